This design comes from an exercise in tuning for small area on the open sky130 flow, not from production work.
At most, simulation tests tie the RTL to the original design; equivalence was not proved.
The runs stand in the order in which they began. Some may have run side by side, so a run need not build on the results above it, and the first need not be the original design.
Some runs may be left out. An edit can pass the tests and still lose a function that they never use.
The RTL of run 1 was laid out without a check of its function.
Power and IR drop assume default switching activity.

[design/flow/run.sh]
#!/bin/bash
# synth_recipe.tcl (not shown) runs the flow's synth.tcl, then flattens the netlist and writes it again
# the make line also repeats each setting of config.mk as NAME=value (left out here)
make -C /OpenROAD-flow-scripts/flow DESIGN_CONFIG=/design/flow/config.mk WORK_HOME=/design/flow/orfs CLKGATE_MAP_FILE= SYNTH_SCRIPT=/design/flow/synth_recipe.tcl finish
[design/flow/config.mk]
export PLATFORM = sky130hd
export DESIGN_NAME = project
export DESIGN_NICKNAME = project
export VERILOG_FILES = /design/flow/design.v
export SDC_FILE = /design/flow/constraint.sdc
export NUM_CORES = 4
export LEC_CHECK = 0
export CAP_MARGIN = 20
export CORE_MARGIN = 2
export CORE_UTILIZATION = 40
export SLEW_MARGIN = 20
[design/flow/constraint.sdc]
create_clock -name core_clock -period 20.0 [get_ports {clk}]
set_input_delay 4.0000 -clock core_clock [delete_from_list [all_inputs] [get_ports {clk}]]
set_output_delay 4.0000 -clock core_clock [all_outputs]
set_load 0.01 [all_outputs]
[design/flow/design.v]
  module project(input clk, left, right, start, rst, output reg [7:0] ROW, COL,
	output reg [7:0] seg7_3, seg7_2, seg7_1, output reg [4:0] state, next_state);
	reg [1:0] matrix[7:0][7:0]; 
	reg [9:0] score;
	reg [3:0] BCD_1;
	reg [3:0] BCD_2;
	reg [3:0] BCD_3;
	reg [9:0] temp;
	reg [2:0] player_X;  
	reg [2:0] player_Y;
	reg player_clk;
	reg [3:0] jump_count;
	reg jump;
	reg [7:0] player_clk_count;
	reg move_finish;
	reg [2:0] rand_num_3; 
	reg [4:0] rand_num_5;
	reg end_game;
	reg [7:0] ROW_REG;
	reg [2:0] generate_fg;  
	reg [4:0] disappear_probility; 
	reg [2:0] display_count;
	reg display;
	reg [7:0] display_clk;
	reg shift_clk;
	reg [10:0] shift_clk_count;
	reg [1:0] shift_flag[7:0];
	parameter S_IDLE = 0, S_INITIAL_GAME = 1, 
	S_GENERATE = 2, S_MOVE = 3, S_MOVE_2 = 4,
	S_NEW_STAIR = 5, S_RST = 6;
	parameter BLANK = 8'b00000000, ZERO = 8'b11000000, ONE = 8'b11111001, TWO = 8'b10100100, THREE = 8'b10110000,
	FOUR = 8'b10011001, FIVE = 8'b10010010, SIX = 8'b10000010, SEVEN = 8'b11111000, EIGHT = 8'b10000000,
	NINE = 8'b10010000;
	parameter PLAYER_MOVE_STOP = 150;
	parameter SHIFT_TIME_SPACE = 1000;
	integer i, j, k, x;
	wire [1:0] above_cell = (player_Y == 3'd7) ? 2'b00 : matrix[player_X][player_Y + 3'd1];
	wire [1:0] below_cell = (player_Y == 3'd0) ? 2'b00 : matrix[player_X][player_Y - 3'd1];
	always@(posedge clk) begin
		case(state)
		S_RST: begin
			disappear_probility <= 31;
		end
		default: begin
			if(score < 10) begin
				disappear_probility <= 31;
			end
			else if(score == 10) begin
				disappear_probility <= 28;
			end
			else if(score == 20) begin
				disappear_probility <= 25;
			end
			else if(score == 30) begin
				disappear_probility <= 20;
			end
			else if(score == 40) begin
				disappear_probility <= 15;
			end
			else if(score == 50) begin
				disappear_probility <= 13;
			end
			else if(score > 60)begin
				disappear_probility <= 10;
			end
		end
		endcase
	end
	always@(posedge clk) begin  
		case(state) 
			S_RST: begin
				player_clk <= 0;
				player_clk_count <= 0;
				shift_clk <= 0;
				shift_clk_count <= 0;
			end
			S_MOVE: begin
				if(player_clk_count < PLAYER_MOVE_STOP) begin
					player_clk_count <= player_clk_count + 1;
					player_clk <= 0;
				end
				else begin
					player_clk <= 1;
					player_clk_count <= 0;
				end
				if(shift_clk_count < SHIFT_TIME_SPACE)begin
					shift_clk_count <= shift_clk_count + 1;
					shift_clk <= 0;
				end
				else begin
					shift_clk <= 1;
					shift_clk_count <= 0;
				end
			end
		endcase
		if(rst) begin
			display <= 0;
			display_clk <= 0;
		end
		else if(display_clk > 150) begin
			display <= ~display;
			display_clk <= 0;
		end
		else begin
			display_clk <= display_clk + 1;
		end
	end
	always@(posedge clk) begin  
		if(rst) begin
			state <= S_RST;
		end
		else begin
			state <= next_state;
		end
	end
	always@(*) begin
		next_state = state;
		case(state)
			S_RST: begin
				next_state = S_IDLE;
			end
			S_IDLE: begin
				if(start == 1) begin
					next_state = S_INITIAL_GAME;
				end
				else begin
					next_state = S_IDLE;
				end
			end
			S_INITIAL_GAME: begin  
				next_state = S_MOVE;
			end
			S_GENERATE: begin 
				if(generate_fg != 0) begin
					next_state = S_GENERATE;
				end
				else begin
					next_state = S_MOVE;
				end
			end
			S_MOVE: begin
				next_state = S_MOVE_2;
			end
			S_MOVE_2: begin  
				if(end_game == 1) begin
					next_state = S_RST;
				end
				else if(move_finish == 1) begin
					next_state = S_NEW_STAIR;
				end
				else begin
					next_state = S_MOVE;
				end
			end
			S_NEW_STAIR: begin	  
				next_state = S_GENERATE;
			end
		endcase
	end
	always@(posedge clk) begin
		case(state)
		S_RST:begin
			end_game <= 0;
		end
		default: begin
				if(player_Y == 0) begin
					end_game <= 1;
				end
			end
		endcase
	end
	always@(posedge clk) begin  
		case(state)
			S_RST: begin
				generate_fg <= 0;
			end
			S_NEW_STAIR:begin
				if(above_cell == 2) begin 
					generate_fg <= 4;
				end
				else if(above_cell == 1) begin
					generate_fg <= 3;
				end
			end
			S_GENERATE:
				if(generate_fg > 0) begin
					generate_fg <= generate_fg - 1;
				end
		endcase
	end
	always @(posedge clk) begin
    case(state)
		S_RST: begin
			move_finish <= 0;
			jump <= 1;
			jump_count <= 0;
			player_X <= 2;
			player_Y <= 2;
		end
        S_MOVE: begin
			if(player_clk == 1) begin
				if (jump_count < 2) begin
					jump_count <= jump_count + 1;
					jump <= 1;
				end
				else begin
					jump <= 0;
				end
				if (right == 1) begin
					if (player_X > 0) begin
						player_X <= player_X - 1;  
					end
					else begin
						player_X <= player_X; 
					end
				end
				else if (left == 1) begin
					if (player_X < 7) begin
						player_X <= player_X + 1;  
					end
					else begin
						player_X <= player_X;
					end
				end
				if (jump == 0) begin
					if (below_cell == 0) begin
						player_Y <= player_Y - 1;  
					end
					else begin
						player_Y <= player_Y;  
						jump <= 1;  
						jump_count <= 0;
						if(player_Y == 4) begin
							move_finish <= 1;
							player_Y <= player_Y - 2;
						end
					end
				end
				else if (jump == 1) begin
					player_Y <= player_Y + 1;  
				end
			end
        end
		S_GENERATE:begin
			move_finish <= 0;
		end
    endcase
	end
	always@(negedge clk) begin  
		if(rst) begin
			score <= 0;
		end
		case(state)
			S_RST: begin
				for (i = 0; i < 8; i = i + 1) begin
					for (j = 0; j < 8; j = j + 1) begin
						matrix[i][j] <= 2'b00; 
					end
					shift_flag[i] <= 2'b00;
				end
			end
			S_INITIAL_GAME: begin  
				score <= 0;
				matrix[3][1] <= 2'b01;
				matrix[2][1] <= 2'b01;
				matrix[1][1] <= 2'b01;
				matrix[7][3] <= 2'b01;
				matrix[6][3] <= 2'b01;
				matrix[5][3] <= 2'b01;
				matrix[4][5] <= 2'b01;
				matrix[3][5] <= 2'b01;
				matrix[2][5] <= 2'b01;
				matrix[5][7] <= 2'b01;
				matrix[6][7] <= 2'b01;
				matrix[7][7] <= 2'b01;
				shift_flag[3] <= 2'b01;
			end
			S_GENERATE: begin
				if(generate_fg == 4) begin  
					for(i = 0; i < 8; i = i + 1) begin
						matrix[i][3] <= 2'b00;
					end
					shift_flag[3] <= 0;
				end
				else if((generate_fg == 3) || (generate_fg == 2)) begin  
					for (i = 0; i < 8; i = i + 1) begin
						matrix[i][0] <= matrix[i][1];  
						matrix[i][1] <= matrix[i][2];  
						matrix[i][2] <= matrix[i][3];  
						matrix[i][3] <= matrix[i][4];  
						matrix[i][4] <= matrix[i][5];  
						matrix[i][5] <= matrix[i][6];  
						matrix[i][6] <= matrix[i][7];  
						matrix[i][7] <= 2'b00;
					end
				end
				else if(generate_fg == 1) begin
					score <= score + 1;
					case(rand_num_3)  
						0:begin
							if(rand_num_5 <= disappear_probility) begin
								matrix[2][7] <= 1;
								matrix[1][7] <= 1;
								matrix[0][7] <= 1;
								shift_flag[7] <= 2'b00;
								shift_flag[6] <= 2'b00;
								shift_flag[5] <= shift_flag[7];
								shift_flag[4] <= shift_flag[6];
								shift_flag[3] <= shift_flag[5];
								shift_flag[2] <= shift_flag[4];
								shift_flag[1] <= shift_flag[3];
								shift_flag[0] <= shift_flag[2];
							end
							else begin
								matrix[2][7] <= 2;
								matrix[1][7] <= 2;
								matrix[0][7] <= 2;
								shift_flag[7] <= 2'b00;
								shift_flag[6] <= 2'b00;
								shift_flag[5] <= shift_flag[7];
								shift_flag[4] <= shift_flag[6];
								shift_flag[3] <= shift_flag[5];
								shift_flag[2] <= shift_flag[4];
								shift_flag[1] <= shift_flag[3];
								shift_flag[0] <= shift_flag[2];
							end
						end
						1:begin
							if(rand_num_5 <= disappear_probility) begin
								matrix[3][7] <= 1;
								matrix[2][7] <= 1;
								matrix[1][7] <= 1;
								shift_flag[7] <= 2'b00;
								shift_flag[6] <= 2'b00;
								shift_flag[5] <= shift_flag[7];
								shift_flag[4] <= shift_flag[6];
								shift_flag[3] <= shift_flag[5];
								shift_flag[2] <= shift_flag[4];
								shift_flag[1] <= shift_flag[3];
								shift_flag[0] <= shift_flag[2];
							end
							else begin
								matrix[3][7] <= 2;
								matrix[2][7] <= 2;
								matrix[1][7] <= 2;
								shift_flag[7] <= 2'b00;
								shift_flag[6] <= 2'b00;
								shift_flag[5] <= shift_flag[7];
								shift_flag[4] <= shift_flag[6];
								shift_flag[3] <= shift_flag[5];
								shift_flag[2] <= shift_flag[4];
								shift_flag[1] <= shift_flag[3];
								shift_flag[0] <= shift_flag[2];
							end
						end
						2:begin
							if(rand_num_5 <= disappear_probility) begin
								matrix[4][7] <= 1;
								matrix[3][7] <= 1;
								matrix[2][7] <= 1;
								shift_flag[7] <= 2'b00;
								shift_flag[6] <= 2'b00;
								shift_flag[5] <= shift_flag[7];
								shift_flag[4] <= shift_flag[6];
								shift_flag[3] <= shift_flag[5];
								shift_flag[2] <= shift_flag[4];
								shift_flag[1] <= shift_flag[3];
								shift_flag[0] <= shift_flag[2];
							end
							else begin
								matrix[4][7] <= 2;
								matrix[3][7] <= 2;
								matrix[2][7] <= 2;
								shift_flag[7] <= 2'b00;
								shift_flag[6] <= 2'b00;
								shift_flag[5] <= shift_flag[7];
								shift_flag[4] <= shift_flag[6];
								shift_flag[3] <= shift_flag[5];
								shift_flag[2] <= shift_flag[4];
								shift_flag[1] <= shift_flag[3];
								shift_flag[0] <= shift_flag[2];
							end
						end
						3:begin
							if(rand_num_5 <= disappear_probility) begin
								matrix[5][7] <= 1;
								matrix[4][7] <= 1;
								matrix[3][7] <= 1;
								shift_flag[7] <= 2'b00;
								shift_flag[6] <= 2'b00;
								shift_flag[5] <= shift_flag[7];
								shift_flag[4] <= shift_flag[6];
								shift_flag[3] <= shift_flag[5];
								shift_flag[2] <= shift_flag[4];
								shift_flag[1] <= shift_flag[3];
								shift_flag[0] <= shift_flag[2];
							end
							else begin
								matrix[5][7] <= 2;
								matrix[4][7] <= 2;
								matrix[3][7] <= 2;
								shift_flag[7] <= 2'b00;
								shift_flag[6] <= 2'b00;
								shift_flag[5] <= shift_flag[7];
								shift_flag[4] <= shift_flag[6];
								shift_flag[3] <= shift_flag[5];
								shift_flag[2] <= shift_flag[4];
								shift_flag[1] <= shift_flag[3];
								shift_flag[0] <= shift_flag[2];
							end
						end
						4:begin
							if(rand_num_5 <= disappear_probility) begin
								matrix[6][7] <= 1;
								matrix[5][7] <= 1;
								matrix[4][7] <= 1;
								shift_flag[7] <= 2'b00;
								shift_flag[6] <= 2'b00;
								shift_flag[5] <= shift_flag[7];
								shift_flag[4] <= shift_flag[6];
								shift_flag[3] <= shift_flag[5];
								shift_flag[2] <= shift_flag[4];
								shift_flag[1] <= shift_flag[3];
								shift_flag[0] <= shift_flag[2];
							end
							else begin
								matrix[6][7] <= 2;
								matrix[5][7] <= 2;
								matrix[4][7] <= 2;
								shift_flag[7] <= 2'b00;
								shift_flag[6] <= 2'b00;
								shift_flag[5] <= shift_flag[7];
								shift_flag[4] <= shift_flag[6];
								shift_flag[3] <= shift_flag[5];
								shift_flag[2] <= shift_flag[4];
								shift_flag[1] <= shift_flag[3];
								shift_flag[0] <= shift_flag[2];
							end
						end
						5:begin
							if(rand_num_5 <= disappear_probility) begin
								matrix[5][7] <= 1;
								matrix[6][7] <= 1;
								matrix[7][7] <= 1;
								shift_flag[7] <= 2'b00;
								shift_flag[6] <= 2'b00;
								shift_flag[5] <= shift_flag[7];
								shift_flag[4] <= shift_flag[6];
								shift_flag[3] <= shift_flag[5];
								shift_flag[2] <= shift_flag[4];
								shift_flag[1] <= shift_flag[3];
								shift_flag[0] <= shift_flag[2];
							end
							else begin
								matrix[5][7] <= 2;
								matrix[6][7] <= 2;
								matrix[7][7] <= 2;
								shift_flag[7] <= 2'b00;
								shift_flag[6] <= 2'b00;
								shift_flag[5] <= shift_flag[7];
								shift_flag[4] <= shift_flag[6];
								shift_flag[3] <= shift_flag[5];
								shift_flag[2] <= shift_flag[4];
								shift_flag[1] <= shift_flag[3];
								shift_flag[0] <= shift_flag[2];
							end
						end
						6:begin
							if(rand_num_5 <= disappear_probility) begin
								matrix[2][7] <= 1;
								matrix[1][7] <= 1;
								matrix[0][7] <= 1;
								shift_flag[7] <= 2'b01;
								shift_flag[6] <= 2'b00;
								shift_flag[5] <= shift_flag[7];
								shift_flag[4] <= shift_flag[6];
								shift_flag[3] <= shift_flag[5];
								shift_flag[2] <= shift_flag[4];
								shift_flag[1] <= shift_flag[3];
								shift_flag[0] <= shift_flag[2];
							end
							else begin
								matrix[3][7] <= 2;
								matrix[2][7] <= 2;
								matrix[1][7] <= 2;
								shift_flag[7] <= 2'b01;
								shift_flag[6] <= 2'b00;
								shift_flag[5] <= shift_flag[7];
								shift_flag[4] <= shift_flag[6];
								shift_flag[3] <= shift_flag[5];
								shift_flag[2] <= shift_flag[4];
								shift_flag[1] <= shift_flag[3];
								shift_flag[0] <= shift_flag[2];
							end
						end
						7:begin
							if(rand_num_5 <= disappear_probility) begin
								matrix[4][7] <= 1;
								matrix[3][7] <= 1;
								matrix[2][7] <= 1;
								shift_flag[7] <= 2'b10;
								shift_flag[6] <= 2'b00;
								shift_flag[5] <= shift_flag[7];
								shift_flag[4] <= shift_flag[6];
								shift_flag[3] <= shift_flag[5];
								shift_flag[2] <= shift_flag[4];
								shift_flag[1] <= shift_flag[3];
								shift_flag[0] <= shift_flag[2];
							end
							else begin
								matrix[5][7] <= 2;
								matrix[4][7] <= 2;
								matrix[3][7] <= 2;
								shift_flag[7] <= 2'b10;
								shift_flag[6] <= 2'b00;
								shift_flag[5] <= shift_flag[7];
								shift_flag[4] <= shift_flag[6];
								shift_flag[3] <= shift_flag[5];
								shift_flag[2] <= shift_flag[4];
								shift_flag[1] <= shift_flag[3];
								shift_flag[0] <= shift_flag[2];
							end
						end
					endcase
				end
			end
			S_MOVE: begin
				if(shift_clk == 1) begin
					for(x = 0; x < 8; x = x + 1) begin
						if(shift_flag[x] == 1 && matrix[7][x] == 0) begin
							matrix[7][x] <= matrix[6][x];
							matrix[6][x] <= matrix[5][x];
							matrix[5][x] <= matrix[4][x];
							matrix[4][x] <= matrix[3][x];
							matrix[3][x] <= matrix[2][x];
							matrix[2][x] <= matrix[1][x];
							matrix[1][x] <= matrix[0][x];
							matrix[0][x] <= 0;
						end
						else if(shift_flag[x] == 2 && matrix[0][x] == 0) begin
							matrix[0][x] <= matrix[1][x];
							matrix[1][x] <= matrix[2][x];
							matrix[2][x] <= matrix[3][x];
							matrix[3][x] <= matrix[4][x];
							matrix[4][x] <= matrix[5][x];
							matrix[5][x] <= matrix[6][x];
							matrix[6][x] <= matrix[7][x];
							matrix[7][x] <= 0;
						end
						else if(shift_flag[x] == 1 && matrix[7][x] != 0) begin
							shift_flag[x] <= 2;
							matrix[0][x] <= matrix[1][x];
							matrix[1][x] <= matrix[2][x];
							matrix[2][x] <= matrix[3][x];
							matrix[3][x] <= matrix[4][x];
							matrix[4][x] <= matrix[5][x];
							matrix[5][x] <= matrix[6][x];
							matrix[6][x] <= matrix[7][x];
							matrix[7][x] <= 0;
						end
						else if(shift_flag[x] == 2 && matrix[0][x] != 0) begin
							shift_flag[x] <= 1;
							matrix[7][x] <= matrix[6][x];
							matrix[6][x] <= matrix[5][x];
							matrix[5][x] <= matrix[4][x];
							matrix[4][x] <= matrix[3][x];
							matrix[3][x] <= matrix[2][x];
							matrix[2][x] <= matrix[1][x];
							matrix[1][x] <= matrix[0][x];
							matrix[0][x] <= 0;
						end
					end
				end
			end
		endcase
	end
	reg [3:0] bcd_3_c, bcd_2_c, bcd_1_c;
	always@(posedge clk) begin
		temp = score;
		bcd_3_c = 0;
		bcd_2_c = 0;
		bcd_1_c = 0;
		for(k = 0; k < 9; k = k + 1)
		begin
			{bcd_3_c, bcd_2_c, bcd_1_c, temp} = {bcd_3_c, bcd_2_c, bcd_1_c, temp} * 2;
			if(bcd_2_c >= 5)
			begin
				bcd_2_c = bcd_2_c + 3;
			end
			if(bcd_1_c >= 5)
			begin
				bcd_1_c = bcd_1_c + 3;
			end
		end
		{bcd_3_c, bcd_2_c, bcd_1_c} = {bcd_3_c, bcd_2_c, bcd_1_c} * 2 + temp[9];
		BCD_3 <= bcd_3_c;
		BCD_2 <= bcd_2_c;
		BCD_1 <= bcd_1_c;
	end
	always@(posedge clk) begin
		case(BCD_3)
			0: seg7_3 <= ZERO;
			1: seg7_3 <= ONE;
			2: seg7_3 <= TWO;
			3: seg7_3 <= THREE;
			4: seg7_3 <= FOUR;
			5: seg7_3 <= FIVE;
			6: seg7_3 <= SIX;
			7: seg7_3 <= SEVEN;
			8: seg7_3 <= EIGHT;
			9: seg7_3 <= NINE;
			default: seg7_3 <= BLANK;
		endcase
	end
	always@(posedge clk) begin
		case(BCD_2)
			0: seg7_2 <= ZERO;
			1: seg7_2 <= ONE;
			2: seg7_2 <= TWO;
			3: seg7_2 <= THREE;
			4: seg7_2 <= FOUR;
			5: seg7_2 <= FIVE;
			6: seg7_2 <= SIX;
			7: seg7_2 <= SEVEN;
			8: seg7_2 <= EIGHT;
			9: seg7_2 <= NINE;
			default: seg7_2 <= BLANK;
		endcase
	end
	always@(posedge clk) begin
		case(BCD_1)
			0: seg7_1 <= ZERO;
			1: seg7_1 <= ONE;
			2: seg7_1 <= TWO;
			3: seg7_1 <= THREE;
			4: seg7_1 <= FOUR;
			5: seg7_1 <= FIVE;
			6: seg7_1 <= SIX;
			7: seg7_1 <= SEVEN;
			8: seg7_1 <= EIGHT;
			9: seg7_1 <= NINE;
			default: seg7_1 <= BLANK;
		endcase
	end
	always@(posedge clk) begin  
		if(rst) begin
			display_count = 0;
		end
		case(state)
			S_IDLE, S_RST:begin
				ROW <= 0;
				COL <= (COL << 1);
			end
			default: begin
				case(display_count)
					0:begin
						ROW_REG = 0;
						for(i = 0; i < 8; i = i + 1) begin
							if(matrix[i][0] == 1 || (player_X == i && player_Y == 0)) begin
								ROW_REG = (ROW_REG << 1) + 1;
							end
							else if(matrix[i][0] == 2 || (player_X == i && player_Y == 0)) begin
								ROW_REG = (ROW_REG << 1) + display;
							end
							else begin
								ROW_REG = (ROW_REG << 1);
							end
						end
						ROW <= ROW_REG;
						display_count = display_count + 1;
						COL <= 8'b10000000;
					end
					1:begin
						ROW_REG = 0;
						for(i = 0; i < 8; i = i + 1) begin
							if(matrix[i][1] == 1|| (player_X == i && player_Y == 1)) begin
								ROW_REG = (ROW_REG << 1) + 1;
							end
							else if(matrix[i][1] == 2 || (player_X == i && player_Y == 1)) begin
								ROW_REG = (ROW_REG << 1) + display;
							end
							else begin
								ROW_REG = (ROW_REG << 1);
							end
						end
						ROW <= ROW_REG;
						display_count = display_count + 1;
						COL <= 8'b01000000;
					end
					2:begin
						ROW_REG = 0;
						for(i = 0; i < 8; i = i + 1) begin
							if(matrix[i][2] == 1 || (player_X == i && player_Y == 2)) begin
								ROW_REG = (ROW_REG << 1) + 1;
							end
							else if(matrix[i][2] == 2 || (player_X == i && player_Y == 2)) begin
								ROW_REG = (ROW_REG << 1) + display;
							end
							else begin
								ROW_REG = (ROW_REG << 1);
							end
						end
						ROW <= ROW_REG;
						display_count = display_count + 1;
						COL <= 8'b00100000;
					end
					3:begin
						ROW_REG = 0;
						for(i = 0; i < 8; i = i + 1) begin
							if(matrix[i][3] == 1 || (player_X == i && player_Y == 3)) begin
								ROW_REG = (ROW_REG << 1) + 1;
							end
							else if(matrix[i][3] == 2 || (player_X == i && player_Y == 3)) begin
								ROW_REG = (ROW_REG << 1) + display;
							end
							else begin
								ROW_REG = (ROW_REG << 1);
							end
						end
						ROW <= ROW_REG;
						display_count = display_count + 1;
						COL <= 8'b00010000;
					end
					4:begin
						ROW_REG = 0;
						for(i = 0; i < 8; i = i + 1) begin
							if(matrix[i][4] == 1 || (player_X == i && player_Y == 4)) begin
								ROW_REG = (ROW_REG << 1) + 1;
							end
							else if(matrix[i][4] == 2 || (player_X == i && player_Y == 4)) begin
								ROW_REG = (ROW_REG << 1) + display;
							end
							else begin
								ROW_REG = (ROW_REG << 1);
							end
						end
						ROW <= ROW_REG;
						display_count = display_count + 1;
						COL <= 8'b00001000;
					end
					5:begin
						ROW_REG = 0;
						for(i = 0; i < 8; i = i + 1) begin
							if(matrix[i][5] == 1 || (player_X == i && player_Y == 5)) begin
								ROW_REG = (ROW_REG << 1) + 1;
							end
							else if(matrix[i][5] == 2 || (player_X == i && player_Y == 5)) begin
								ROW_REG = (ROW_REG << 1) + display;
							end
							else begin
								ROW_REG = (ROW_REG << 1);
							end
						end
						ROW <= ROW_REG;
						display_count = display_count + 1;
						COL <= 8'b00000100;
					end
					6:begin
						ROW_REG = 0;
						for(i = 0; i < 8; i = i + 1) begin
							if(matrix[i][6] == 1 || (player_X == i && player_Y == 6)) begin
								ROW_REG = (ROW_REG << 1) + 1;
							end
							else if(matrix[i][6] == 2 || (player_X == i && player_Y == 6)) begin
								ROW_REG = (ROW_REG << 1) + display;
							end
							else begin
								ROW_REG = (ROW_REG << 1);
							end
						end
						ROW <= ROW_REG;
						display_count = display_count + 1;
						COL <= 8'b00000010;
					end
					7:begin
						ROW_REG = 0;
						for(i = 0; i < 8; i = i + 1) begin
							if(matrix[i][7] == 1 || (player_X == i && player_Y == 7)) begin
								ROW_REG = (ROW_REG << 1) + 1;
							end
							else if(matrix[i][7] == 2 || (player_X == i && player_Y == 7)) begin
								ROW_REG = (ROW_REG << 1) + display;
							end
							else begin
								ROW_REG = (ROW_REG << 1);
							end
						end
						ROW <= ROW_REG;
						COL <= 8'b00000001;
						display_count = 0;
					end
					default: begin
						display_count = 0;
					end
				endcase
			end
		endcase
	end
	always@(posedge clk) begin
		case(state) 
			S_RST: begin
				rand_num_5 <= 1;
				rand_num_3 <= 1;
			end
			default: begin
				if(rand_num_5 == 31) begin
					rand_num_5 <= 0;
				end
				else begin
					rand_num_5 <= rand_num_5 + 1;
				end
				if(rand_num_3 == 7) begin
					rand_num_3 <= 0;
				end
				else begin
					rand_num_3 <= rand_num_3 + 1;
				end
			end
		endcase
	end
endmodule 
==> results.json, run 1 <==
{
  "status": "finished clean",
  "leakage_uw": 0.00926,
  "cts_buffer_depth": 3,
  "root_buffer": "clkbuf_16",
  "critPathMaxFanout": 9,
  "layout-drive-gt1-share_pct": 6.70,
  "holdPathEnd": "COL[4]$_DFF_P_",
  "start_kind": "register",
  "r2r-end": "BCD_2[3]$_DFF_P_",
  "ff2ff_path_depth": 36,
  "syn2layout_area_growth_pct": 14.1,
  "cp_top_family": "compound AO/OA/AOI/OAI gates",
  "drc": 0,
  "rsz0062_at_grt": "no",
  "clock_insertion_delay_worst_skew_ns": 0.62,
  "synth.avg_cell_area_um2": 8.53,
  "async_flop_share_pct": 0,
  "skew_ns": 0.0669,
  "p_int_uw": 2110,
  "layout.nets": 2590,
  "antenna_found_initial": 5,
  "min_path_cells": 2,
  "whs_ns": 0.449,
  "critPathCaptureType": "register",
  "cts_resized": 0,
  "critPathRequiredTime_ns": 20.46,
  "p_seq_share_pct": 35.9,
  "first_pass_iters": 8,
  "finalSetupViolCount": 0,
  "swShare_pct": 52.0,
  "grt_pass1_wl_um": 126000,
  "grt_max_degree": 84,
  "worst_slew_pin_slew_ns": 1.10,
  "arrival_ns": 18.19,
  "worst_path_largest_cell_delay_ns": 0.55,
  "p_switching_uw": 2290,
  "post_cts_buffers": 0,
  "pwr-share-comb_pct": 45.8,
  "p_per_area_mw_per_mm2": 191,
  "dieArea_mm2": 0.0524,
  "htree_levels": 2,
  "grt_usage_pct": 31.6,
  "io_buffers": 54,
  "io_pins": 55,
  "synth_seq_area_share_pct": 35.9,
  "n_fill_cell": 5024,
  "grt_pass1_vias": 19600,
  "std_cell_rows": 82,
  "dp_hpwl_um": 58600,
  "ant_nets": 0,
  "hold_path.class": "register to register",
  "numCtsBuffers": 34,
  "slew_viol_final": 0,
  "path_clk_slew_ns": 0.06,
  "rrSetupSlack_ns": 2.26,
  "initial_utilization_pct": 40.4,
  "worst-setup-path-type": "register to register",
  "relSlewSlack_pct": 26.8,
  "ys_warn_count": 3,
  "die_w_um": 229,
  "pwr-share-clk_pct": 18.3,
  "syn_inst": 2373,
  "critPathBufInv": 8,
  "cts_tree": "yes",
  "cp_common_cell": "ha_1",
  "worstReg2RegStart": "score[7]$_DFF_N_",
  "totalWireLength_um": 85000,
  "vias": 20400,
  "grt-ovfl-total": 0,
  "initialDrtViolationCount": 2748,
  "synth_area_mm2": 0.0202,
  "ys_ff_latch": 273,
  "drv_cap": 0,
  "irDropWorstVdd_uv": 90.6,
  "slowest_stage": "o21ai_0",
  "final_cell_mix": "270 x nand2_1, 254 x inv_1, 248 x o21ai_0, 180 x edfxtp_1, 166 x nor2_1",
  "final_cell_count_no_fill": 3183,
  "tns_ns": 0,
  "dp_cells": 2966,
  "wl_per_cell_um": 26.7,
  "place_congestion": 1.06,
  "hold_buffers": 0,
  "ys.flop_type": "edfxtp_1",
  "yosys.cell_types.count": 106,
  "cts.sinks": 273,
  "routed_via_density": 6.40,
  "final_common_cell": "nand2_1",
  "min-delay-start": "COL[3]$_DFF_P_",
  "die_y_um": 229,
  "synth_edf_count": 180,
  "coreArea_mm2": 0.0501,
  "finalHoldViolations": 0
}
cells by family (layout without fill, tap and decap cells):
group                    after synthesis  count (layout)  share of synthesized area [%]
AO/OA/AOI/OAI                        744             744                           24.6
XOR/XNOR                              50              50                           2.31
adder cells (fa/ha/maj)              104             104                           6.45
buffers and inverters                277             412                           5.33
flip-flops                           273             273                           35.9
multiplexers                         146             146                           7.31
other                                  1               4                         0.0185
AND/OR/NAND/NOR                      778             778                           18.1
state kept, by name, indices dropped and copies added (netlist names), 10 cells and up:
signal / count
score: 10
shift_clk_count: 11
shift_flag: 16
matrix: 128
metrics by stage:
| step | cell area, µm² | power [µW] | utilization (%) | setup WS (ns) |
|---|---|---|---|---|
| after floorplan | 20200 | 2570 | - | 3.73 |
| after global placement | 21300 | 3520 | 42.6 | 2.97 |
| after detailed placement | 21300 | 3530 | 42.6 | 2.52 |
| after CTS | 23100 | 4310 | 46.1 | 2.49 |
| after global routing | 23100 | 4580 | 46.1 | 1.61 |
| final | 23100 | 4410 | 46.1 | 2.26 |
Yosys cell counts, types with 38 or more instances:
| library cell | instances | area, µm² |
|---|---|---|
| inv_1 | 98 | 368 |
| edfxtp_1 | 180 | 5410 |
| nor2_1 | 168 | 631 |
| nor3_1 | 48 | 240 |
| a21oi_1 | 138 | 691 |
| nand3_1 | 100 | 500 |
| mux2i_1 | 137 | 1370 |
| clkbuf_1 | 134 | 503 |
| nand2_1 | 270 | 1010 |
| o21ai_0 | 249 | 1250 |
| a22oi_1 | 38 | 285 |
| ha_1 | 101 | 1260 |
| dfxtp_1 | 93 | 1860 |
| a31oi_1 | 41 | 257 |
metal layers:
metal  vias to the layer above  track usage [%]  part of all wire (%)
li1                       9025                -                     -
met1                      9833             41.0                    40
met2                      1223             48.4                    44
met3                       279             7.55                    10
met4                         4             17.8                   5.9
met5                         -                0                 0.027
worst min-delay path: stages (launching register included):
cell,delay (ns)
dfxtp_1,0.31
nand2_1,0.05
nand2_1,0.04
power groups by stage:
| stage | Combinational (µW) | Sequential [µW] | Clock, µW |
|---|---|---|---|
| after floorplan | 1350 | 1180 | 46.0 |
| after global placement | 1940 | 1530 | 46.0 |
| after detailed placement | 1950 | 1540 | 46.0 |
| after CTS | 1960 | 1530 | 815 |
| after global routing | 2160 | 1560 | 859 |
| final | 2020 | 1580 | 805 |
worst max-delay path by stage:
stage	end	startpoint	slack, ns	cells past startpoint
2_1_floorplan	BCD_2[3]$_DFF_P_	score[7]$_DFF_N_	3.73	39
3_3_place_gp	BCD_2[3]$_DFF_P_	score[7]$_DFF_N_	2.97	36
3_5_place_dp	BCD_2[3]$_DFF_P_	score[7]$_DFF_N_	2.52	36
4_1_cts	BCD_2[3]$_DFF_P_	score[7]$_DFF_N_	2.49	36
5_1_grt	BCD_2[3]$_DFF_P_	score[7]$_DFF_N_	1.61	36
6_report	BCD_2[3]$_DFF_P_	score[7]$_DFF_N_	2.26	36
area by class of cell:
class                           instances  area [µm²]  share of cell area (%)
Inverter                              104         393                    1.70
Tap cell                              672         841                    3.64
Clock buffer                           35         876                    3.79
Multi-Input combinational cell       1823       12000                    51.8
Sequential cell                       273        7270                    31.5
Timing Repair Buffer                   93         833                    3.61
Antenna cell                            3        7.51                  0.0325
Clock inverter                        180         911                    3.94
==> run 2: changes to the inputs <==
==> design/flow/design.v (replaced) <==
module project(input clk, left, right, start, rst, output reg [7:0] ROW, output [7:0] COL,
	output [7:0] seg7_3, seg7_2, seg7_1, output [4:0] state, output [4:0] next_state);
	localparam S_IDLE = 3'd0, S_INITIAL_GAME = 3'd1, S_GENERATE = 3'd2, S_MOVE = 3'd3,
		S_MOVE_2 = 3'd4, S_NEW_STAIR = 3'd5, S_RST = 3'd6;
	reg [2:0] st;
	reg [2:0] ns;
	assign state = {2'b00, st};
	assign next_state = {2'b00, ns};
	wire st_rst  = (st == S_RST);
	wire st_idle = (st == S_IDLE);
	wire st_init = (st == S_INITIAL_GAME);
	wire st_gen  = (st == S_GENERATE);
	wire st_move = (st == S_MOVE);
	wire st_new  = (st == S_NEW_STAIR);
	reg [2:0] fg;
	wire fg_act = fg[1] | fg[0];
	wire fg4 = ~fg[1] & fg[0];
	wire fg3 = ~fg[2] & fg[1];
	wire fg2 = fg[2] & fg[0];
	wire fg1 = fg[1] & ~fg[0];
	wire fgZ = fg[2] & ~fg[1];
	reg end_game, move_finish;
	always @(*) begin
		ns = st;
		case (st)
			S_RST: ns = S_IDLE;
			S_IDLE: ns = start ? S_INITIAL_GAME : S_IDLE;
			S_INITIAL_GAME: ns = S_MOVE;
			S_GENERATE: ns = fg_act ? S_GENERATE : S_MOVE;
			S_MOVE: ns = S_MOVE_2;
			S_MOVE_2: ns = end_game ? S_RST : (move_finish ? S_NEW_STAIR : S_MOVE);
			S_NEW_STAIR: ns = S_GENERATE;
			default: ns = st;
		endcase
	end
	always @(posedge clk)
		st <= rst ? S_RST : ns;
	reg [7:0] pc;
	wire pclk = pc[7] & pc[4] & pc[2] & pc[1] & pc[0];
	always @(posedge clk)
		if (st_rst) pc <= 8'd0;
		else if (st_move) pc <= pclk ? 8'd1 : pc + 8'd1;
	reg [9:0] sc;
	wire sclk = sc[9] & sc[8] & sc[7] & sc[6] & sc[5] & sc[3] & sc[0];
	always @(posedge clk)
		if (st_rst) sc <= 10'd0;
		else if (st_move) sc <= sclk ? 10'd1 : sc + 10'd1;
	reg [7:0] dclk;
	reg disp;
	wire dwrap = dclk[7] & dclk[4] & dclk[2] & dclk[1] & dclk[0];
	always @(posedge clk)
		if (rst) begin
			dclk <= 8'd0;
			disp <= 1'b0;
		end else if (dwrap) begin
			dclk <= 8'd0;
			disp <= ~disp;
		end else
			dclk <= dclk + 8'd1;
	reg [4:0] rnd;
	always @(posedge clk)
		if (st_rst) rnd <= 5'd1;
		else rnd <= rnd + 5'd1;
	reg [3:0] sc_h, sc_t, sc_u;
	reg clr_p;
	always @(posedge clk)
		clr_p <= rst | st_init;
	wire s_wrap = sc_h[3] & sc_h[1] & sc_t[1] & ~sc_t[2] & ~sc_t[0] & sc_u[1] & sc_u[0] & ~sc_u[2];
	always @(posedge clk)
		if (fgZ) begin
			if (s_wrap) begin
				sc_h <= 4'd0; sc_t <= 4'd0; sc_u <= 4'd0;
			end else if (sc_u[3] & sc_u[0]) begin
				sc_u <= 4'd0;
				if (sc_t[3] & sc_t[0]) begin
					sc_t <= 4'd0;
					sc_h <= sc_h + 4'd1;
				end else
					sc_t <= sc_t + 4'd1;
			end else
				sc_u <= sc_u + 4'd1;
		end else if (clr_p) begin
			sc_h <= 4'd0; sc_t <= 4'd0; sc_u <= 4'd0;
		end
	function [7:0] seg;
		input [3:0] d;
		case (d)
			4'd0: seg = 8'b11000000;
			4'd1: seg = 8'b11111001;
			4'd2: seg = 8'b10100100;
			4'd3: seg = 8'b10110000;
			4'd4: seg = 8'b10011001;
			4'd5: seg = 8'b10010010;
			4'd6: seg = 8'b10000010;
			4'd7: seg = 8'b11111000;
			4'd8: seg = 8'b10000000;
			4'd9: seg = 8'b10010000;
			default: seg = 8'b00000000;
		endcase
	endfunction
	assign seg7_3 = seg(sc_h);
	assign seg7_2 = seg(sc_t);
	assign seg7_1 = seg(sc_u);
	reg [4:0] limit;
	always @(*) begin
		if (sc_h != 4'd0) limit = 5'd10;
		else case (sc_t)
			4'd0: limit = 5'd31;
			4'd1: limit = 5'd28;
			4'd2: limit = 5'd25;
			4'd3: limit = 5'd20;
			4'd4: limit = 5'd15;
			4'd5: limit = 5'd13;
			4'd6: limit = (sc_u == 4'd0) ? 5'd13 : 5'd10;
			default: limit = 5'd10;
		endcase
	end
	wire solid_new = (rnd <= limit);
	reg [2:0] pos0, pos1, pos2, pos3;
	reg typ0, typ1, typ2, typ3;
	reg [1:0] dir0, dir1, dir2, dir3;
	reg [2:0] npos0, npos1, npos2, npos3;
	reg ntyp0, ntyp1, ntyp2, ntyp3;
	reg [1:0] ndir0, ndir1, ndir2, ndir3;
	task automatic slide;
		input [2:0] p;
		input [1:0] d;
		output [2:0] np;
		output [1:0] nd;
		begin
			np = p;
			nd = d;
			if (d == 2'd1) begin
				if (p == 3'd5) begin np = 3'd4; nd = 2'd2; end
				else np = p + 3'd1;
			end else if (d == 2'd2) begin
				if (p == 3'd0) begin np = 3'd1; nd = 2'd1; end
				else np = p - 3'd1;
			end
		end
	endtask
	always @(*) begin
		npos0 = pos0; npos1 = pos1; npos2 = pos2; npos3 = pos3;
		ntyp0 = typ0; ntyp1 = typ1; ntyp2 = typ2; ntyp3 = typ3;
		ndir0 = dir0; ndir1 = dir1; ndir2 = dir2; ndir3 = dir3;
		if (st_init) begin
			npos0 = 3'd1; ntyp0 = 1'b0; ndir0 = 2'd0;
			npos1 = 3'd5; ntyp1 = 1'b0; ndir1 = 2'd1;
			npos2 = 3'd2; ntyp2 = 1'b0; ndir2 = 2'd0;
			npos3 = 3'd5; ntyp3 = 1'b0; ndir3 = 2'd0;
		end else if (st_gen) begin
			if (fg4) begin
				ndir1 = 2'd3;
			end else if (fg2) begin
				npos0 = pos1; ntyp0 = typ1; ndir0 = dir1;
				npos1 = pos2; ntyp1 = typ2; ndir1 = dir2;
				npos2 = pos3; ntyp2 = typ3; ndir2 = dir3;
				ndir3 = 2'd3;
			end else if (fg1) begin
				ntyp3 = ~solid_new;
				case (rnd[2:0])
					3'd6: begin npos3 = solid_new ? 3'd0 : 3'd1; ndir3 = 2'd1; end
					3'd7: begin npos3 = solid_new ? 3'd2 : 3'd3; ndir3 = 2'd2; end
					default: begin npos3 = rnd[2:0]; ndir3 = 2'd0; end
				endcase
			end
		end else if (st_move & sclk) begin
			slide(pos0, dir0, npos0, ndir0);
			slide(pos1, dir1, npos1, ndir1);
			slide(pos2, dir2, npos2, ndir2);
			slide(pos3, dir3, npos3, ndir3);
		end
	end
	always @(posedge clk) begin
		pos0 <= npos0; pos1 <= npos1; pos2 <= npos2; pos3 <= npos3;
		typ0 <= ntyp0; typ1 <= ntyp1; typ2 <= ntyp2; typ3 <= ntyp3;
		dir0 <= ndir0; dir1 <= ndir1; dir2 <= ndir2; dir3 <= ndir3;
	end
	function covers;
		input [2:0] p;
		input [2:0] x;
		reg [3:0] d;
		begin
			d = {1'b0, x} - {1'b0, p};
			covers = (d[3:2] == 2'b00) & (d[1:0] != 2'b11);
		end
	endfunction
	reg [2:0] px, py;
	reg [1:0] jp;  
	reg [2:0] bpos;
	reg bvalid;
	always @(*) begin
		case (py[2:1])
			2'd1: begin bpos = npos0; bvalid = (ndir0 != 2'd3); end
			2'd2: begin bpos = npos1; bvalid = 1'b1; end
			2'd3: begin bpos = npos2; bvalid = 1'b1; end
			default: begin bpos = npos0; bvalid = 1'b0; end
		endcase
	end
	wire below = ~py[0] & bvalid & covers(bpos, px);
	wire above = covers(pos1, px);
	always @(posedge clk) begin
		if (st_rst) begin
			move_finish <= 1'b0;
			jp <= 2'd0;
			px <= 3'd2;
			py <= 3'd2;
		end else if (st_move) begin
			if (pclk) begin
				if (right) begin
					if (px != 3'd0) px <= px - 3'd1;
				end else if (left) begin
					if (px != 3'd7) px <= px + 3'd1;
				end
				if (jp != 2'd3) begin
					jp <= jp + 2'd1;
					py <= py + 3'd1;
				end else if (!below) begin
					py <= py - 3'd1;
				end else begin
					jp <= 2'd0;
					if (py == 3'd4) begin
						move_finish <= 1'b1;
						py <= 3'd2;
					end
				end
			end
		end else if (st_gen)
			move_finish <= 1'b0;
	end
	always @(posedge clk)
		if (st_rst) end_game <= 1'b0;
		else if (py == 3'd0) end_game <= 1'b1;
	always @(posedge clk)
		if (st_rst) fg <= 3'b000;
		else if (st_new) fg <= above ? (typ1 ? 3'b001 : 3'b011) : 3'b000;
		else if (st_gen & (fg_act | fg[2])) fg <= {fg[1], fg[0], ~fg[2]};
	reg [2:0] dc;
	reg colv;
	reg [2:0] coli;
	wire [2:0] r = rst ? 3'd0 : dc;
	wire show = ~(st_idle | st_rst);
	wire half = st_gen & fg3;
	reg [2:0] spos;
	reg styp;
	reg [1:0] sdir;
	always @(*)
		case (r[2:1])
			2'd0: begin spos = npos0; styp = ntyp0; sdir = ndir0; end
			2'd1: begin spos = npos1; styp = ntyp1; sdir = ndir1; end
			2'd2: begin spos = npos2; styp = ntyp2; sdir = ndir2; end
			default: begin spos = npos3; styp = ntyp3; sdir = ndir3; end
		endcase
	wire has = (r[0] ^ half) & (sdir != 2'd3);
	wire lit = ~styp | disp;
	reg [7:0] rowv;
	integer i;
	always @(*)
		for (i = 0; i < 8; i = i + 1)
			rowv[7 - i] = (has & lit & covers(spos, i)) | (px == i && py == r);
	always @(posedge clk) begin
		if (show) begin
			ROW <= rowv;
			dc <= r + 3'd1;
			coli <= r;
			colv <= 1'b1;
		end else begin
			ROW <= 8'd0;
			dc <= r;
			coli <= coli - 3'd1;
			colv <= colv & (coli != 3'd0);
		end
	end
	assign COL = colv ? (8'h80 >> coli) : 8'h00;
endmodule
==> run 2 against run 1 <==
Against the previous run: clock power is 58% lower; first-iteration DRC count is 81% lower; synthesized cell count is 61% lower; area after synthesis is 60% lower; register-to-register slack better by 13 ns; worst setup slack better by 8.3 ns; worst hold slack worse by 0.0091 ns; die area is 59% lower; via count is 67% lower; total power is 71% lower; critical path type is now input pin to output pin.
==> results.json, run 2 <==
{
  "grt_pass1_wl_um": 32900,
  "ant_nets": 0,
  "synth_xor_area_share_pct": 3.46,
  "status": "finished clean",
  "ys_warn_count": 1,
  "coreArea_mm2": 0.0200,
  "ys_top_cells_by_area": "dfxtp_1 28%, ha_1 11%, edfxtp_1 4.4%, nand2_1 3.9%, nor2_1 3.9%",
  "final_cell_mix": "112 x dfxtp_1, 84 x nor2_1, 84 x nand2_1, 73 x ha_1, 63 x inv_1",
  "io_pins": 55,
  "std_cell_rows": 52,
  "largest_reg_flops": 10,
  "cts_buffer_depth": 2,
  "synth_area_mm2": 0.00810,
  "finalSetupViolCount": 0,
  "synth-simple-area-share_pct": 23.9,
  "initialDrtViolationCount": 518,
  "layout.nets": 1037,
  "start_kind": "input pin",
  "critPathRequiredTime_ns": 16.00,
  "synthMuxAreaShare_pct": 2.41,
  "synth_top_family_by_area": "simple AND/OR/NAND/NOR gates",
  "cp_cell_sequence": "clkdlybuf4s50_1, nor2_1, o22ai_1, nor2_1, a31oi_1, clkdlybuf4s50_1",
  "ys.flop_type": "dfxtp_1",
  "synth-compound-area-share_pct": 19.5,
  "hold_buffers": 0,
  "min_period_ns": 9.48,
  "drv_cap": 0,
  "worst-setup-path-type": "input pin to output pin",
  "ys_ff_latch": 124,
  "synth_seq_area_share_pct": 32.1,
  "slew_viol_final": 0,
  "totalWireLength_um": 19800,
  "layout-drive-gt1-share_pct": 8.56,
  "drc": 0,
  "hold_path.class": "register to register",
  "antenna_found_initial": 0,
  "p_per_area_mw_per_mm2": 136,
  "synthAdderAreaFrac_pct": 11.8,
  "register_area_mm2": 0.00260,
  "tns_ns": 0,
  "worstSetupStartpoint": "start",
  "irDropWorstVdd_uv": 75.8,
  "synth.avg_cell_area_um2": 8.65,
  "place_congestion": 0.864,
  "wl_per_cell_um": 16.0,
  "synth_edf_count": 12,
  "dp_hpwl_um": 14600,
  "grt_pass1_vias": 6442,
  "finalHoldViolations": 0,
  "regMostFlops": "sc",
  "dieArea_mm2": 0.0214,
  "grt_max_degree": 22,
  "grt_usage_pct": 19.0,
  "yosysMostFrequentCell": "dfxtp_1",
  "cts.sinks": 124,
  "synthTopCellsByCount": "112 x dfxtp_1, 84 x nand2_1, 84 x nor2_1, 73 x ha_1, 63 x inv_1",
  "first_pass_iters": 5,
  "yosys.area.top_type_share_pct": 27.7,
  "routed_via_density": 5.46,
  "yosysTopAreaCell": "dfxtp_1",
  "min-delay-start": "rnd[0]$_SDFF_PP1_",
  "root_buffer": "clkbuf_16",
  "die_y_um": 146,
  "n_fill_cell": 2036,
  "numCtsBuffers": 17,
  "syn_inst": 937,
  "async_flop_share_pct": 0,
  "worst_path_largest_cell_delay_ns": 0.57,
  "initial_utilization_pct": 40.4,
  "slowest_stage": "clkdlybuf4s50_1",
  "arrival_ns": 5.48,
  "worst_slew_pin_slew_ns": 0.798,
  "rsz0062_at_grt": "no",
  "final_common_cell": "dfxtp_1",
  "clock_insertion_delay_worst_skew_ns": 0.43,
  "period_share_pct": 47.4,
  "die_w_um": 146,
  "placed_area_mm2": 0.00865,
  "syn2layout_area_growth_pct": 14.7,
  "multi_input_area_mm2": 0.00496,
  "grt-ovfl-total": 0,
  "yosys.cell_types.count": 106,
  "relSlewSlack_pct": 46.7,
  "worstReg2RegStart": "st[1]$_SDFF_PP1_",
  "path_clk_slew_ns": 0.06,
  "skew_ns": 0.0103,
  "num_antenna_cells": 0,
  "htree_levels": 4,
  "cts_resized": 0,
  "vias": 6768,
  "io_buffers": 50,
  "critPathCaptureType": "output pin",
  "fmax_mhz": 105,
  "design_area_mm2": 0.00930,
  "post_cts_buffers": 0,
  "critPathMaxFanout": 2,
  "cts_tree": "yes",
  "leakage_uw": 0.00381
}
==> run 2: worst max-delay path: cells and delay by family <==
kind                   cells  cell delay [ns]
buffers and inverters      2             1.02
AO/OA/AOI/OAI              2             0.37
AND/OR/NAND/NOR            2             0.10
==> run 2: final cells by class <==
cell class | count | share of cell area [%]
inverter | 65 | 2.62
multi-input combinational | 698 | 53.3
sequential | 124 | 28.0
tap | 270 | 3.63
clock buffer | 21 | 5.30
timing repair buffer | 51 | 5.46
clock inverter | 11 | 1.66
==> run 2: stage by stage <==
step	hold slack, ns	instances	total power (µW)	setup WS (ns)	utilization (%)
after floorplan	0.400	940	772	11.54	-
after global placement	0.432	1208	927	10.55	43.2
after detailed placement	0.429	1208	930	10.54	43.2
after CTS	0.443	1240	1270	10.52	46.4
after global routing	0.465	1240	1360	10.39	46.4
final	0.440	1240	1270	10.52	46.4
==> run 2: logic make-up (layout without fill, tap and decap cells) <==
group,after synthesis,count (layout)
compound gates,213,213
xor+xnor,32,32
fa+ha+maj,75,75
buf+inv,118,148
flops,124,124
mux,18,18
other cells,1,4
simple gates,356,356
==> run 2: per-layer routing <==
layer | up-vias | wire [µm] | global-route usage (%)
met5 | - | 0 | 0
met4 | 0 | 357 | 6.17
met3 | 34 | 887 | 3.97
met2 | 156 | 9030 | 29.8
met1 | 3191 | 9540 | 26.2
li1 | 3387 | - | -
==> run 2: path summary, 6_finish.rpt <==
path                              to  slack, ns  cells past startpoint
setup / recovery       next_state[0]      10.52                      6
hold / removal     rnd[0]$_SDFF_PP1_       0.44                      1
setup reg to reg  py[1]$_SDFFE_PP1P_      15.27                     14
hold reg to reg    rnd[0]$_SDFF_PP1_       0.44                      1
==> run 2: power by group <==
group / total [µW] / internal, µW / switching [µW]
clock network: 336 / 215 / 120
registers: 410 / 318 / 92.3
logic: 521 / 231 / 291
total: 1270 / 764 / 503
==> run 3: changes to the inputs <==
--- a/design/flow/design.v
+++ b/design/flow/design.v
@@ -7,4 +7,40 @@
 	assign state = {2'b00, st};
 	assign next_state = {2'b00, ns};
+	function [9:0] inc;
+		input [9:0] a;
+		integer k;
+		reg c;
+		begin
+			c = 1'b1;
+			for (k = 0; k < 10; k = k + 1) begin
+				inc[k] = a[k] ^ c;
+				c = c & a[k];
+			end
+		end
+	endfunction
+	function [9:0] dec;
+		input [9:0] a;
+		integer k;
+		reg b;
+		begin
+			b = 1'b1;
+			for (k = 0; k < 10; k = k + 1) begin
+				dec[k] = a[k] ^ b;
+				b = b & ~a[k];
+			end
+		end
+	endfunction
+	function le;
+		input [4:0] a;
+		input [4:0] b;
+		integer k;
+		reg res;
+		begin
+			res = 1'b1;
+			for (k = 0; k < 5; k = k + 1)
+				res = (~a[k] & b[k]) | (~(a[k] ^ b[k]) & res);
+			le = res;
+		end
+	endfunction
 	wire st_rst  = (st == S_RST);
 	wire st_idle = (st == S_IDLE);
@@ -40,10 +76,10 @@
 	always @(posedge clk)
 		if (st_rst) pc <= 8'd0;
-		else if (st_move) pc <= pclk ? 8'd1 : pc + 8'd1;
+		else if (st_move) pc <= pclk ? 8'd1 : inc({2'b0, pc});
 	reg [9:0] sc;
 	wire sclk = sc[9] & sc[8] & sc[7] & sc[6] & sc[5] & sc[3] & sc[0];
 	always @(posedge clk)
 		if (st_rst) sc <= 10'd0;
-		else if (st_move) sc <= sclk ? 10'd1 : sc + 10'd1;
+		else if (st_move) sc <= sclk ? 10'd1 : inc(sc);
 	reg [7:0] dclk;
 	reg disp;
@@ -57,9 +93,9 @@
 			disp <= ~disp;
 		end else
-			dclk <= dclk + 8'd1;
+			dclk <= inc({2'b0, dclk});
 	reg [4:0] rnd;
 	always @(posedge clk)
 		if (st_rst) rnd <= 5'd1;
-		else rnd <= rnd + 5'd1;
+		else rnd <= inc({5'b0, rnd});
 	reg [3:0] sc_h, sc_t, sc_u;
 	reg clr_p;
@@ -75,46 +111,40 @@
 				if (sc_t[3] & sc_t[0]) begin
 					sc_t <= 4'd0;
-					sc_h <= sc_h + 4'd1;
+					sc_h <= inc({6'b0, sc_h});
 				end else
-					sc_t <= sc_t + 4'd1;
+					sc_t <= inc({6'b0, sc_t});
 			end else
-				sc_u <= sc_u + 4'd1;
+				sc_u <= inc({6'b0, sc_u});
 		end else if (clr_p) begin
 			sc_h <= 4'd0; sc_t <= 4'd0; sc_u <= 4'd0;
 		end
-	function [7:0] seg;
+	function [6:0] seg;
 		input [3:0] d;
-		case (d)
-			4'd0: seg = 8'b11000000;
-			4'd1: seg = 8'b11111001;
-			4'd2: seg = 8'b10100100;
-			4'd3: seg = 8'b10110000;
-			4'd4: seg = 8'b10011001;
-			4'd5: seg = 8'b10010010;
-			4'd6: seg = 8'b10000010;
-			4'd7: seg = 8'b11111000;
-			4'd8: seg = 8'b10000000;
-			4'd9: seg = 8'b10010000;
-			default: seg = 8'b00000000;
-		endcase
-	endfunction
-	assign seg7_3 = seg(sc_h);
-	assign seg7_2 = seg(sc_t);
-	assign seg7_1 = seg(sc_u);
-	reg [4:0] limit;
+		reg a;
+		begin
+			a = ~d[3] & ~d[1] & (d[2] ^ d[0]);
+			seg[6] = (~d[3] & ~d[2] & ~d[1]) | (d[2] & d[1] & d[0]);
+			seg[5] = ~d[3] & ((~d[2] & (d[1] | d[0])) | (d[1] & d[0]));
+			seg[4] = d[0] | (d[2] & ~d[1]);
+			seg[3] = a | (d[2] & d[1] & d[0]);
+			seg[2] = ~d[3] & ~d[2] & d[1] & ~d[0];
+			seg[1] = d[2] & (d[1] ^ d[0]);
+			seg[0] = a;
+		end
+	endfunction
+	assign seg7_3 = {~(sc_h[3] & sc_h[1]), seg(sc_h)};
+	assign seg7_2 = {1'b1, seg(sc_t)};
+	assign seg7_1 = {1'b1, seg(sc_u)};
+	reg solid_new;
 	always @(*) begin
-		if (sc_h != 4'd0) limit = 5'd10;
-		else case (sc_t)
-			4'd0: limit = 5'd31;
-			4'd1: limit = 5'd28;
-			4'd2: limit = 5'd25;
-			4'd3: limit = 5'd20;
-			4'd4: limit = 5'd15;
-			4'd5: limit = 5'd13;
-			4'd6: limit = (sc_u == 4'd0) ? 5'd13 : 5'd10;
-			default: limit = 5'd10;
-		endcase
-	end
-	wire solid_new = (rnd <= limit);
+		if (sc_h != 4'd0) solid_new = le(rnd, 5'd10);
+		else if (sc_t == 4'd0) solid_new = 1'b1;
+		else if (sc_t == 4'd1) solid_new = le(rnd, 5'd28);
+		else if (sc_t == 4'd2) solid_new = le(rnd, 5'd25);
+		else if (sc_t == 4'd3) solid_new = le(rnd, 5'd20);
+		else if (sc_t == 4'd4) solid_new = le(rnd, 5'd15);
+		else if (sc_t == 4'd5 || (sc_t == 4'd6 && sc_u == 4'd0)) solid_new = le(rnd, 5'd13);
+		else solid_new = le(rnd, 5'd10);
+	end
 	reg [2:0] pos0, pos1, pos2, pos3;
 	reg typ0, typ1, typ2, typ3;
@@ -133,8 +163,8 @@
 			if (d == 2'd1) begin
 				if (p == 3'd5) begin np = 3'd4; nd = 2'd2; end
-				else np = p + 3'd1;
+				else np = inc({7'b0, p});
 			end else if (d == 2'd2) begin
 				if (p == 3'd0) begin np = 3'd1; nd = 2'd1; end
-				else np = p - 3'd1;
+				else np = dec({7'b0, p});
 			end
 		end
@@ -186,4 +216,18 @@
 		end
 	endfunction
+	function span;
+		input [2:0] p;
+		input [2:0] x;
+		case (x)
+			3'd0: span = ~p[2] & ~p[1] & ~p[0];
+			3'd1: span = ~p[2] & ~p[1];
+			3'd2: span = ~p[2] & ~(p[1] & p[0]);
+			3'd3: span = ~p[2] & (p[1] | p[0]);
+			3'd4: span = (~p[2] & p[1]) | (p[2] & ~p[1] & ~p[0]);
+			3'd5: span = (~p[2] & p[1] & p[0]) | (p[2] & ~p[1]);
+			3'd6: span = p[2];
+			default: span = p[2] & p[0];
+		endcase
+	endfunction
 	reg [2:0] px, py;
 	reg [1:0] jp;  
@@ -209,13 +253,13 @@
 			if (pclk) begin
 				if (right) begin
-					if (px != 3'd0) px <= px - 3'd1;
+					if (px != 3'd0) px <= dec({7'b0, px});
 				end else if (left) begin
-					if (px != 3'd7) px <= px + 3'd1;
+					if (px != 3'd7) px <= inc({7'b0, px});
 				end
 				if (jp != 2'd3) begin
-					jp <= jp + 2'd1;
-					py <= py + 3'd1;
+					jp <= inc({8'b0, jp});
+					py <= inc({7'b0, py});
 				end else if (!below) begin
-					py <= py - 3'd1;
+					py <= dec({7'b0, py});
 				end else begin
 					jp <= 2'd0;
@@ -258,9 +302,9 @@
 	always @(*)
 		for (i = 0; i < 8; i = i + 1)
-			rowv[7 - i] = (has & lit & covers(spos, i)) | (px == i && py == r);
+			rowv[7 - i] = (has & lit & span(spos, i)) | (px == i && py == r);
 	always @(posedge clk) begin
 		if (show) begin
 			ROW <= rowv;
-			dc <= r + 3'd1;
+			dc <= inc({7'b0, r});
 			coli <= r;
 			colv <= 1'b1;
@@ -268,8 +312,13 @@
 			ROW <= 8'd0;
 			dc <= r;
-			coli <= coli - 3'd1;
+			coli <= dec({7'b0, coli});
 			colv <= colv & (coli != 3'd0);
 		end
 	end
-	assign COL = colv ? (8'h80 >> coli) : 8'h00;
+	genvar gi;
+	generate
+		for (gi = 0; gi < 8; gi = gi + 1) begin : g_col
+			assign COL[7 - gi] = colv & (coli == gi);
+		end
+	endgenerate
 endmodule
--- a/design/flow/config.mk
+++ b/design/flow/config.mk
@@ -6,4 +6,5 @@
 export NUM_CORES = 4
 export LEC_CHECK = 0
+export ABC_AREA = 1
 export CAP_MARGIN = 20
 export CORE_MARGIN = 2
==> run 3 against run 2 <==
Against the previous run: largest power group unchanged; fmax rose by 3.4%; still clean on timing, DRC and antenna; combinational power is 9.0% lower; flip-flop and latch count decreased by 24; worst setup slack better by 0.31 ns; critical path type unchanged.
==> results.json, run 3 <==
{
  "min_period_ns": 9.18,
  "cp_common_cell": "clkdlybuf4s50_1",
  "final_cell_mix": "190 x nand2_1, 139 x inv_1, 94 x nor2_1, 88 x dfxtp_1, 67 x o21ai_0",
  "dp_hpwl_um": 11800,
  "die_y_um": 133,
  "numCtsBuffers": 9,
  "dieArea_mm2": 0.0177,
  "grt-ovfl-total": 0,
  "layout-drive-gt1-share_pct": 6.96,
  "cts_resized": 0,
  "initialDrtViolationCount": 377,
  "cp_top_family": "buffers and inverters",
  "first_pass_iters": 5,
  "io_buffers": 48,
  "grt_pass1_wl_um": 26200,
  "leakage_uw": 0.00353,
  "ys.flop_type": "dfxtp_1",
  "final_common_cell": "nand2_1",
  "cts.sinks": 100,
  "placed_area_mm2": 0.00730,
  "critPathBufInv": 2,
  "htree_levels": 3,
  "io_pins": 55,
  "drv_cap": 0,
  "synthTopCellsByCount": "190 x nand2_1, 139 x inv_1, 94 x nor2_1, 88 x dfxtp_1, 67 x o21ai_0",
  "final_cell_count_no_fill": 1212,
  "antenna_found_initial": 0,
  "regMostFlops": "sc",
  "arrival_ns": 5.18,
  "critPathMaxFanout": 2,
  "worst_slack_ns": 10.83,
  "slowest_stage": "clkdlybuf4s50_1",
  "dp_cells": 1196,
  "ys_top_cells_by_area": "dfxtp_1 26%, nand2_1 11%, ha_1 10%, inv_1 7.8%, edfxtp_1 5.4%",
  "worst_path_largest_cell_delay_ns": 0.57,
  "coreArea_mm2": 0.0165,
  "design_area_mm2": 0.00760,
  "die_w_um": 133,
  "totalWireLength_um": 15600,
  "syn2layout_area_growth_pct": 13.9,
  "status": "finished clean",
  "slew_viol_final": 0,
  "layout.nets": 1049,
  "wl_per_cell_um": 12.9,
  "vias": 6016,
  "root_buffer": "clkbuf_16",
  "grt_max_degree": 26,
  "period_share_pct": 45.9,
  "largest_reg_flops": 10,
  "finalHoldViolations": 0,
  "clock_insertion_delay_worst_skew_ns": 0.36,
  "initial_utilization_pct": 40.5,
  "hold_buffers": 0,
  "ys_ff_latch": 100,
  "synth_edf_count": 12,
  "yosys.cell_types.count": 58,
  "yosysMostFrequentCell": "nand2_1",
  "async_flop_share_pct": 0,
  "cts_buffer_depth": 2,
  "cp_cell_sequence": "clkdlybuf4s50_1, nand2_1, o211ai_1, clkdlybuf4s50_1",
  "routed_via_density": 4.96,
  "syn_inst": 949,
  "num_antenna_cells": 0,
  "worst_slew_pin_slew_ns": 1.06,
  "drc": 0,
  "worst-setup-path-type": "input pin to output pin",
  "post_cts_buffers": 0,
  "yosysTopAreaCell": "dfxtp_1",
  "synth_area_mm2": 0.00667,
  "critPathRequiredTime_ns": 16.00,
  "irDropWorstVdd_uv": 81.6,
  "grt_usage_pct": 17.9,
  "tns_ns": 0,
  "hold_path.class": "register to register",
  "finalSetupViolCount": 0,
  "yosys.area.top_type_share_pct": 26.4,
  "synth_seq_area_share_pct": 31.8,
  "rsz0062_at_grt": "no",
  "p_per_area_mw_per_mm2": 128,
  "skew_ns": 0.0113,
  "path_clk_slew_ns": 0.07,
  "critPathCaptureType": "output pin",
  "fmax_mhz": 109,
  "grt_pass1_vias": 5354,
  "start_kind": "input pin",
  "ant_nets": 0,
  "std_cell_rows": 47,
  "finalPower_uw": 973,
  "place_congestion": 0.844,
  "post-place-ws_ns": 10.83,
  "relSlewSlack_pct": 28.9,
  "cts_tree": "yes",
  "ys_warn_count": 1,
  "synth.avg_cell_area_um2": 7.03
}
-- run 3: cell count changes in the layout (fill, tap and decap cells not counted), sizes merged, moves of 23 or more --
cell and delta:
dfxtp -24, o21ai +40, nand3 +33, nand2 +115, inv +85, nand2b -23
-- run 3: kinds of logic (layout without fill, tap and decap cells) --
| group | Yosys count | after routing | synth area share (%) |
|---|---|---|---|
| simple gates | 411 | 411 | 28.2 |
| compound gates | 186 | 186 | 16.2 |
| buf+inv | 178 | 217 | 10.8 |
| flops | 100 | 100 | 31.8 |
| fa+ha+maj | 57 | 57 | 10.9 |
| xor+xnor | 15 | 15 | 1.97 |
| other cells | 2 | 6 | 0.113 |
-- run 3: routing by layer --
layer	vias up	track usage, %	wire, µm
met5	-	0	0
met2	100	27.5	6730
met4	0	6.44	229
met1	2732	26.0	8050
li1	3174	-	-
met3	10	2.17	585
-- run 3: final timing paths --
check | from | endpoint | slack (ns) | cells after the start
max | start | next_state[0] | 10.83 | 4
min | dclk[0]$_SDFF_PP0_ | dclk[0]$_SDFF_PP0_ | 0.45 | 1
max reg2reg | st[1]$_SDFF_PP1_ | py[2]$_SDFFE_PP0P_ | 15.92 | 20
min reg2reg | dclk[0]$_SDFF_PP0_ | dclk[0]$_SDFF_PP0_ | 0.45 | 1
-- run 3: layout make-up --
type | count | area (µm²)
Timing Repair Buffer | 49 | 488
Sequential cell | 100 | 2120
Clock buffer | 10 | 250
Clock inverter | 6 | 43.8
Tap cell | 220 | 275
Fill cell | 1743 | 8870
Multi-Input combinational cell | 675 | 3840
Inverter | 152 | 581
-- run 3: stage by stage --
step	hold WS (ns)	utilization [%]
floorplan	0.396	-
global placement	0.421	44.4
detailed placement	0.426	44.4
CTS	0.455	46.1
global route	0.463	46.1
finish	0.451	46.1
-- run 3: where the power goes --
group | internal, µW | switching [µW]
Clock | 92.7 | 83.2
Combinational | 182 | 292
Sequential | 260 | 63.1
==> run 4: changes to the inputs <==
--- a/design/flow/config.mk
+++ b/design/flow/config.mk
@@ -10,3 +10,6 @@
 export CORE_MARGIN = 2
 export CORE_UTILIZATION = 40
+export CTS_BUF_LIST = sky130_fd_sc_hd__clkbuf_8
+export CTS_CLUSTER_DIAMETER = 500
+export CTS_CLUSTER_SIZE = 100
 export SLEW_MARGIN = 20
==> run 4 against run 3 <==
Against the previous run: wire length shrank 1.2%; worst hold slack improved by 0.0069 ns; critical path depth did not move; combinational power about the same; core utilization shrank 0.59 points; die area stayed put.
==> results.json, run 4 <==
{
  "status": "finished clean",
  "critPathMaxFanout": 2,
  "yosysMostFrequentCell": "nand2_1",
  "yosys.cell_types.count": 58,
  "p_per_area_mw_per_mm2": 124,
  "routed_via_density": 4.97,
  "synthTopCellsByCount": "190 x nand2_1, 139 x inv_1, 94 x nor2_1, 88 x dfxtp_1, 67 x o21ai_0",
  "io_buffers": 48,
  "arrival_ns": 5.18,
  "ys_top_cells_by_area": "dfxtp_1 26%, nand2_1 11%, ha_1 10%, inv_1 7.8%, edfxtp_1 5.4%",
  "critPathCaptureType": "output pin",
  "grt_pass1_wl_um": 26000,
  "syn2layout_area_growth_pct": 12.5,
  "critPathRequiredTime_ns": 16.00,
  "totalWireLength_um": 15400,
  "root_buffer": "clkbuf_8",
  "ys.flop_type": "dfxtp_1",
  "fin_util_pct": 45.6,
  "cts_resized": 0,
  "worstReg2RegStart": "st[1]$_SDFF_PP1_",
  "swShare_pct": 46.3,
  "cts_tree": "yes",
  "slew_viol_final": 0,
  "cts_buffer_depth": 2,
  "ys_warn_count": 1,
  "design_area_mm2": 0.00750,
  "dp_hpwl_um": 11800,
  "skew_ns": 0.0177,
  "ant_nets": 0,
  "ff2ff_path_depth": 20,
  "rsz0062_at_grt": "no",
  "dieArea_mm2": 0.0177,
  "irDropWorstVdd_uv": 78.9,
  "placed_area_mm2": 0.00730,
  "p_int_uw": 501,
  "first_pass_iters": 5,
  "initial_utilization_pct": 40.5,
  "finalPower_uw": 932,
  "rrSetupSlack_ns": 15.93,
  "hold_path.class": "register to register",
  "syn_inst": 949,
  "min_period_ns": 9.18,
  "std_cell_rows": 47,
  "place_congestion": 0.844,
  "pwr-share-comb_pct": 50.8,
  "synth_area_mm2": 0.00667,
  "regMostFlops": "sc",
  "leakage_uw": 0.00349,
  "p_switching_uw": 431,
  "synth.avg_cell_area_um2": 7.03,
  "die_w_um": 133,
  "synth_seq_area_share_pct": 31.8,
  "finalHoldViolations": 0,
  "async_flop_share_pct": 0,
  "grt_usage_pct": 17.7,
  "post_cts_buffers": 0,
  "clock_insertion_delay_worst_skew_ns": 0.39,
  "grt_pass1_vias": 5325,
  "finalSetupViolCount": 0,
  "final_cell_mix": "190 x nand2_1, 139 x inv_1, 94 x nor2_1, 88 x dfxtp_1, 67 x o21ai_0",
  "largest_reg_flops": 10,
  "min-delay-start": "rnd[0]$_SDFF_PP1_",
  "yosysTopAreaCell": "dfxtp_1",
  "hold_buffers": 0,
  "vias": 6026,
  "grt-ovfl-total": 0,
  "holdPathEnd": "rnd[0]$_SDFF_PP1_",
  "num_antenna_cells": 0,
  "drc": 0,
  "relSlewSlack_pct": 29.5,
  "htree_levels": 3,
  "p_seq_share_pct": 34.6,
  "coreArea_mm2": 0.0165,
  "tns_ns": 0,
  "period_share_pct": 45.9,
  "worst-setup-path-type": "input pin to output pin",
  "io_pins": 55,
  "die_y_um": 133,
  "pwr-share-clk_pct": 14.6,
  "layout-drive-gt1-share_pct": 6.96,
  "initialDrtViolationCount": 400,
  "fmax_mhz": 109,
  "antenna_found_initial": 0,
  "ys_ff_latch": 100,
  "worst_slew_pin_slew_ns": 1.05,
  "path_clk_slew_ns": 0.11,
  "r2r-end": "py[2]$_SDFFE_PP0P_",
  "numCtsBuffers": 9,
  "min_path_cells": 1,
  "final_common_cell": "nand2_1",
  "grt_max_degree": 26,
  "yosys.area.top_type_share_pct": 26.4,
  "layout.nets": 1049,
  "cts.sinks": 100,
  "start_kind": "input pin",
  "synth_edf_count": 12,
  "drv_cap": 0,
  "wl_per_cell_um": 12.7
}
==> run 4: cells by family after synthesis <==
| group | Yosys count | synth area share (%) |
|---|---|---|
| flops | 100 | 31.8 |
| buf+inv | 178 | 10.8 |
| other cells | 2 | 0.113 |
| compound gates | 186 | 16.2 |
| simple gates | 411 | 28.2 |
| fa+ha+maj | 57 | 10.9 |
| xor+xnor | 15 | 1.97 |
==> run 4: layout make-up <==
cell class | count | area (µm²)
Sequential cell | 100 | 2120
Clock buffer | 9 | 124
Clock inverter | 7 | 73.8
Timing Repair Buffer | 49 | 488
Fill cell | 1753 | 8960
Inverter | 152 | 581
Multi-Input combinational cell | 675 | 3840
Tap cell | 220 | 275
==> run 4: metrics by stage <==
step                setup WS (ns)  instances  hold slack [ns]
finish                      10.83       1212            0.458
global route                10.75       1212            0.463
CTS                         10.81       1212            0.454
detailed placement          10.83       1196            0.426
global placement            10.82       1196            0.421
floorplan                   11.81        953            0.396
==> run 4: routing by layer <==
layer	global-route usage (%)	share of wire, %	wire, µm
met5	0	0	0
met3	2.28	3.7	569
met1	25.9	52	8000
met2	27.4	43	6630
met4	5.32	1.4	216
==> run 4: worst max-delay path, stage by stage <==
cell	delay (ns)
clkdlybuf4s50_1	0.45
nand2_1	0.05
o211ai_1	0.11
clkdlybuf4s50_1	0.57
==> run 4: power groups by stage <==
stage / clock network [µW] / logic [µW] / registers, µW
after global routing: 147 / 541 / 331
after floorplan: 0 / 341 / 308
after global placement: 0 / 472 / 326
after detailed placement: 0 / 473 / 326
after CTS: 141 / 476 / 322
final: 136 / 473 / 322
==> run 4: how the worst max path moves through the flow <==
stage	start	to	depth (start not counted)
after floorplan	start	next_state[0]	2
after global placement	start	next_state[0]	4
after detailed placement	start	next_state[0]	4
after CTS	start	next_state[0]	4
after global routing	start	next_state[0]	4
final	start	next_state[0]	4
==> run 5: changes to the inputs <==
--- a/design/flow/design.v
+++ b/design/flow/design.v
@@ -3,8 +3,4 @@
 	localparam S_IDLE = 3'd0, S_INITIAL_GAME = 3'd1, S_GENERATE = 3'd2, S_MOVE = 3'd3,
 		S_MOVE_2 = 3'd4, S_NEW_STAIR = 3'd5, S_RST = 3'd6;
-	reg [2:0] st;
-	reg [2:0] ns;
-	assign state = {2'b00, st};
-	assign next_state = {2'b00, ns};
 	function [9:0] inc;
 		input [9:0] a;
@@ -43,16 +39,18 @@
 		end
 	endfunction
+	reg [2:0] st;
+	reg [2:0] ns;
+	assign state = {2'b00, st};
+	assign next_state = {2'b00, ns};
 	wire st_rst  = (st == S_RST);
 	wire st_idle = (st == S_IDLE);
-	wire st_init = (st == S_INITIAL_GAME);
 	wire st_gen  = (st == S_GENERATE);
 	wire st_move = (st == S_MOVE);
+	wire st_move2 = (st == S_MOVE_2);
 	wire st_new  = (st == S_NEW_STAIR);
 	reg [2:0] fg;
 	wire fg_act = fg[1] | fg[0];
-	wire fg4 = ~fg[1] & fg[0];
 	wire fg3 = ~fg[2] & fg[1];
 	wire fg2 = fg[2] & fg[0];
-	wire fg1 = fg[1] & ~fg[0];
 	wire fgZ = fg[2] & ~fg[1];
 	reg end_game, move_finish;
@@ -72,34 +70,43 @@
 	always @(posedge clk)
 		st <= rst ? S_RST : ns;
+	function [7:0] lf8;
+		input [7:0] q;
+		lf8 = {q[6:0], q[7] ^ q[2]};
+	endfunction
+	function [9:0] lf10;
+		input [9:0] q;
+		lf10 = {q[8:0], q[9] ^ q[2]};
+	endfunction
 	reg [7:0] pc;
-	wire pclk = pc[7] & pc[4] & pc[2] & pc[1] & pc[0];
+	wire pclk = ~(pc[7] | pc[6] | pc[4] | pc[2] | pc[1]);
 	always @(posedge clk)
-		if (st_rst) pc <= 8'd0;
-		else if (st_move) pc <= pclk ? 8'd1 : inc({2'b0, pc});
+		if (st_rst) pc <= 8'b00100101;
+		else if (st_move) pc <= pclk ? 8'b01001011 : lf8(pc);
 	reg [9:0] sc;
-	wire sclk = sc[9] & sc[8] & sc[7] & sc[6] & sc[5] & sc[3] & sc[0];
+	wire sclk = ~(sc[8] | sc[7] | sc[6] | sc[5] | sc[4] | sc[2] | sc[1] | sc[0]);
 	always @(posedge clk)
-		if (st_rst) sc <= 10'd0;
-		else if (st_move) sc <= sclk ? 10'd1 : inc(sc);
+		if (st_rst) sc <= 10'b0000000010;
+		else if (st_move) sc <= sclk ? 10'b0000000100 : lf10(sc);
 	reg [7:0] dclk;
 	reg disp;
-	wire dwrap = dclk[7] & dclk[4] & dclk[2] & dclk[1] & dclk[0];
+	wire dwrap = ~(dclk[7] | dclk[6] | dclk[4] | dclk[2] | dclk[1]);
 	always @(posedge clk)
 		if (rst) begin
-			dclk <= 8'd0;
+			dclk <= 8'b00100101;
 			disp <= 1'b0;
 		end else if (dwrap) begin
-			dclk <= 8'd0;
+			dclk <= 8'b00100101;
 			disp <= ~disp;
 		end else
-			dclk <= inc({2'b0, dclk});
+			dclk <= lf8(dclk);
 	reg [4:0] rnd;
+	wire [4:0] rnd_inc = inc({5'b0, rnd});
 	always @(posedge clk)
 		if (st_rst) rnd <= 5'd1;
-		else rnd <= inc({5'b0, rnd});
+		else rnd <= rnd_inc;
 	reg [3:0] sc_h, sc_t, sc_u;
 	reg clr_p;
 	always @(posedge clk)
-		clr_p <= rst | st_init;
+		clr_p <= rst | (st == S_INITIAL_GAME);
 	wire s_wrap = sc_h[3] & sc_h[1] & sc_t[1] & ~sc_t[2] & ~sc_t[0] & sc_u[1] & sc_u[0] & ~sc_u[2];
 	always @(posedge clk)
@@ -136,21 +143,41 @@
 	assign seg7_2 = {1'b1, seg(sc_t)};
 	assign seg7_1 = {1'b1, seg(sc_u)};
+	reg [2:0] pos0, pos1, pos2, pos3;
+	reg typ0, typ1, typ2, typ3;
+	reg [1:0] dir0, dir1, dir2, dir3;
+	function span;
+		input [2:0] p;
+		input [2:0] x;
+		case (x)
+			3'd0: span = ~p[2] & ~p[1] & ~p[0];
+			3'd1: span = ~p[2] & ~p[1];
+			3'd2: span = ~p[2] & ~(p[1] & p[0]);
+			3'd3: span = ~p[2] & (p[1] | p[0]);
+			3'd4: span = (~p[2] & p[1]) | (p[2] & ~p[1] & ~p[0]);
+			3'd5: span = (~p[2] & p[1] & p[0]) | (p[2] & ~p[1]);
+			3'd6: span = p[2];
+			default: span = p[2] & p[0];
+		endcase
+	endfunction
+	reg [2:0] px, py;
+	reg [1:0] jp;  
+	wire above = span(pos1, px);
+	wire ev_init = st_idle & start;                   
+	wire ev_clear = st_new & above & typ1;            
+	wire ev_scroll = st_gen & fg3;                    
+	wire ev_new = st_gen & fg2;                       
+	wire ev_slide = sclk & ((st_move2 & ~move_finish) | (st_gen & ~fg_act));  
+	wire [4:0] r5 = rnd_inc;   
 	reg solid_new;
 	always @(*) begin
-		if (sc_h != 4'd0) solid_new = le(rnd, 5'd10);
+		if (sc_h != 4'd0) solid_new = le(r5, 5'd10);
 		else if (sc_t == 4'd0) solid_new = 1'b1;
-		else if (sc_t == 4'd1) solid_new = le(rnd, 5'd28);
-		else if (sc_t == 4'd2) solid_new = le(rnd, 5'd25);
-		else if (sc_t == 4'd3) solid_new = le(rnd, 5'd20);
-		else if (sc_t == 4'd4) solid_new = le(rnd, 5'd15);
-		else if (sc_t == 4'd5 || (sc_t == 4'd6 && sc_u == 4'd0)) solid_new = le(rnd, 5'd13);
-		else solid_new = le(rnd, 5'd10);
+		else if (sc_t == 4'd1) solid_new = le(r5, 5'd28);
+		else if (sc_t == 4'd2) solid_new = le(r5, 5'd25);
+		else if (sc_t == 4'd3) solid_new = le(r5, 5'd20);
+		else if (sc_t == 4'd4) solid_new = le(r5, 5'd15);
+		else if (sc_t == 4'd5 || (sc_t == 4'd6 && sc_u == 4'd0)) solid_new = le(r5, 5'd13);
+		else solid_new = le(r5, 5'd10);
 	end
-	reg [2:0] pos0, pos1, pos2, pos3;
-	reg typ0, typ1, typ2, typ3;
-	reg [1:0] dir0, dir1, dir2, dir3;
-	reg [2:0] npos0, npos1, npos2, npos3;
-	reg ntyp0, ntyp1, ntyp2, ntyp3;
-	reg [1:0] ndir0, ndir1, ndir2, ndir3;
 	task automatic slide;
 		input [2:0] p;
@@ -162,38 +189,39 @@
 			nd = d;
 			if (d == 2'd1) begin
-				if (p == 3'd5) begin np = 3'd4; nd = 2'd2; end
-				else np = inc({7'b0, p});
+				np = inc({7'b0, p});
+				if (p == 3'd4) nd = 2'd2;
 			end else if (d == 2'd2) begin
-				if (p == 3'd0) begin np = 3'd1; nd = 2'd1; end
-				else np = dec({7'b0, p});
+				np = dec({7'b0, p});
+				if (p == 3'd1) nd = 2'd1;
 			end
 		end
 	endtask
+	reg [2:0] npos0, npos1, npos2, npos3;
+	reg ntyp0, ntyp1, ntyp2, ntyp3;
+	reg [1:0] ndir0, ndir1, ndir2, ndir3;
 	always @(*) begin
 		npos0 = pos0; npos1 = pos1; npos2 = pos2; npos3 = pos3;
 		ntyp0 = typ0; ntyp1 = typ1; ntyp2 = typ2; ntyp3 = typ3;
 		ndir0 = dir0; ndir1 = dir1; ndir2 = dir2; ndir3 = dir3;
-		if (st_init) begin
+		if (ev_init) begin
 			npos0 = 3'd1; ntyp0 = 1'b0; ndir0 = 2'd0;
-			npos1 = 3'd5; ntyp1 = 1'b0; ndir1 = 2'd1;
+			npos1 = 3'd5; ntyp1 = 1'b0; ndir1 = 2'd2;
 			npos2 = 3'd2; ntyp2 = 1'b0; ndir2 = 2'd0;
 			npos3 = 3'd5; ntyp3 = 1'b0; ndir3 = 2'd0;
-		end else if (st_gen) begin
-			if (fg4) begin
-				ndir1 = 2'd3;
-			end else if (fg2) begin
-				npos0 = pos1; ntyp0 = typ1; ndir0 = dir1;
-				npos1 = pos2; ntyp1 = typ2; ndir1 = dir2;
-				npos2 = pos3; ntyp2 = typ3; ndir2 = dir3;
-				ndir3 = 2'd3;
-			end else if (fg1) begin
-				ntyp3 = ~solid_new;
-				case (rnd[2:0])
-					3'd6: begin npos3 = solid_new ? 3'd0 : 3'd1; ndir3 = 2'd1; end
-					3'd7: begin npos3 = solid_new ? 3'd2 : 3'd3; ndir3 = 2'd2; end
-					default: begin npos3 = rnd[2:0]; ndir3 = 2'd0; end
-				endcase
-			end
-		end else if (st_move & sclk) begin
+		end else if (ev_clear) begin
+			ndir1 = 2'd3;
+		end else if (ev_scroll) begin
+			npos0 = pos1; ntyp0 = typ1; ndir0 = dir1;
+			npos1 = pos2; ntyp1 = typ2; ndir1 = dir2;
+			npos2 = pos3; ntyp2 = typ3; ndir2 = dir3;
+			ndir3 = 2'd3;
+		end else if (ev_new) begin
+			ntyp3 = ~solid_new;
+			case (r5[2:0])
+				3'd6: begin npos3 = solid_new ? 3'd0 : 3'd1; ndir3 = 2'd1; end
+				3'd7: begin npos3 = solid_new ? 3'd2 : 3'd3; ndir3 = 2'd2; end
+				default: begin npos3 = r5[2:0]; ndir3 = 2'd0; end
+			endcase
+		end else if (ev_slide) begin
 			slide(pos0, dir0, npos0, ndir0);
 			slide(pos1, dir1, npos1, ndir1);
@@ -207,41 +235,15 @@
 		dir0 <= ndir0; dir1 <= ndir1; dir2 <= ndir2; dir3 <= ndir3;
 	end
-	function covers;
-		input [2:0] p;
-		input [2:0] x;
-		reg [3:0] d;
-		begin
-			d = {1'b0, x} - {1'b0, p};
-			covers = (d[3:2] == 2'b00) & (d[1:0] != 2'b11);
-		end
-	endfunction
-	function span;
-		input [2:0] p;
-		input [2:0] x;
-		case (x)
-			3'd0: span = ~p[2] & ~p[1] & ~p[0];
-			3'd1: span = ~p[2] & ~p[1];
-			3'd2: span = ~p[2] & ~(p[1] & p[0]);
-			3'd3: span = ~p[2] & (p[1] | p[0]);
-			3'd4: span = (~p[2] & p[1]) | (p[2] & ~p[1] & ~p[0]);
-			3'd5: span = (~p[2] & p[1] & p[0]) | (p[2] & ~p[1]);
-			3'd6: span = p[2];
-			default: span = p[2] & p[0];
-		endcase
-	endfunction
-	reg [2:0] px, py;
-	reg [1:0] jp;  
 	reg [2:0] bpos;
 	reg bvalid;
 	always @(*) begin
 		case (py[2:1])
-			2'd1: begin bpos = npos0; bvalid = (ndir0 != 2'd3); end
-			2'd2: begin bpos = npos1; bvalid = 1'b1; end
-			2'd3: begin bpos = npos2; bvalid = 1'b1; end
-			default: begin bpos = npos0; bvalid = 1'b0; end
+			2'd1: begin bpos = pos0; bvalid = (dir0 != 2'd3); end
+			2'd2: begin bpos = pos1; bvalid = 1'b1; end
+			2'd3: begin bpos = pos2; bvalid = 1'b1; end
+			default: begin bpos = pos0; bvalid = 1'b0; end
 		endcase
 	end
-	wire below = ~py[0] & bvalid & covers(bpos, px);
-	wire above = covers(pos1, px);
+	wire below = ~py[0] & bvalid & span(bpos, px);
 	always @(posedge clk) begin
 		if (st_rst) begin
@@ -291,8 +293,8 @@
 	always @(*)
 		case (r[2:1])
-			2'd0: begin spos = npos0; styp = ntyp0; sdir = ndir0; end
-			2'd1: begin spos = npos1; styp = ntyp1; sdir = ndir1; end
-			2'd2: begin spos = npos2; styp = ntyp2; sdir = ndir2; end
-			default: begin spos = npos3; styp = ntyp3; sdir = ndir3; end
+			2'd0: begin spos = pos0; styp = typ0; sdir = dir0; end
+			2'd1: begin spos = pos1; styp = typ1; sdir = dir1; end
+			2'd2: begin spos = pos2; styp = typ2; sdir = dir2; end
+			default: begin spos = pos3; styp = typ3; sdir = dir3; end
 		endcase
 	wire has = (r[0] ^ half) & (sdir != 2'd3);
==> run 5 against run 4 <==
Against the previous run: area after synthesis down 7.6%; flip-flop and latch count unchanged; worst hold slack worse by 0.040 ns; largest cell class unchanged.
==> results.json, run 5 <==
{
  "finalPower_uw": 884,
  "coreArea_mm2": 0.0151,
  "status": "finished clean",
  "synthTopCellsByCount": "190 x nand2_1, 139 x inv_1, 88 x dfxtp_1, 78 x nor2_1, 70 x o21ai_0",
  "path_clk_slew_ns": 0.09,
  "use_met2_pct": 27.5,
  "drv_cap": 0,
  "syn2layout_area_growth_pct": 13.9,
  "num_antenna_cells": 0,
  "critPathBufInv": 2,
  "min_period_ns": 9.90,
  "routed_via_density": 4.93,
  "ant_nets": 0,
  "worstReg2RegStart": "st[2]$_SDFF_PP1_",
  "rrSetupSlack_ns": 17.76,
  "critPathRequiredTime_ns": 16.00,
  "rsz0062_at_grt": "no",
  "irDropWorstVdd_uv": 94.7,
  "final_cell_mix": "190 x nand2_1, 140 x inv_1, 88 x dfxtp_1, 78 x nor2_1, 70 x o21ai_0",
  "fmax_mhz": 101,
  "yosysTopAreaCell": "dfxtp_1",
  "layout.nets": 974,
  "synth_area_mm2": 0.00616,
  "period_share_pct": 49.5,
  "grt_max_degree": 31,
  "grt-ovfl-total": 0,
  "async_flop_share_pct": 0,
  "htree_levels": 3,
  "vias": 5553,
  "die_y_um": 128,
  "layout-drive-gt1-share_pct": 6.72,
  "antenna_found_initial": 0,
  "ys_warn_count": 1,
  "drc": 0,
  "cp_top_family": "buffers and inverters",
  "cts_tree": "yes",
  "wl_per_cell_um": 12.6,
  "totalWireLength_um": 14200,
  "io_buffers": 48,
  "cts_resized": 0,
  "final_common_cell": "nand2_1",
  "critPathMaxFanout": 15,
  "synth_edf_count": 12,
  "initial_utilization_pct": 40.7,
  "root_buffer": "clkbuf_8",
  "skew_ns": 0.0115,
  "grt_pass1_vias": 5025,
  "place_congestion": 0.888,
  "yosysMostFrequentCell": "nand2_1",
  "min-delay-start": "dclk[3]$_SDFF_PP0_",
  "regMostFlops": "sc",
  "use_met3_pct": 4.38,
  "slew_viol_final": 0,
  "start_kind": "input pin",
  "yosys.area.top_type_share_pct": 28.6,
  "initialDrtViolationCount": 380,
  "numCtsBuffers": 9,
  "slowest_stage": "clkdlybuf4s50_1",
  "worstSetupStartpoint": "start",
  "finalHoldViolations": 0,
  "worst_path_largest_cell_delay_ns": 0.57,
  "std_cell_rows": 45,
  "worst-setup-path-type": "input pin to output pin",
  "critPathCaptureType": "output pin",
  "grt_usage_pct": 18.0,
  "hold_path.class": "register to register",
  "grt_pass1_wl_um": 24000,
  "ys.flop_type": "dfxtp_1",
  "met1_usage_pct": 25.6,
  "worst_slew_pin_slew_ns": 0.683,
  "synth_seq_area_share_pct": 34.5,
  "cts_buffer_depth": 2,
  "clock_insertion_delay_worst_skew_ns": 0.38,
  "busiest_layer": "met2",
  "die_w_um": 128,
  "io_pins": 55,
  "cts.sinks": 100,
  "syn_inst": 888,
  "largest_reg_flops": 10,
  "synth.avg_cell_area_um2": 6.94,
  "ys_top_cells_by_area": "dfxtp_1 29%, nand2_1 12%, inv_1 8.5%, ha_1 7.3%, edfxtp_1 5.9%",
  "cp_common_cell": "o21ai_0",
  "finalSetupViolCount": 0,
  "relSlewSlack_pct": 54.4,
  "dp_hpwl_um": 10900,
  "cp_cell_sequence": "clkdlybuf4s50_1, nand3_1, o21ai_0, o21ai_0, o21ai_0, clkdlybuf4s50_1",
  "first_pass_iters": 4,
  "ys_ff_latch": 100,
  "leakage_uw": 0.00335,
  "tns_ns": 0,
  "yosys.cell_types.count": 50,
  "post_cts_buffers": 0,
  "p_per_area_mw_per_mm2": 126,
  "hold_buffers": 0,
  "dieArea_mm2": 0.0164,
  "arrival_ns": 5.90
}
-- run 5: cell count changes in the layout (fill, tap and decap cells not counted), sizes merged, moves of 7 or more --
cell   delta
nor3      -7
nor2     -15
nand3    -11
a21oi    -11
ha       -19
o21ai     +8
-- run 5: final timing paths --
kind                              to  cells after the start
setup / recovery       next_state[0]                      6
hold / removal    dclk[4]$_SDFF_PP0_                      2
setup reg to reg       dc[1]$_DFF_P_                      8
hold reg to reg   dclk[4]$_SDFF_PP0_                      2
-- run 5: metrics by stage --
| stage | hold WS, ns | instances | area, µm² | setup WS [ns] | util (%) |
|---|---|---|---|---|---|
| finish | 0.418 | 1126 | 7010 | 10.10 | 46.3 |
| global route | 0.422 | 1126 | 7010 | 9.95 | 46.3 |
| CTS | 0.418 | 1126 | 7010 | 10.08 | 46.3 |
| detailed placement | 0.403 | 1110 | 6790 | 10.10 | 44.8 |
| global placement | 0.399 | 1110 | 6790 | 10.11 | 44.8 |
| floorplan | 0.394 | 892 | 6170 | 11.47 | - |
-- run 5: layout make-up --
cell class | count | area [µm²]
clock buffer | 13 | 179
clock inverter | 3 | 42.5
fill | 1576 | 8130
inverter | 156 | 591
multi-input combinational | 617 | 3360
sequential | 100 | 2120
tap | 188 | 235
timing repair buffer | 49 | 488
-- run 5: metal layers --
metal  wire, µm  vias to the layer above
li1           -                     2957
met1       7210                     2494
met2       6170                       92
met3        588                       10
met4        182                        0
met5          0                        -
-- run 5: power breakdown --
group          switching, µW  total, µW  internal (µW)  leakage, µW
clock network           69.6        141           71.6     0.000117
registers               53.6        309            256     0.000846
logic                    263        433            170      0.00239
total                    386        884            498      0.00335
-- run 5: cells by family after synthesis --
logic type	share of synthesized area, %
xor+xnor	2.99
other cells	0.122
simple gates	26.9
buf+inv	11.3
flops	34.5
fa+ha+maj	7.31
compound gates	16.9
-- run 5: worst register-to-register path, cell delays in order (launching register included) --
cell	delay, ns
dfxtp_1	0.56
inv_2	0.15
nor2_4	0.31
inv_1	0.07
buf_4	0.24
nand2_1	0.44
inv_1	0.19
nand2_1	0.08
o21ai_0	0.08
==> run 6: changes to the inputs <==
--- a/design/flow/design.v
+++ b/design/flow/design.v
@@ -185,13 +185,15 @@
 		output [2:0] np;
 		output [1:0] nd;
+		reg u;
 		begin
-			np = p;
-			nd = d;
-			if (d == 2'd1) begin
-				np = inc({7'b0, p});
-				if (p == 3'd4) nd = 2'd2;
-			end else if (d == 2'd2) begin
-				np = dec({7'b0, p});
-				if (p == 3'd1) nd = 2'd1;
+			u = d[0];
+			np[0] = ~p[0];
+			np[1] = p[1] ^ ~(u ^ p[0]);
+			np[2] = p[2] ^ (u ? (p[1] & p[0]) : (~p[1] & ~p[0]));
+			nd[1] = 1'b1;
+			nd[0] = u ? ~p[2] : (~p[2] & ~p[1] & p[0]);
+			if (~d[1]) begin
+				np = p;
+				nd = d;
 			end
 		end
@@ -206,19 +208,19 @@
 		if (ev_init) begin
 			npos0 = 3'd1; ntyp0 = 1'b0; ndir0 = 2'd0;
-			npos1 = 3'd5; ntyp1 = 1'b0; ndir1 = 2'd2;
+			npos1 = 3'd5; ntyp1 = 1'b0; ndir1 = 2'b10;
 			npos2 = 3'd2; ntyp2 = 1'b0; ndir2 = 2'd0;
 			npos3 = 3'd5; ntyp3 = 1'b0; ndir3 = 2'd0;
 		end else if (ev_clear) begin
-			ndir1 = 2'd3;
+			ndir1 = 2'b01;
 		end else if (ev_scroll) begin
 			npos0 = pos1; ntyp0 = typ1; ndir0 = dir1;
 			npos1 = pos2; ntyp1 = typ2; ndir1 = dir2;
 			npos2 = pos3; ntyp2 = typ3; ndir2 = dir3;
-			ndir3 = 2'd3;
+			ndir3 = 2'b01;
 		end else if (ev_new) begin
 			ntyp3 = ~solid_new;
 			case (r5[2:0])
-				3'd6: begin npos3 = solid_new ? 3'd0 : 3'd1; ndir3 = 2'd1; end
-				3'd7: begin npos3 = solid_new ? 3'd2 : 3'd3; ndir3 = 2'd2; end
+				3'd6: begin npos3 = solid_new ? 3'd0 : 3'd1; ndir3 = 2'b11; end
+				3'd7: begin npos3 = solid_new ? 3'd2 : 3'd3; ndir3 = 2'b10; end
 				default: begin npos3 = r5[2:0]; ndir3 = 2'd0; end
 			endcase
@@ -239,5 +241,5 @@
 	always @(*) begin
 		case (py[2:1])
-			2'd1: begin bpos = pos0; bvalid = (dir0 != 2'd3); end
+			2'd1: begin bpos = pos0; bvalid = (dir0 != 2'b01); end
 			2'd2: begin bpos = pos1; bvalid = 1'b1; end
 			2'd3: begin bpos = pos2; bvalid = 1'b1; end
@@ -298,5 +300,5 @@
 			default: begin spos = pos3; styp = typ3; sdir = dir3; end
 		endcase
-	wire has = (r[0] ^ half) & (sdir != 2'd3);
+	wire has = (r[0] ^ half) & (sdir != 2'b01);
 	wire lit = ~styp | disp;
 	reg [7:0] rowv;
==> design/flow/flow/run.sh (new file) <==
#!/bin/bash
# Own layout flow: the standard ORFS flow (standard.sh), with
#  - no adder-cell extraction in synthesis (ADDER_MAP_FILE empty), area-oriented ABC;
#  - the smallest buffer (buf_1) on every input and output port;
#  - clock tree built from small clock buffers, without dummy load cells.
# Registers, their names and cell types are those of the standard synthesis.
set -euo pipefail
cd "$(dirname "$0")/.."
bash standard.sh \
  ADDER_MAP_FILE= \
  ABC_AREA=1 \
  ABC_LOAD_IN_FF=0 \
  "BUFFER_PORTS_ARGS=-buffer_cell sky130_fd_sc_hd__buf_1" \
  "CTS_ARGS=-sink_clustering_enable -repair_clock_nets -dont_use_dummy_load -buf_list sky130_fd_sc_hd__clkbuf_8 -sink_clustering_size 20 -sink_clustering_max_diameter 60" \
  finish > flow_make.log 2>&1
==> design/flow/standard.sh (new file) <==
#!/bin/bash
# synth_recipe.tcl (not shown) runs the flow's synth.tcl, then flattens the netlist and writes it again
# the make line also repeats each setting of config.mk as NAME=value (left out here)
make -C /OpenROAD-flow-scripts/flow DESIGN_CONFIG=/design/flow/config.mk WORK_HOME=/design/flow/orfs CLKGATE_MAP_FILE= SYNTH_SCRIPT=/design/flow/synth_recipe.tcl "${@:-finish}"
--- a/design/flow/config.mk
+++ b/design/flow/config.mk
@@ -10,6 +10,3 @@
 export CORE_MARGIN = 2
 export CORE_UTILIZATION = 40
-export CTS_BUF_LIST = sky130_fd_sc_hd__clkbuf_8
-export CTS_CLUSTER_DIAMETER = 500
-export CTS_CLUSTER_SIZE = 100
 export SLEW_MARGIN = 20
removed: design/flow/run.sh
==> run 6 against run 5 <==
Against the previous run: still clean on timing, DRC and antenna; critical path depth down 1; worst hold slack worse by 0.0049 ns; global-route usage down 0.076 points; critical path type unchanged; largest power group unchanged; highest routed layer unchanged.
==> results.json, run 6 <==
{
  "period_share_pct": 46.9,
  "critPathRequiredTime_ns": 16.00,
  "slew_viol_final": 0,
  "std_cell_rows": 43,
  "fin_util_pct": 43.6,
  "syn2layout_area_growth_pct": 7.38,
  "dieArea_mm2": 0.0149,
  "yosysMostFrequentCell": "nand2_1",
  "antenna_found_initial": 0,
  "ys.flop_type": "dfxtp_1",
  "grt_pass1_wl_um": 21300,
  "grt-ovfl-total": 0,
  "io_pins": 55,
  "layout.nets": 892,
  "synth_area_mm2": 0.00557,
  "skew_ns": 0.0277,
  "initial_utilization_pct": 40.6,
  "arrival_ns": 5.38,
  "synth.avg_cell_area_um2": 6.57,
  "synthTopCellsByCount": "201 x nand2_1, 120 x inv_1, 114 x nor2_1, 88 x dfxtp_1, 64 x o21ai_0",
  "initialDrtViolationCount": 285,
  "critPathMaxFanout": 21,
  "dp_hpwl_um": 9810,
  "vias": 5237,
  "path_clk_slew_ns": 0.08,
  "n_fill_cell": 1506,
  "worst-setup-path-type": "input pin to output pin",
  "synth_seq_area_share_pct": 38.1,
  "start_kind": "input pin",
  "regMostFlops": "sc",
  "worst_slew_pin_slew_ns": 0.793,
  "numCtsBuffers": 9,
  "place_congestion": 0.877,
  "yosys.cell_types.count": 48,
  "ant_nets": 0,
  "first_pass_iters": 5,
  "die_w_um": 122,
  "status": "finished clean",
  "syn_inst": 849,
  "post_cts_buffers": 0,
  "ys_warn_count": 1,
  "grt_pass1_vias": 4484,
  "cts_resized": 0,
  "yosys.area.top_type_share_pct": 31.6,
  "finalHoldViolations": 0,
  "relSlewSlack_pct": 47.0,
  "drc": 0,
  "grt_usage_pct": 17.9,
  "layout-drive-gt1-share_pct": 4.63,
  "grt_max_degree": 29,
  "root_buffer": "clkbuf_8",
  "tns_ns": 0,
  "worst_slack_ns": 10.62,
  "cts_tree": "yes",
  "num_antenna_cells": 0,
  "final_cell_mix": "201 x nand2_1, 120 x inv_1, 114 x nor2_1, 88 x dfxtp_1, 64 x o21ai_0",
  "largest_reg_flops": 10,
  "critPathCaptureType": "output pin",
  "cts.sinks": 100,
  "min_period_ns": 9.38,
  "leakage_uw": 0.00277,
  "hold_buffers": 0,
  "io_buffers": 48,
  "hold_path.class": "register to register",
  "ys_top_cells_by_area": "dfxtp_1 32%, nand2_1 14%, inv_1 8.1%, nor2_1 7.7%, edfxtp_1 6.5%",
  "cts_buffer_depth": 2,
  "die_y_um": 122,
  "async_flop_share_pct": 0,
  "ys_ff_latch": 100,
  "yosysTopAreaCell": "dfxtp_1",
  "htree_levels": 3,
  "fmax_mhz": 107,
  "routed_via_density": 4.92,
  "coreArea_mm2": 0.0137,
  "p_per_area_mw_per_mm2": 140,
  "synth_edf_count": 12,
  "post-place-ws_ns": 10.60,
  "irDropWorstVdd_uv": 54.1,
  "rsz0062_at_grt": "no",
  "final_common_cell": "nand2_1",
  "totalWireLength_um": 13100,
  "wl_per_cell_um": 12.3,
  "clock_insertion_delay_worst_skew_ns": 0.39,
  "drv_cap": 0,
  "finalSetupViolCount": 0
}
[run 6: cell types whose count changed after synthesis, sizes merged, moves of 3 or more]
cell	delta
o31ai	-8
clkbuf	+3
inv	-28
nor2	+32
nand3	+5
o2111ai	+3
nand2	+7
xnor2	-4
a21oi	-4
ha	-36
o21ai	-13
a211oi	+3
buf	+4
nor3	-4
[run 6: worst paths after layout]
| path | end | from | slack (ns) | depth (start not counted) |
|---|---|---|---|---|
| max | next_state[0] | start | 10.62 | 5 |
| min | dclk[6]$_SDFF_PP0_ | dclk[5]$_SDFF_PP1_ | 0.41 | 2 |
| max reg2reg | dc[2]$_DFF_P_ | st[2]$_SDFF_PP1_ | 17.74 | 10 |
| min reg2reg | dclk[6]$_SDFF_PP0_ | dclk[5]$_SDFF_PP1_ | 0.41 | 2 |
[run 6: per-layer routing]
metal | vias to the layer above | share of wire [%] | GRT usage, % | wire length [µm]
met5 | - | 0 | 0 | 0
met4 | 0 | 1.6 | 6.25 | 212
met3 | 13 | 4.2 | 3.93 | 552
met2 | 102 | 44 | 28.2 | 5810
met1 | 2327 | 50 | 24.3 | 6490
li1 | 2795 | - | - | -
[run 6: stage by stage]
| step | hold slack [ns] | cell area, µm² | power, µW | cells |
|---|---|---|---|---|
| 4_1_cts | 0.411 | 5990 | 842 | 1065 |
| 5_1_grt | 0.444 | 5990 | 917 | 1065 |
| 3_5_place_dp | 0.398 | 5860 | 736 | 1056 |
| 3_3_place_gp | 0.397 | 5860 | 736 | 1056 |
| 6_report | 0.413 | 5990 | 836 | 1065 |
| 2_1_floorplan | 0.394 | 5590 | 632 | 853 |
[run 6: cells by family after synthesis]
kind of cell	synth area share [%]
AOI/OAI and AO/OA	16.6
xor gates and xnor gates	2.65
buffers and inverters	11.2
DFF	38.1
other	0.135
and+or+nand+nor	31.3
[run 6: cell type report]
type	count	area [µm²]	area share (%)
Tap cell	180	225	3.76
Timing Repair Buffer	49	188	3.14
Clock buffer	9	124	2.07
Multi-Input combinational cell	598	2840	47.5
Inverter	129	484	8.09
Sequential cell	100	2120	35.5
[run 6: critical path: stages]
cell and delay (ns):
buf_1 0.07, nand3_1 0.57, and3_1 0.46, o221ai_1 0.09
buf_1 0.18
[run 6: power by group]
| part | switching [µW] | internal, µW | leakage (µW) |
|---|---|---|---|
| logic | 255 | 133 | 0.00186 |
| clock network | 63.2 | 40.5 | 0.0000647 |
| registers | 74.3 | 270 | 0.000849 |
| total | 393 | 443 | 0.00277 |

==> afterwards: timing with drivers on the ports <==
No port has a modelled driver above. Below, the same layouts with a new extraction and two added sets of constraints. Step 1 assumes that a clkbuf_16 drives the clock port and a buf_2 every other input. Step 2 also shifts input and output timing later by t, the mid clock arrival at the registers, as if the neighbouring blocks saw the same clock. Slacks: ideal / step 1 / step 2; pairs: ideal / step 1.
run	shift t [ns]	slack for setup (ns)	hold WS [ns]	latest minus earliest clock arrival (ns)	pins driven straight from the clock port
run 2	0.465	10.515 / 10.491 / 10.491	0.440 / 0.440 / 0.440	0.011 / 0.011	1
run 3	0.400	10.825 / 10.803 / 10.803	0.451 / 0.451 / 0.451	0.012 / 0.011	1
run 4	0.418	10.825 / 10.803 / 10.803	0.458 / 0.458 / 0.458	0.018 / 0.018	1
run 5	0.410	10.096 / 10.075 / 10.075	0.418 / 0.418 / 0.418	0.012 / 0.012	1
run 6	0.408	10.623 / 10.601 / 10.601	0.413 / 0.413 / 0.413	0.028 / 0.028	1
After both steps setup and hold are still met in every run listed. The setup slack of run 2, which loses most, moves by -0.024 ns with the drivers and by -0.024 ns with both steps.
